This design comes from an exercise in tuning for small area on the open sky130 flow, not from production work.
Only simulation tests tie the RTL to the original design; equivalence was not proved.
Order is by start time. A run may have started before the one above it ended, and the first run may already hold edits.
Not every run is shown, and edits may drop behaviour that the tests do not exercise.
In runs 8 to 11 the design's own scripts or RTL, not TritonCTS, make the clock network.
No driver is modelled on the clock port, so clock power and skew are understated where the tree is cut down; a real chip needs a root buffer or a tree.
Power is estimated from default activity; no workload was simulated.

$ cat design/flow/design.v
`timescale 1ns / 1ps
module sevseg (
    input clk,
    input rst,
    input [3:0] binary_input_0,  
    input [3:0] binary_input_1,
    input [3:0] binary_input_2,
    input [3:0] binary_input_3,
    output reg [3:0] IO_SSEG_SEL,  
    output reg [6:0] IO_SSEG  
    );
    reg [1:0] current_LED;
    reg [7:0] LED_out [3:0];
    reg [18:0] counter; 
    parameter max_counter = 5;  
    wire [3:0] four_bit_data [3:0];  
    assign  four_bit_data[0] = binary_input_0;
    assign  four_bit_data[1] = binary_input_1;
    assign  four_bit_data[2] = binary_input_2;
    assign  four_bit_data[3] = binary_input_3;
    integer i;
    always @(posedge clk) begin
      if (rst) begin
        counter <= 0;
        current_LED <= 0;
        for (i = 0; i < 4; i = i + 1)
            LED_out[i] <= 8'd0;
        IO_SSEG_SEL <= 4'b1111;
        IO_SSEG <= 7'b1111111;
      end else begin
        if (counter < max_counter) begin
            counter <= counter+1;
        end else begin
            current_LED <= current_LED + 1;
            counter <= 0;
        end
		case(four_bit_data[current_LED])  
			 4'b0000 : LED_out[current_LED] <= 7'b1000000;  
			 4'b0001 : LED_out[current_LED] <= 7'b1111001;  
			 4'b0010 : LED_out[current_LED] <= 7'b0100100;  
			 4'b0011 : LED_out[current_LED] <= 7'b0110000;  
			 4'b0100 : LED_out[current_LED] <= 7'b0011001;  
			 4'b0101 : LED_out[current_LED] <= 7'b0010010;  
			 4'b0110 : LED_out[current_LED] <= 7'b0000010;  
			 4'b0111 : LED_out[current_LED] <= 7'b1111000;  
			 4'b1000 : LED_out[current_LED] <= 7'b0000000;  
			 4'b1001 : LED_out[current_LED] <= 7'b0011000;  
			 4'b1010 : LED_out[current_LED] <= 7'b0001000;  
			 4'b1011 : LED_out[current_LED] <= 7'b0000011;  
			 4'b1100 : LED_out[current_LED] <= 7'b1000110;  
			 4'b1101 : LED_out[current_LED] <= 7'b0100001;  
			 4'b1110 : LED_out[current_LED] <= 7'b0000110;  
			 default : LED_out[current_LED] <= 7'b0001110;  
		 endcase
        case(current_LED)
            0: begin
                IO_SSEG_SEL <= 4'b1110;
                IO_SSEG <= LED_out[0];
            end
            1: begin
                IO_SSEG_SEL <= 4'b1101;
                IO_SSEG <= LED_out[1];            
            end
            2: begin
                IO_SSEG_SEL <= 4'b1011;
                IO_SSEG <= LED_out[2];
            end
            3: begin
                IO_SSEG_SEL <= 4'b0111;
                IO_SSEG <= LED_out[3];
            end                
        endcase        
      end  
    end    
endmodule
`timescale 1ns / 1ps
module Digital_Clock(
    input clk,  
    input rst,  
    input IO_BTN_C,IO_BTN_U, IO_BTN_L, IO_BTN_R, IO_BTN_D,  
    input [0:0] IO_SWITCH, 
    output [6:0] IO_SSEG, output [3:0] IO_SSEG_SEL,  
    output [0:0] IO_LED  
    );
    reg [31:0] counter;
    parameter max_counter = 23;   
    parameter set_counter = 5;    
    reg [5:0] Hours, Minutes, Seconds; 
    reg [3:0] Digit_0,Digit_1, Digit_2, Digit_3; 
    reg [0:0] current_bit;       
    reg Military_or_AMPM;  
    reg AM_PM;   
    assign IO_LED[0] = AM_PM;
    sevseg display(.clk(clk),        
        .rst(rst),
        .binary_input_0(Digit_0),
        .binary_input_1(Digit_1),
        .binary_input_2(Digit_2),
        .binary_input_3(Digit_3),
        .IO_SSEG_SEL(IO_SSEG_SEL),
        .IO_SSEG(IO_SSEG));
    parameter Hours_And_Minutes = 1'b0;  
    parameter Set_Clock = 1'b1;          
    reg [0:0] Current_Mode;  
    always @(posedge clk) begin
      if (rst) begin
        counter <= 0;
        Hours <= 0;
        Minutes <= 0;
        Seconds <= 0;
        Digit_0 <= 0;
        Digit_1 <= 0;
        Digit_2 <= 0;
        Digit_3 <= 0;
        current_bit <= 0;
        Military_or_AMPM <= 0;
        AM_PM <= 0;
        Current_Mode <= Set_Clock;
      end else begin
        case(Current_Mode)
            Hours_And_Minutes: begin  
                if (IO_BTN_C) begin
                    Current_Mode <= Set_Clock;  
                    counter <= 0;
                    current_bit <= 0;
                    Seconds <= 0;  
                end
                if (counter < max_counter) begin  
                    counter <= counter + 1;
                end else begin
                    counter <= 0;
                    Seconds <= Seconds + 1;
                end                                
            end  
            Set_Clock: begin
                if (IO_BTN_C) begin  
                    Current_Mode <= Hours_And_Minutes;
                end
                if (counter < (set_counter)) begin  
                    counter <= counter + 1;
                end else begin
                    counter <= 0;
                    case (current_bit)
                        1'b0: begin  
                            if (IO_BTN_U) begin  
                                Minutes <= Minutes + 1;
                            end
                            if (IO_BTN_D) begin  
                                if (Minutes > 0) begin
                                    Minutes <= Minutes - 1;
                                end else if (Hours > 1) begin
                                    Hours <= Hours - 1;
                                    Minutes <= 59;
                                end else if (Hours == 1) begin
                                    Hours <= 12;
                                    Minutes <= 59;
                                end
                            end
                            if (IO_BTN_L || IO_BTN_R) begin  
                                current_bit <= 1;
                            end
                        end  
                        1'b1: begin  
                            if (IO_BTN_U) begin  
                                Hours <= Hours + 1;
                            end
                            if (IO_BTN_D) begin  
                                if (Hours > 1) begin
                                    Hours <= Hours - 1;
                                end else if (Hours == 1) begin
                                    Hours <= 12;
                                end
                            end
                            if (IO_BTN_R || IO_BTN_L) begin  
                                current_bit <= 0;
                            end
                        end  
                endcase    
                end                    
            end  
        endcase  
        if (Seconds >= 60) begin  
                Seconds <= 0;
                Minutes <= Minutes + 1;
        end
        if (Minutes >= 60) begin  
                Minutes <= 0;
                Hours <= Hours + 1;
        end
        if (Hours >= 24) begin  
            Hours <= 0;
        end
        Military_or_AMPM <= IO_SWITCH[0];
        if (Military_or_AMPM) begin  
            Digit_0 <= Minutes % 10;   
            Digit_1 <= Minutes / 10;   
            Digit_2 <= Hours % 10;     
            Digit_3 <= Hours / 10;     
            AM_PM <= 0;
        end 
        else begin               
            Digit_0 <= Minutes % 10;   
            Digit_1 <= Minutes / 10;   
            if (Hours < 12) begin
                if (Hours == 0) begin  
                    Digit_2 <= 2;
                    Digit_3 <= 1;
                end else begin
                    Digit_2 <= Hours % 10;     
                    Digit_3 <= Hours / 10;     
                end
                AM_PM <= 0;
            end else begin  
                if (Hours == 12) begin  
                    Digit_2 <= 2;
                    Digit_3 <= 1;
                end else begin
                    Digit_2 <= (Hours - 12) % 10;     
                    Digit_3 <= (Hours - 12) / 10;     
                end
                AM_PM <= 1;                        
            end  
        end  
      end  
    end  
endmodule
$ cat design/flow/run.sh
#!/bin/bash
# synth_recipe.tcl (not shown) runs the flow's synth.tcl, then flattens the netlist and writes it again
# the make line also repeats each setting of config.mk as NAME=value (left out here)
make -C /OpenROAD-flow-scripts/flow DESIGN_CONFIG=/design/flow/config.mk WORK_HOME=/design/flow/orfs CLKGATE_MAP_FILE= SYNTH_SCRIPT=/design/flow/synth_recipe.tcl finish
$ cat design/flow/config.mk
export PLATFORM = sky130hd
export DESIGN_NAME = Digital_Clock
export DESIGN_NICKNAME = Digital_Clock
export VERILOG_FILES = /design/flow/design.v
export SDC_FILE = /design/flow/constraint.sdc
export NUM_CORES = 4
export LEC_CHECK = 0
export CAP_MARGIN = 20
export CORE_MARGIN = 2
export CORE_UTILIZATION = 35
export PLACE_DENSITY = 0.6
export SLEW_MARGIN = 20
$ cat design/flow/constraint.sdc
create_clock -name core_clock -period 10.0 [get_ports {clk}]
set_input_delay 2.0000 -clock core_clock [delete_from_list [all_inputs] [get_ports {clk}]]
set_output_delay 2.0000 -clock core_clock [all_outputs]
set_load 0.01 [all_outputs]
==> flow_summary.yaml, run 1 <==
placement:
  port_buffers: 19
  dp_hpwl_mm: 9.134
  placedCellCount: 951
  gp_congestion: 0.8504
  dpl-instance-area_um2: 6777
synthesis:
  yosys_warnings: 2
  syn_area_um2: 6295
  synth_edf_count: 28
  ys_seq_area_share_pct: 45.48
  synthFlopType: "dfxtp_1"
  synth_top_cell_area_share_pct: 32.12
  syn-mean-instance-area_um2: 9.005
  ys_ff_latch: 129
  yosysTopAreaCell: "dfxtp_1"
  synth_cell_types: 74
  ys_top_cells_by_area: "dfxtp_1, edfxtp_1, nor2_1"
  ys_async_sr_fraction_pct: 0
  netlist_instances: 699
worst_setup_path:
  rr_startpoint: "Hours[3]"
  path_cells: "clkdlybuf4s50_1 -> clkinv_1 -> a2111oi_4 -> nor2_2 -> nor2_2 -> nand2_2 -> a211o_1 -> a31oi_1"
  worstRegToRegCells: 10
  critPathSlowestCell: "clkdlybuf4s50_1"
  crit_arrival_ns: 4.18
  required_ns: 10.34
  reg2reg_to: "Digit_2[1]"
  cp-startpoint: "IO_BTN_D"
  critPathMaxStageDelay_ns: 0.64
  endpoint: "Hours[4]"
  path_common_cell: "nor2_2"
  startpoint_type: "input port"
  cp_max_fo: 9
  regToRegSetupSlack_ns: 6.32
  path_class: "in2reg"
  end_kind: "flip-flop"
die:
  num_rows: 49
  die_h_um: 138.1
  coreArea_um2: 17780
  chipWidth_um: 138.1
  ios: 20
  dieArea_um2: 19070
  start_util_pct: 35.40
clock_network:
  cts_made_buffers: 17
  cts_resized: 0
  path_clk_slew_ns: 0.06
  hold_buffers: 0
  cts_setup_buffers: 0
  clkLatencyLatePin_ns: 0.41
  cts_tree: "done"
  h-tree-depth: 4
  clockBufferDepth: 2
  clock_sinks: 129
  cts_root_buf: "clkbuf_16"
finish:
  syn_to_final_growth_pct: 17.31
  layoutNonFillerInstCount: 983
  n_antenna_cell: 0
  nNetsFinal: 772
  mostFrequentLayoutCells: "dfxtp_1, nor2_1, nand2_1, conb_1, a21oi_1"
  fillers: 1743
  final_util_pct: 41.53
  drive_above_1_share_pct: 7.162
  final_common_cell: "dfxtp_1"
  fin_area_um2: 7385
  seq_area_um2: 2863
  multi_input_area_um2: 3311
power:
  clockPowerShare_pct: 35.6
  irDropWorstVdd_v: 0.0001293
  p_sw_mw: 0.5905
  p_int_mw: 1.194
  leakagePower_nw: 2.912
  seq_power_share_pct: 36.2
  power_frac_comb_pct: 28.2
  switching_share_pct: 33.09
  p_per_area_nw_per_um2: 241.7
sta:
  setup_viol: 0
  finalCritPeriodShare_pct: 38.41
  setup-tns-final_ns: 0
  drv_slew: 0
  finalHoldViolations: 0
  worstMarginPinSlew_ns: 0.8762
  fmax_mhz: 260.3
  min_period_ns: 3.841
  skew_ns: 0.008917
  rsz0062_at_grt: "false"
  timing.slew.headroom_pct: 41.51
detailed_routing:
  dr.pass1.iters: 5
  via_per_inst: 5.194
  ant_nets: 0
  drt-total-wl_mm: 13.61
  routedWlPerCell_um: 13.84
  num_vias: 5106
  drtIter0Drc: 452
  drc: 0
status:
  status: "timing/DRC/antenna clean"
worst_hold_path:
  hold_path_class: "reg2reg"
grt:
  grt-ovfl-total: 0
  grt_start_max_net_pins: 53
  grt_pass1_wl_mm: 23.36
  grt_antenna_before_repair: 0
  grt_usage_pct: 14.75
  grt_pass1_vias: 4695
flow_run:
  cap_violations: 0
## critical path, delay by kind of cell
family | cells | cell delay, ns
buffers and inverters | 2 | 0.97
AO/OA/AOI/OAI | 3 | 0.86
AND/OR/NAND/NOR | 3 | 0.35
## how the worst min path moves through the flow
stage,slack [ns],from,cells after the start,end
global route,0.48,display.counter[0],1,display.counter[0]
finish,0.44,display.counter[0],1,display.counter[0]
CTS,0.45,display.counter[0],1,display.counter[0]
detailed placement,0.44,display.counter[0],1,display.counter[0]
global placement,0.43,display.counter[0],1,display.counter[0]
floorplan,0.41,display.counter[0],1,display.counter[0]
## state kept, by name (all words and copies together), names as in the netlist
signal and count:
AM_PM 1, Current_Mode 1, Digit_0 4, Digit_1 3, Digit_2 4, Digit_3 4
Hours 6, Military_or_AMPM 1, Minutes 6, Seconds 6, counter 32, current_bit 1
display.IO_SSEG 7, display.IO_SSEG_SEL 4, display.LED_out 28, display.counter 19, display.current_LED 2
## cell type report
class / count / share of cell area, %
clock inverter: 14 / 2.423
inverter: 29 / 1.474
multi-input combinational: 542 / 44.83
sequential: 129 / 38.77
clock buffer: 18 / 5.812
tap: 229 / 3.880
timing repair buffer: 22 / 2.813
## logic make-up after synthesis
kind of cell	after synthesis	share of synthesized area (%)
other	2	0.1193
AND/OR/NAND/NOR	257	20.14
flip-flops	129	45.48
adder cells (fa/ha/maj)	24	4.731
XOR/XNOR	14	1.948
buffers and inverters	70	4.432
AO/OA/AOI/OAI	193	21.51
multiplexers	10	1.650
## layer usage
| layer | track usage (%) | part of all wire (%) | vias to the layer above |
|---|---|---|---|
| li1 | - | - | 2585 |
| met1 | 20.04 | 48 | 2385 |
| met2 | 22.95 | 46 | 124 |
| met3 | 4.122 | 5.1 | 12 |
| met4 | 4.458 | 1.0 | 0 |
| met5 | 0 | 0 | - |
## cells in the mapped netlist, drive strengths merged (15+ instances only)
master	n
nand2	53
nand3	19
a21oi	40
o21ai	39
ha	23
nand2b	19
nor2	80
a21o	15
inv	28
dfxtp	101
nor3	15
clkbuf	32
edfxtp	28
## stage by stage
stage | hold slack, ns | total power [mW] | setup WS, ns
4_1_cts | 0.4460 | 1.794 | 6.202
3_5_place_dp | 0.4367 | 1.152 | 5.761
2_1_floorplan | 0.4128 | 1.043 | 6.444
6_report | 0.4428 | 1.785 | 6.159
3_3_place_gp | 0.4288 | 1.153 | 5.850
5_1_grt | 0.4762 | 1.896 | 6.037
## power groups by stage
stage                     clock, mW  combinational, mW  sequential [mW]
after floorplan                   0              0.422            0.621
after global placement            0              0.497            0.656
after detailed placement          0              0.496            0.656
after CTS                     0.650              0.499            0.645
after global routing          0.675              0.567            0.654
final                         0.636              0.503            0.646
==> run 2: changes to the inputs <==
==> design/flow/design.v (replaced) <==
module sevseg (
    input  [3:0] d,
    output [6:0] seg
    );
    assign seg[0] = (d[2] & ~d[1] & ~d[0]) | (~d[3] & ~d[2] & ~d[1] & d[0]);
    assign seg[1] = (d[2] & d[1] & ~d[0]) | (d[2] & ~d[1] & d[0]);
    assign seg[2] = ~d[2] & d[1] & ~d[0];
    assign seg[3] = (d[2] & ~d[1] & ~d[0]) | (~d[2] & ~d[1] & d[0]) | (d[2] & d[1] & d[0]);
    assign seg[4] = d[0] | (d[2] & ~d[1]);
    assign seg[5] = (~d[2] & d[1]) | (d[1] & d[0]) | (~d[3] & ~d[2] & d[0]);
    assign seg[6] = (~d[3] & ~d[2] & ~d[1]) | (d[2] & d[1] & d[0]);
endmodule
module Digital_Clock(
    input clk,
    input rst,
    input IO_BTN_C, IO_BTN_U, IO_BTN_L, IO_BTN_R, IO_BTN_D,
    input [0:0] IO_SWITCH,
    output [6:0] IO_SSEG, output [3:0] IO_SSEG_SEL,
    output [0:0] IO_LED
    );
    reg [1:0] ca;
    reg [2:0] cj;
    reg       mode;          
    reg [5:0] Seconds;       
    reg [2:0] mt;            
    reg [3:0] mo;            
    reg [1:0] ht;            
    reg [3:0] ho;            
    reg       current_bit;
    reg       Military_or_AMPM;
    reg       AM_PM;
    assign IO_LED[0] = AM_PM;
    wire cj5   = cj[2] & ~cj[1];
    wire ctr5  = ca[1] | ca[0] | cj5;            
    wire ctr23 = ca[1] & ~ca[0] & cj5;           
    wire tick  = mode & ctr5;                    
    wire tickm = tick & ~current_bit;
    wire tickh = tick & current_bit;
    wire sec60 = Seconds[5] & ~Seconds[4] & ~Seconds[2] & ~Seconds[1] & ~Seconds[0];
    wire [5:0] sec_inc = {Seconds[4:0], ~(Seconds[5] ^ Seconds[4])};
    wire min60 = mt[2] & mt[1];
    wire mo9   = mo[3] & mo[0];
    wire mo0   = ~(mo[3] | mo[2] | mo[1] | mo[0]);
    wire m_nz  = ~mo0 | (mt != 3'd0);
    wire h_nz  = (ho != 4'd0) | (ht != 2'd0);
    wire dn = IO_BTN_D, up = IO_BTN_U;
    wire dec_m = tickm & dn & (m_nz | h_nz);
    wire inc_m = sec60 | (tickm & up & ~(dn & (m_nz | h_nz)));
    wire dec_h = dn & h_nz & (tickh | (tickm & ~m_nz));
    wire inc_h = min60 | (tickh & up & ~(dn & h_nz));
    wire ci_m = inc_m & mo9;
    wire bi_m = dec_m & mo0;
    wire [3:0] n_mo; wire [2:0] n_mt; wire [5:0] n_h; wire [5:0] hdig;
    assign n_mo[0] = (~mo[0] & dec_m) | (~mo[0] & inc_m) | (mo[0] & ~inc_m & ~dec_m);
    assign n_mo[1] = (mo[1] & mo[0] & ~inc_m) | (mo[3] & ~mo[0] & dec_m) | (mo[1] & ~mo[0] & ~dec_m) | (~mo[3] & ~mo[1] & mo[0] & inc_m) | (mo[2] & ~mo[1] & ~mo[0] & dec_m);
    assign n_mo[2] = (mo[2] & ~mo[0] & ~dec_m) | (mo[3] & ~mo[0] & dec_m) | (mo[2] & ~mo[1] & mo[0]) | (mo[2] & mo[1] & ~inc_m) | (~mo[2] & mo[1] & mo[0] & inc_m);
    assign n_mo[3] = (mo[3] & ~mo[0] & ~dec_m) | (mo[3] & mo[0] & ~inc_m) | (mo[2] & mo[1] & mo[0] & inc_m) | (~mo[3] & ~mo[2] & ~mo[1] & ~mo[0] & dec_m);
    assign n_mt[0] = (~mt[0] & bi_m) | (~mt[0] & ci_m) | (mt[0] & ~ci_m & ~bi_m);
    assign n_mt[1] = (mt[1] & mt[0] & ~ci_m) | (mt[2] & ~mt[0] & bi_m) | (~mt[1] & mt[0] & ci_m) | (~mt[2] & mt[1] & ~mt[0] & ~bi_m);
    assign n_mt[2] = (mt[2] & mt[0]) | (mt[1] & mt[0] & ci_m) | (mt[2] & ~mt[1] & ~bi_m) | (~mt[2] & ~mt[1] & ~mt[0] & bi_m);
    assign n_h[0] = (~ho[0] & dec_h) | (~ho[0] & inc_h) | (ho[0] & ~inc_h & ~dec_h);
    assign n_h[1] = (ho[1] & ~ho[0] & ~dec_h) | (ho[1] & ho[0] & ~inc_h) | (ho[3] & ~ho[0] & dec_h) | (ho[2] & ~ho[1] & ~ho[0] & dec_h) | (~ho[3] & ~ho[1] & ho[0] & inc_h) | (~ht[1] & ~ht[0] & ~ho[3] & ~ho[2] & ho[0] & dec_h);
    assign n_h[2] = (ho[2] & ~ho[1] & ho[0]) | (ho[2] & ho[1] & ~inc_h) | (ho[3] & ~ho[0] & dec_h) | (~ho[2] & ho[1] & ho[0] & inc_h) | (~ht[1] & ho[2] & ~ho[0] & ~dec_h);
    assign n_h[3] = (ho[3] & ho[0] & ~inc_h) | (ho[3] & ~ho[0] & ~dec_h) | (ho[2] & ho[1] & ho[0] & inc_h) | (~ho[3] & ~ho[2] & ~ho[1] & ~ho[0] & dec_h);
    assign n_h[4] = (ht[0] & ~ho[3] & ~dec_h) | (ht[0] & ho[0] & ~inc_h) | (ht[0] & ho[3] & ~ho[0]) | (ht[0] & ho[2]) | (ht[0] & ho[1]) | (ht[1] & ~ho[1] & ~ho[0] & dec_h) | (~ht[0] & ho[3] & ho[0] & inc_h) | (~ht[1] & ~ht[0] & ~ho[3] & ~ho[2] & ~ho[1] & dec_h);
    assign n_h[5] = (ht[1] & ho[0]) | (ht[1] & ho[1]) | (ht[1] & ~ho[2] & ~dec_h) | (ht[0] & ho[3] & ho[0] & inc_h);
    assign hdig[0] = (ho[0]);
    assign hdig[1] = (Military_or_AMPM & ho[1]) | (~ht[1] & ~ht[0] & ho[1]) | (~Military_or_AMPM & ht[0] & ho[3]) | (~Military_or_AMPM & ht[0] & ho[2] & ~ho[1]) | (~Military_or_AMPM & ht[1] & ho[2]) | (~ht[1] & ~ho[2] & ho[1] & ~ho[0]) | (~Military_or_AMPM & ~ht[1] & ~ht[0] & ~ho[3] & ~ho[2] & ~ho[0]);
    assign hdig[2] = (Military_or_AMPM & ho[2]) | (ho[2] & ho[1]) | (~Military_or_AMPM & ht[0] & ho[3]) | (~ht[1] & ~ht[0] & ho[2]);
    assign hdig[3] = (~ht[0] & ho[3]) | (Military_or_AMPM & ho[3]) | (~Military_or_AMPM & ht[1] & ~ho[2] & ~ho[1]);
    assign hdig[4] = (Military_or_AMPM & ht[0]) | (~Military_or_AMPM & ht[1] & ho[2]) | (~Military_or_AMPM & ht[1] & ho[1]) | (ht[0] & ~ho[3] & ~ho[2] & ~ho[1]) | (ht[0] & ~ho[3] & ~ho[2] & ~ho[0]) | (~Military_or_AMPM & ~ht[1] & ~ho[3] & ~ho[2] & ~ho[1] & ~ho[0]);
    assign hdig[5] = (Military_or_AMPM & ht[1]);
    reg [2:0] ph;
    reg [1:0] cl;
    reg       blank;             
    wire wrap  = ph[2] & ~ph[1];
    wire ph0   = ~ph[2] & ~ph[0];
    wire [1:0] cl_n = wrap ? {cl[0], ~cl[1]} : cl;
    reg [3:0] dig;
    always @(*) begin
        case (cl_n)
            2'b00: dig = mo;
            2'b01: dig = {1'b0, mt};
            2'b11: dig = hdig[3:0];
            default: dig = {2'b0, hdig[5:4]};
        endcase
    end
    reg [3:0] cd;                
    reg [3:0] L0, L2;            
    reg [2:0] L1;                
    reg [1:0] L3;                
    reg [3:0] O;                 
    always @(posedge clk) begin
        blank <= rst;
        if (rst) begin
            ca <= 2'd0; cj <= 3'd0;
            mode <= 1'b1;
            Seconds <= 6'd0;
            mt <= 3'd0; mo <= 4'd0; ht <= 2'd0; ho <= 4'd0;
            current_bit <= 1'b0;
            Military_or_AMPM <= 1'b0;
            AM_PM <= 1'b0;
            ph <= 3'd0;
            cl <= 2'd0;
            cd <= 4'd0;
            L0 <= 4'd8; L1 <= 3'd7; L2 <= 4'd8; L3 <= 2'd3;
        end else begin
            if (tick) begin
                ca <= 2'd0; cj <= 3'd0;
            end else begin
                cj <= {cj[1:0], ~cj[2]};
                if (cj5) ca <= {ca[0], ~ca[1]};
            end
            if (IO_BTN_C) mode <= ~mode;
            if (sec60) Seconds <= 6'd0;
            else if (!mode) begin
                if (ctr23) Seconds <= sec_inc;
                else if (IO_BTN_C) Seconds <= 6'd0;
            end
            mt <= n_mt; mo <= n_mo; ht <= n_h[5:4]; ho <= n_h[3:0];
            if (!mode && IO_BTN_C) current_bit <= 1'b0;
            else if (tick && (IO_BTN_L || IO_BTN_R)) current_bit <= ~current_bit;
            Military_or_AMPM <= IO_SWITCH[0];
            AM_PM <= !Military_or_AMPM && (ht[1] | (ht[0] & (ho[3] | ho[2] | ho[1])));
            ph <= {ph[1:0], ~ph[2]};
            cl <= cl_n;
            cd <= dig;
            case (cl)
                2'b00: L0 <= cd;
                2'b01: L1 <= cd[2:0];
                2'b11: L2 <= cd;
                default: L3 <= cd[1:0];
            endcase
        end
        case (cl)
            2'b00: O <= L0;
            2'b01: O <= {&L1, L1 & {3{~&L1}}};
            2'b11: O <= L2;
            default: O <= {&L3, 1'b0, L3 & {2{~&L3}}};
        endcase
    end
    wire [6:0] seg;
    sevseg decoder(.d(O), .seg(seg));
    assign IO_SSEG = seg | {7{blank}};
    wire [1:0] clp = ph0 ? {~cl[0], cl[1]} : cl;   
    assign IO_SSEG_SEL = {4{blank}} | {~(clp == 2'b10), ~(clp == 2'b11), ~(clp == 2'b01), ~(clp == 2'b00)};
endmodule
--- a/design/flow/config.mk
+++ b/design/flow/config.mk
@@ -5,6 +5,7 @@
 export SDC_FILE = /design/flow/constraint.sdc
 export NUM_CORES = 4
 export LEC_CHECK = 0
+export ABC_AREA = 1
 export CAP_MARGIN = 20
 export CORE_MARGIN = 2
 export CORE_UTILIZATION = 35
==> run 2 against run 1 <==
Against the previous run: non-clock buffer count decreased by 3; sequential power decreased by 64%; global-route usage decreased by 0.093 points; critical endpoint is now IO_SSEG_SEL[1]; flip-flop and latch count down 74; area after synthesis fell by 53%.
==> flow_summary.yaml, run 2 <==
synthesis:
  synth_top_cell_area_share_pct: 37.24
  synth_cell_types: 36
  synthFlopType: "dfxtp_1"
  synth_commonest_cells: "nand2_1, nor2_1, inv_1, dfxtp_1, nand3_1"
  netlist_instances: 447
  ys_top_cells_by_area: "dfxtp_1, nand2_1, nand3_1"
  synth_edf_count: 0
  syn_area_um2: 2957
  ys_async_sr_fraction_pct: 0
  ys_ff_latch: 55
  ys_seq_area_share_pct: 37.24
  yosysTopAreaCell: "dfxtp_1"
  yosysMostFrequentCell: "nand2_1"
  syn-mean-instance-area_um2: 6.614
  yosys_warnings: 1
die:
  coreArea_um2: 8217
  ios: 20
  die_h_um: 95.91
  start_util_pct: 35.98
  dieArea_um2: 9199
  num_rows: 33
  chipWidth_um: 95.91
flow_run:
  cap_violations: 0
sta:
  fmax_mhz: 259.7
  drv_slew: 0
  setup-tns-final_ns: 0
  setup_viol: 0
  min_period_ns: 3.851
  timing.slew.headroom_pct: 52.24
  finalCritPeriodShare_pct: 38.51
  worstMarginPinSlew_ns: 0.7141
  rsz0062_at_grt: "false"
  skew_ns: 0.008419
  finalHoldViolations: 0
detailed_routing:
  dr.pass1.iters: 4
  drt-total-wl_mm: 6.175
  ant_nets: 0
  routedWlPerCell_um: 10.81
  top_layer: "met4"
  drtIter0Drc: 130
  m1WireLength_mm: 2.984
  drc: 0
  dr_wl_met2_mm: 2.900
  via_per_inst: 4.772
  met3WireLength_um: 237
  num_vias: 2725
clock_network:
  cts_tree: "done"
  h-tree-depth: 2
  clock_sinks: 55
  path_clk_slew_ns: 0.10
  cts_made_buffers: 5
  cts_resized: 0
  cts_root_buf: "clkbuf_8"
  clkLatencyLatePin_ns: 0.31
  hold_buffers: 0
  cts_setup_buffers: 0
  clockBufferDepth: 2
grt:
  grt_pass1_vias: 2549
  grt_usage_pct: 14.66
  grt_pass1_wl_mm: 10.92
  grt-ovfl-total: 0
  grt_start_max_net_pins: 22
  grt_antenna_before_repair: 0
worst_setup_path:
  path_class: "reg2out"
  crit_arrival_ns: 1.85
  critPathMaxStageDelay_ns: 0.54
  startpoint_type: "flip-flop"
  end_kind: "primary output"
  path_common_cell: "inv_1"
  worstRegToRegCells: 9
  cp_max_fo: 7
  path_cells: "inv_1 -> o21ai_0 -> inv_1 -> nand3_1 -> clkdlybuf4s50_1"
  critPathSlowestCell: "clkdlybuf4s50_1"
  required_ns: 8.00
finish:
  syn_to_final_growth_pct: 13.42
  layoutNonFillerInstCount: 571
  largest_register_ffs: 6
  drive_above_1_share_pct: 6.652
  nNetsFinal: 474
  final_common_cell: "nand2_1"
  largest-register: "Seconds"
  mostFrequentLayoutCells: "nand2_1, nor2_1, inv_1, dfxtp_1, nand3_1"
  n_antenna_cell: 0
power:
  p_per_area_nw_per_um2: 134.5
  leakagePower_nw: 1.469
  irDropWorstVdd_v: 0.00009281
  power.total_mw: 0.4510
worst_hold_path:
  hold_depth: 2
  hold_path_class: "reg2reg"
placement:
  dp_hpwl_mm: 4.684
  gp_congestion: 0.9064
  placedCellCount: 563
  port_buffers: 19
status:
  status: "timing/DRC/antenna clean"
-- run 2: cell types whose count changed after synthesis, moves of 23 or more --
cell	delta
edfxtp_1	-28
nand3_1	+32
inv_1	+33
clkbuf_1	-30
dfxtp_1	-46
nand2_1	+50
a21oi_1	-23
-- run 2: final timing paths --
kind,slack [ns],startpoint,to
worst min-delay path,0.42,cj[0],cj[1]
worst max register to register,8.24,ho[0],ho[1]
worst min register to register,0.42,cj[0],cj[1]
worst max-delay path,6.15,cl[1],IO_SSEG_SEL[1]
-- run 2: per-layer routing --
layer	vias to the layer above	global-route usage, %
li1	1486	-
met1	1185	18.96
met2	49	25.52
met3	5	2.349
met4	0	3.452
met5	-	0
-- run 2: power breakdown --
| part | total, mW | internal, mW | switching, mW |
|---|---|---|---|
| clock | 0.171 | 0.100 | 0.0711 |
| sequential | 0.232 | 0.226 | 0.00606 |
| combinational | 0.0477 | 0.0194 | 0.0283 |
-- run 2: area by class of cell --
type / count / area [µm²]
Fill cell: 881 / 4863
Multi-Input combinational cell: 320 / 1558
Sequential cell: 55 / 1101
Inverter: 64 / 240.2
Timing Repair Buffer: 19 / 190.2
Tap cell: 105 / 131.4
Clock buffer: 6 / 72.57
Clock inverter: 2 / 60.06
-- run 2: stage by stage --
step	hold slack, ns	instance area (µm²)	utilization, %	setup slack (ns)
final	0.4184	3353	40.81	6.149
after global routing	0.4279	3353	40.81	5.968
after CTS	0.4193	3353	40.81	6.130
after detailed placement	0.4041	3221	39.20	5.949
after global placement	0.4004	3221	39.20	5.972
after floorplan	0.3929	2957	-	7.081
-- run 2: critical path, delay by kind of cell, from the launching register on --
family,cells,cell delay [ns]
AOI/OAI and AO/OA,1,0.28
DFF,1,0.44
buffers and inverters,3,0.74
and+or+nand+nor,1,0.09
-- run 2: cells by family (layout without fill, tap and decap cells) --
logic type               Yosys count  in the layout  synth area share [%]
AO/OA/AOI/OAI                     67             67                 12.91
adder cells (fa/ha/maj)            1              1                0.4231
buffers and inverters             72             91                 10.07
flip-flops                        55             55                 37.24
AND/OR/NAND/NOR                  252            252                 39.36
==> run 3: changes to the inputs <==
--- a/design/flow/design.v
+++ b/design/flow/design.v
@@ -72,7 +72,8 @@
     assign hdig[5] = (Military_or_AMPM & ht[1]);
     reg [2:0] ph;
     reg [1:0] cl;
-    reg       blank;             
+    reg       fr;                
+    wire blank = ~ph[2] & ph[1] & ~ph[0];
     wire wrap  = ph[2] & ~ph[1];
     wire ph0   = ~ph[2] & ~ph[0];
     wire [1:0] cl_n = wrap ? {cl[0], ~cl[1]} : cl;
@@ -87,23 +88,21 @@
     end
     reg [3:0] cd;                
     reg [3:0] L0, L2;            
-    reg [2:0] L1;                
-    reg [1:0] L3;                
+    reg [2:0] L1;
+    reg [1:0] L3;
     reg [3:0] O;                 
     always @(posedge clk) begin
-        blank <= rst;
         if (rst) begin
             ca <= 2'd0; cj <= 3'd0;
             mode <= 1'b1;
             Seconds <= 6'd0;
             mt <= 3'd0; mo <= 4'd0; ht <= 2'd0; ho <= 4'd0;
             current_bit <= 1'b0;
-            Military_or_AMPM <= 1'b0;
             AM_PM <= 1'b0;
-            ph <= 3'd0;
+            ph <= 3'b010;
+            fr <= 1'b1;
             cl <= 2'd0;
             cd <= 4'd0;
-            L0 <= 4'd8; L1 <= 3'd7; L2 <= 4'd8; L3 <= 2'd3;
         end else begin
             if (tick) begin
                 ca <= 2'd0; cj <= 3'd0;
@@ -120,9 +119,9 @@
             mt <= n_mt; mo <= n_mo; ht <= n_h[5:4]; ho <= n_h[3:0];
             if (!mode && IO_BTN_C) current_bit <= 1'b0;
             else if (tick && (IO_BTN_L || IO_BTN_R)) current_bit <= ~current_bit;
-            Military_or_AMPM <= IO_SWITCH[0];
             AM_PM <= !Military_or_AMPM && (ht[1] | (ht[0] & (ho[3] | ho[2] | ho[1])));
-            ph <= {ph[1:0], ~ph[2]};
+            ph <= {ph[1] & (ph[2] | ph[0]), ph[0], ~ph[2]};
+            if (wrap && cl == 2'b10) fr <= 1'b0;
             cl <= cl_n;
             cd <= dig;
             case (cl)
@@ -132,11 +131,13 @@
                 default: L3 <= cd[1:0];
             endcase
         end
-        case (cl)
+        Military_or_AMPM <= IO_SWITCH[0];
+        if (fr && ph0) O <= 4'd8;
+        else case (cl)
             2'b00: O <= L0;
-            2'b01: O <= {&L1, L1 & {3{~&L1}}};
+            2'b01: O <= {1'b0, L1};
             2'b11: O <= L2;
-            default: O <= {&L3, 1'b0, L3 & {2{~&L3}}};
+            default: O <= {2'b0, L3};
         endcase
     end
     wire [6:0] seg;
==> design/flow/flow/run.sh (new file) <==
#!/bin/bash
# Own layout flow: the standard ORFS flow (standard.sh), with three changes:
#  - synthesis maps the logic with flow/abc_deep.script (deeper area-oriented
#    ABC optimisation) instead of ORFS's ABC script, and leaves adders to ABC
#    (no separate half/full adder cells); registers come out exactly as in
#    the standard synthesis;
#  - port buffers use sky130_fd_sc_hd__buf_1;
#  - CTS does not add dummy loads.
set -euo pipefail
W=$PWD
cp flow/abc_deep.script abc_deep.script
{
  echo "proc abc {args} {"
  echo "  set i [lsearch -exact \$args -script]"
  echo "  if {\$i >= 0} { lset args [expr {\$i + 1}] $W/abc_deep.script }"
  echo "  yosys abc {*}\$args"
  echo "}"
  echo "source $W/synth_recipe.tcl"
} > own_synth.tcl
bash standard.sh SYNTH_SCRIPT=$W/own_synth.tcl ADDER_MAP_FILE= \
  "BUFFER_PORTS_ARGS=-buffer_cell sky130_fd_sc_hd__buf_1" \
  "CTS_ARGS=-sink_clustering_enable -repair_clock_nets -dont_use_dummy_load" \
  finish > flow.log 2>&1
==> design/flow/flow/abc_deep.script (new file) <==
strash
&get -n
&deepsyn -T 20
&put
dch -f
amap
topo
==> design/flow/standard.sh (new file) <==
#!/bin/bash
# synth_recipe.tcl (not shown) runs the flow's synth.tcl, then flattens the netlist and writes it again
# the make line also repeats each setting of config.mk as NAME=value (left out here)
make -C /OpenROAD-flow-scripts/flow DESIGN_CONFIG=/design/flow/config.mk WORK_HOME=/design/flow/orfs CLKGATE_MAP_FILE= SYNTH_SCRIPT=/design/flow/synth_recipe.tcl "${@:-finish}"
--- a/design/flow/config.mk
+++ b/design/flow/config.mk
@@ -5,7 +5,6 @@
 export SDC_FILE = /design/flow/constraint.sdc
 export NUM_CORES = 4
 export LEC_CHECK = 0
-export ABC_AREA = 1
 export CAP_MARGIN = 20
 export CORE_MARGIN = 2
 export CORE_UTILIZATION = 35
removed: design/flow/run.sh
==> run 3 against run 2 <==
Against the previous run: still clean; core utilization decreased by 1.3 points; sequential power increased by 3%; first-iteration DRC count decreased by 39%.
==> flow_summary.yaml, run 3 <==
sta:
  drv_slew: 0
  setup_viol: 0
  finalHoldViolations: 0
  rsz0062_at_grt: "false"
  fmax_mhz: 253.4
  setup-tns-final_ns: 0
  skew_ns: 0.01543
  finalCritPeriodShare_pct: 39.47
  timing.slew.headroom_pct: 59.14
  min_period_ns: 3.947
  worstMarginPinSlew_ns: 0.6106
die:
  dieArea_um2: 7565
  start_util_pct: 35.87
  ios: 20
  chipWidth_um: 86.98
  num_rows: 30
  coreArea_um2: 6719
  die_h_um: 86.98
finish:
  mostFrequentLayoutCells: "nor2_1, clkinv_1, dfxtp_1, nand2_1, buf_1"
  final_util_pct: 39.55
  syn_to_final_growth_pct: 10.28
  fillers: 697
  multi_input_area_um2: 1006
  nNetsFinal: 323
  n_antenna_cell: 0
  seq_area_um2: 1231
  largest_register_ffs: 6
  final_common_cell: "nor2_1"
  drive_above_1_share_pct: 1.917
  largest-register: "Seconds"
detailed_routing:
  drtIter0Drc: 79
  dr.pass1.iters: 4
  num_vias: 2063
  routedWlPerCell_um: 12.73
  drt-total-wl_mm: 5.002
  via_per_inst: 5.249
  drc: 0
  ant_nets: 0
worst_setup_path:
  cp_max_fo: 11
  required_ns: 8.00
  crit_arrival_ns: 1.95
  path_cells: "nor2_1 -> nand2_1 -> clkinv_1 -> a31oi_1 -> clkinv_1 -> or3_1 -> buf_1"
  startpoint_type: "flip-flop"
  path_class: "reg2out"
  path_delay_family: "simple AND/OR/NAND/NOR gates"
  end_kind: "primary output"
  critPathBufInv: 3
  critPathSlowestCell: "dfxtp_1"
  path_common_cell: "clkinv_1"
  critPathMaxStageDelay_ns: 0.39
  regToRegSetupSlack_ns: 7.67
synthesis:
  synth_top_cell_area_share_pct: 34.89
  yosysMostFrequentCell: "nor2_1"
  synth_cell_types: 33
  synth_commonest_cells: "nor2_1, clkinv_1, dfxtp_1, nand2_1"
  ys_async_sr_fraction_pct: 0
  ys_ff_latch: 55
  syn_area_um2: 2410
  synthFlopType: "dfxtp_1"
  ys_seq_area_share_pct: 51.09
  yosys_warnings: 1
  netlist_instances: 288
  yosysTopAreaCell: "dfxtp_1"
  syn-mean-instance-area_um2: 8.367
  synth_edf_count: 13
  ys_top_cells_by_area: "dfxtp_1, edfxtp_1, nor2_1"
worst_hold_path:
  hold_path_class: "reg2reg"
grt:
  met3_usage_pct: 3.033
  grt_antenna_before_repair: 0
  grt_start_max_net_pins: 25
  grt-busiest-layer: "met2"
  use_met1_pct: 19.17
  grt_usage_pct: 14.29
  grt-ovfl-total: 0
  grt_pass1_wl_mm: 8.604
  met2_usage_pct: 23.11
  grt_pass1_vias: 1872
power:
  leakagePower_nw: 0.8789
  irDropWorstVdd_v: 0.00005869
  p_per_area_nw_per_um2: 143.8
clock_network:
  clock_sinks: 55
  cts_tree: "done"
  clkLatencyLatePin_ns: 0.30
  hold_buffers: 0
  cts_made_buffers: 5
  path_clk_slew_ns: 0.09
  clockBufferDepth: 2
  cts_setup_buffers: 0
  cts_resized: 0
  h-tree-depth: 2
  cts_root_buf: "clkbuf_8"
status:
  status: "timing/DRC/antenna clean"
placement:
  dp_hpwl_mm: 3.797
  port_buffers: 19
  gp_congestion: 0.8853
flow_run:
  cap_violations: 0
==> run 3: changes by cell type in the layout (fill, tap and decap cells not counted), moves of 15 or more <==
| cell | before | now |
|---|---|---|
| nand2_1 | 102 | 23 |
| clkdlybuf4s50_1 | 19 | 0 |
| clkinv_1 | 1 | 46 |
| nand3_1 | 51 | 9 |
| nor2_1 | 66 | 51 |
| buf_1 | 0 | 19 |
| inv_1 | 60 | 0 |
==> run 3: worst paths after layout <==
kind / startpoint / to / cells after the start
max: ph[2] / IO_SSEG[3] / 7
min: cd[3] / L0[3] / 0
max reg2reg: ho[2] / ht[0] / 10
min reg2reg: cd[3] / L0[3] / 0
==> run 3: worst reg2reg max path, stage by stage (launching register included) <==
cell	delay, ns
dfxtp_1	0.38
clkinv_1	0.15
nand2_1	0.08
nor3_1	0.19
nand2_1	0.13
nand2_1	0.11
a41oi_1	0.24
nor2_1	0.30
clkinv_1	0.13
o311ai_0	0.36
a31oi_1	0.13
==> run 3: area by class of cell <==
| type | count | area share, % |
|---|---|---|
| inverters | 46 | 6.497 |
| repair buffers | 20 | 2.966 |
| well taps | 80 | 3.766 |
| multi-input cells | 187 | 37.85 |
| clock buffers | 5 | 2.589 |
| flip-flops and latches | 55 | 46.33 |
==> run 3: cells by family after synthesis <==
kind of cell	count (synthesis)	share of synthesized area, %
AO/OA/AOI/OAI	79	22.33
AND/OR/NAND/NOR	108	19.42
flip-flops	55	51.09
buffers and inverters	46	7.165
==> run 3: per-stage QoR <==
stage / hold WS [ns] / instances / power, mW / area (µm²) / setup WS, ns
detailed placement: 0.4064 / 388 / 0.2777 / 2589 / 6.364
floorplan: 0.3920 / 288 / 0.2652 / 2410 / 6.635
global placement: 0.4102 / 388 / 0.2770 / 2589 / 6.419
CTS: 0.4211 / 393 / 0.3854 / 2658 / 6.034
finish: 0.4135 / 393 / 0.3822 / 2658 / 6.053
global route: 0.4340 / 393 / 0.3995 / 2658 / 5.851
==> run 3: per-layer routing <==
layer / wire length (µm) / up-vias / part of all wire (%)
li1: - / 1078 / -
met1: 2420 / 945 / 48
met2: 2302 / 34 / 46
met3: 215 / 6 / 4.3
met4: 63 / 0 / 1.3
met5: 0 / - / 0
==> run 3: where the power goes <==
part	internal (mW)	switching (mW)	total, mW
Sequential	0.233	0.00463	0.238
Clock	0.0454	0.0645	0.110
Combinational	0.0120	0.0227	0.0348
==> run 4: changes to the inputs <==
--- a/design/flow/design.v
+++ b/design/flow/design.v
@@ -24,8 +24,7 @@
     reg [5:0] Seconds;       
     reg [2:0] mt;            
     reg [3:0] mo;            
-    reg [1:0] ht;            
-    reg [3:0] ho;            
+    reg [4:0] hr;            
     reg       current_bit;
     reg       Military_or_AMPM;
     reg       AM_PM;
@@ -42,7 +41,7 @@
     wire mo9   = mo[3] & mo[0];
     wire mo0   = ~(mo[3] | mo[2] | mo[1] | mo[0]);
     wire m_nz  = ~mo0 | (mt != 3'd0);
-    wire h_nz  = (ho != 4'd0) | (ht != 2'd0);
+    wire h_nz;
     wire dn = IO_BTN_D, up = IO_BTN_U;
     wire dec_m = tickm & dn & (m_nz | h_nz);
     wire inc_m = sec60 | (tickm & up & ~(dn & (m_nz | h_nz)));
@@ -50,7 +49,9 @@
     wire inc_h = min60 | (tickh & up & ~(dn & h_nz));
     wire ci_m = inc_m & mo9;
     wire bi_m = dec_m & mo0;
-    wire [3:0] n_mo; wire [2:0] n_mt; wire [5:0] n_h; wire [5:0] hdig;
+    wire [3:0] n_mo; wire [2:0] n_mt; wire [4:0] n_h; wire [5:0] hdig;
+    wire [0:0] h_ge12, h_nzv;
+    assign h_nz = h_nzv[0];
     assign n_mo[0] = (~mo[0] & dec_m) | (~mo[0] & inc_m) | (mo[0] & ~inc_m & ~dec_m);
     assign n_mo[1] = (mo[1] & mo[0] & ~inc_m) | (mo[3] & ~mo[0] & dec_m) | (mo[1] & ~mo[0] & ~dec_m) | (~mo[3] & ~mo[1] & mo[0] & inc_m) | (mo[2] & ~mo[1] & ~mo[0] & dec_m);
     assign n_mo[2] = (mo[2] & ~mo[0] & ~dec_m) | (mo[3] & ~mo[0] & dec_m) | (mo[2] & ~mo[1] & mo[0]) | (mo[2] & mo[1] & ~inc_m) | (~mo[2] & mo[1] & mo[0] & inc_m);
@@ -58,18 +59,19 @@
     assign n_mt[0] = (~mt[0] & bi_m) | (~mt[0] & ci_m) | (mt[0] & ~ci_m & ~bi_m);
     assign n_mt[1] = (mt[1] & mt[0] & ~ci_m) | (mt[2] & ~mt[0] & bi_m) | (~mt[1] & mt[0] & ci_m) | (~mt[2] & mt[1] & ~mt[0] & ~bi_m);
     assign n_mt[2] = (mt[2] & mt[0]) | (mt[1] & mt[0] & ci_m) | (mt[2] & ~mt[1] & ~bi_m) | (~mt[2] & ~mt[1] & ~mt[0] & bi_m);
-    assign n_h[0] = (~ho[0] & dec_h) | (~ho[0] & inc_h) | (ho[0] & ~inc_h & ~dec_h);
-    assign n_h[1] = (ho[1] & ~ho[0] & ~dec_h) | (ho[1] & ho[0] & ~inc_h) | (ho[3] & ~ho[0] & dec_h) | (ho[2] & ~ho[1] & ~ho[0] & dec_h) | (~ho[3] & ~ho[1] & ho[0] & inc_h) | (~ht[1] & ~ht[0] & ~ho[3] & ~ho[2] & ho[0] & dec_h);
-    assign n_h[2] = (ho[2] & ~ho[1] & ho[0]) | (ho[2] & ho[1] & ~inc_h) | (ho[3] & ~ho[0] & dec_h) | (~ho[2] & ho[1] & ho[0] & inc_h) | (~ht[1] & ho[2] & ~ho[0] & ~dec_h);
-    assign n_h[3] = (ho[3] & ho[0] & ~inc_h) | (ho[3] & ~ho[0] & ~dec_h) | (ho[2] & ho[1] & ho[0] & inc_h) | (~ho[3] & ~ho[2] & ~ho[1] & ~ho[0] & dec_h);
-    assign n_h[4] = (ht[0] & ~ho[3] & ~dec_h) | (ht[0] & ho[0] & ~inc_h) | (ht[0] & ho[3] & ~ho[0]) | (ht[0] & ho[2]) | (ht[0] & ho[1]) | (ht[1] & ~ho[1] & ~ho[0] & dec_h) | (~ht[0] & ho[3] & ho[0] & inc_h) | (~ht[1] & ~ht[0] & ~ho[3] & ~ho[2] & ~ho[1] & dec_h);
-    assign n_h[5] = (ht[1] & ho[0]) | (ht[1] & ho[1]) | (ht[1] & ~ho[2] & ~dec_h) | (ht[0] & ho[3] & ho[0] & inc_h);
-    assign hdig[0] = (ho[0]);
-    assign hdig[1] = (Military_or_AMPM & ho[1]) | (~ht[1] & ~ht[0] & ho[1]) | (~Military_or_AMPM & ht[0] & ho[3]) | (~Military_or_AMPM & ht[0] & ho[2] & ~ho[1]) | (~Military_or_AMPM & ht[1] & ho[2]) | (~ht[1] & ~ho[2] & ho[1] & ~ho[0]) | (~Military_or_AMPM & ~ht[1] & ~ht[0] & ~ho[3] & ~ho[2] & ~ho[0]);
-    assign hdig[2] = (Military_or_AMPM & ho[2]) | (ho[2] & ho[1]) | (~Military_or_AMPM & ht[0] & ho[3]) | (~ht[1] & ~ht[0] & ho[2]);
-    assign hdig[3] = (~ht[0] & ho[3]) | (Military_or_AMPM & ho[3]) | (~Military_or_AMPM & ht[1] & ~ho[2] & ~ho[1]);
-    assign hdig[4] = (Military_or_AMPM & ht[0]) | (~Military_or_AMPM & ht[1] & ho[2]) | (~Military_or_AMPM & ht[1] & ho[1]) | (ht[0] & ~ho[3] & ~ho[2] & ~ho[1]) | (ht[0] & ~ho[3] & ~ho[2] & ~ho[0]) | (~Military_or_AMPM & ~ht[1] & ~ho[3] & ~ho[2] & ~ho[1] & ~ho[0]);
-    assign hdig[5] = (Military_or_AMPM & ht[1]);
+    assign n_h[0] = (~hr[0] & dec_h) | (~hr[0] & inc_h) | (hr[0] & ~inc_h & ~dec_h);
+    assign n_h[1] = (hr[1] & ~hr[0] & ~dec_h) | (hr[1] & hr[0] & ~inc_h) | (~hr[1] & ~hr[0] & dec_h) | (~hr[1] & hr[0] & inc_h);
+    assign n_h[2] = (hr[2] & ~hr[1] & ~dec_h) | (hr[2] & hr[0] & ~inc_h) | (hr[2] & hr[1] & ~hr[0]) | (~hr[2] & hr[1] & hr[0] & inc_h) | (~hr[2] & ~hr[1] & ~hr[0] & dec_h) | (~hr[4] & ~hr[3] & ~hr[2] & ~hr[1] & dec_h);
+    assign n_h[3] = (hr[3] & hr[2] & ~inc_h) | (~hr[4] & hr[3] & ~hr[2] & ~dec_h) | (hr[3] & hr[0] & dec_h) | (hr[3] & ~hr[0] & inc_h) | (~hr[3] & hr[2] & hr[1] & hr[0] & inc_h) | (hr[3] & hr[1] & dec_h) | (hr[3] & hr[2] & ~hr[1]) | (~hr[3] & ~hr[2] & ~hr[1] & ~hr[0] & dec_h) | (~hr[4] & ~hr[3] & ~hr[2] & ~hr[1] & dec_h);
+    assign n_h[4] = (hr[4] & hr[0]) | (hr[4] & hr[1]) | (hr[4] & hr[2]) | (hr[4] & ~hr[3] & ~dec_h) | (hr[3] & hr[2] & hr[1] & hr[0] & inc_h);
+    assign hdig[0] = (hr[0]);
+    assign hdig[1] = (~hr[4] & ~hr[3] & hr[1]) | (Military_or_AMPM & hr[3] & hr[2] & ~hr[1]) | (~Military_or_AMPM & ~hr[3] & ~hr[2] & hr[1]) | (~Military_or_AMPM & hr[3] & hr[2] & hr[1]) | (Military_or_AMPM & hr[4] & hr[2] & hr[1]) | (Military_or_AMPM & hr[4] & ~hr[3] & ~hr[2] & ~hr[1]) | (~Military_or_AMPM & hr[4] & hr[3]) | (hr[3] & hr[2] & ~hr[1] & ~hr[0]) | (~Military_or_AMPM & ~hr[4] & ~hr[3] & ~hr[2] & ~hr[0]);
+    assign hdig[2] = (~hr[4] & ~hr[3] & hr[2]) | (Military_or_AMPM & hr[3] & hr[2] & hr[1]) | (~Military_or_AMPM & hr[4] & ~hr[3] & ~hr[2]) | (Military_or_AMPM & hr[4] & ~hr[2] & ~hr[1]);
+    assign hdig[3] = (~hr[4] & hr[3] & ~hr[2] & ~hr[1]) | (~Military_or_AMPM & hr[4] & hr[2] & ~hr[1]) | (Military_or_AMPM & hr[4] & ~hr[2] & hr[1]);
+    assign hdig[4] = (hr[3] & ~hr[2] & hr[1]) | (Military_or_AMPM & hr[3] & hr[2]) | (Military_or_AMPM & hr[4] & ~hr[3] & ~hr[2]) | (~Military_or_AMPM & hr[4] & hr[2] & hr[1]) | (~Military_or_AMPM & hr[4] & hr[3]) | (hr[3] & hr[2] & ~hr[1] & ~hr[0]) | (~Military_or_AMPM & ~hr[4] & ~hr[3] & ~hr[2] & ~hr[1] & ~hr[0]);
+    assign hdig[5] = (Military_or_AMPM & hr[4] & hr[3]) | (Military_or_AMPM & hr[4] & hr[2]);
+    assign h_ge12[0] = (hr[4]) | (hr[3] & hr[2]);
+    assign h_nzv[0] = (hr[4]) | (hr[3]) | (hr[2]) | (hr[0]) | (hr[1]);
     reg [2:0] ph;
     reg [1:0] cl;
     reg       fr;                
@@ -96,7 +98,7 @@
             ca <= 2'd0; cj <= 3'd0;
             mode <= 1'b1;
             Seconds <= 6'd0;
-            mt <= 3'd0; mo <= 4'd0; ht <= 2'd0; ho <= 4'd0;
+            mt <= 3'd0; mo <= 4'd0; hr <= 5'd0;
             current_bit <= 1'b0;
             AM_PM <= 1'b0;
             ph <= 3'b010;
@@ -116,10 +118,10 @@
                 if (ctr23) Seconds <= sec_inc;
                 else if (IO_BTN_C) Seconds <= 6'd0;
             end
-            mt <= n_mt; mo <= n_mo; ht <= n_h[5:4]; ho <= n_h[3:0];
+            mt <= n_mt; mo <= n_mo; hr <= n_h;
             if (!mode && IO_BTN_C) current_bit <= 1'b0;
             else if (tick && (IO_BTN_L || IO_BTN_R)) current_bit <= ~current_bit;
-            AM_PM <= !Military_or_AMPM && (ht[1] | (ht[0] & (ho[3] | ho[2] | ho[1])));
+            AM_PM <= !Military_or_AMPM && h_ge12[0];
             ph <= {ph[1] & (ph[2] | ph[0]), ph[0], ~ph[2]};
             if (wrap && cl == 2'b10) fr <= 1'b0;
             cl <= cl_n;
==> run 4 against run 3 <==
Against the previous run: combinational power grew 110%; flip-flop and latch count shrank 1; synthesized cell count grew 1.0%; register-to-register slack lost 0.19 ns; largest power group unchanged.
==> flow_summary.yaml, run 4 <==
clock_network:
  h-tree-depth: 2
  path_clk_slew_ns: 0.11
  clkLatencyLatePin_ns: 0.31
  hold_buffers: 0
  cts_setup_buffers: 0
  cts_resized: 0
  cts_tree: "done"
  clock_sinks: 54
  cts_made_buffers: 5
  clockBufferDepth: 2
  cts_root_buf: "clkbuf_8"
die:
  coreArea_um2: 6422
  dieArea_um2: 7415
  start_util_pct: 36.74
  chipWidth_um: 86.11
  num_rows: 29
  die_h_um: 86.11
  ios: 20
finish:
  multi_input_area_um2: 975.9
  nNetsFinal: 326
  seq_area_um2: 1211
  drive_above_1_share_pct: 1.899
  mostFrequentLayoutCells: "nor2_1, clkinv_1, dfxtp_1, nand2_1, a21oi_1"
  fillers: 667
  top_regs: "Seconds: 6 flops, hr: 5 flops"
  syn_to_final_growth_pct: 10.34
  final_common_cell: "nor2_1"
  layoutNonFillerInstCount: 393
  largest-register: "Seconds"
  largest_register_ffs: 6
  n_antenna_cell: 0
detailed_routing:
  num_vias: 2057
  routedWlPerCell_um: 12.76
  drc: 0
  drt-total-wl_mm: 5.013
  ant_nets: 0
  drtIter0Drc: 150
  dr.pass1.iters: 4
  via_per_inst: 5.234
grt:
  grt-ovfl-total: 0
  grt_start_max_net_pins: 24
  grt_usage_pct: 14.45
  grt_pass1_wl_mm: 8.597
  grt_pass1_vias: 1918
  grt_antenna_before_repair: 0
sta:
  setup-tns-final_ns: 0
  rsz0062_at_grt: "false"
  skew_ns: 0.03684
  drv_slew: 0
  timing.slew.headroom_pct: 57.25
  fmax_mhz: 255.7
  setup_viol: 0
  worstMarginPinSlew_ns: 0.6251
  min_period_ns: 3.912
  finalHoldViolations: 0
  finalCritPeriodShare_pct: 39.12
  timing.final.ws_setup_ns: 6.088
synthesis:
  synth_cell_types: 30
  yosysTopAreaCell: "dfxtp_1"
  syn_area_um2: 2360
  ys_top_cells_by_area: "dfxtp_1, edfxtp_1, nor2_1"
  syn-mean-instance-area_um2: 8.109
  yosysMostFrequentCell: "nor2_1"
  synthFlopType: "dfxtp_1"
  ys_async_sr_fraction_pct: 0
  netlist_instances: 291
  synth_top_cell_area_share_pct: 34.78
  synth_commonest_cells: "nor2_1, clkinv_1, dfxtp_1, nand2_1, a21oi_1"
  ys_seq_area_share_pct: 51.33
  synth_edf_count: 13
  yosys_warnings: 1
  ys_ff_latch: 54
worst_setup_path:
  cp-startpoint: "ph[2]"
  reg2reg_to: "mt[1]"
  cp_max_fo: 5
  crit_arrival_ns: 1.91
  worstRegToRegCells: 12
  required_ns: 8.00
  endpoint: "IO_SSEG[5]"
  startpoint_type: "flip-flop"
  regToRegSetupSlack_ns: 7.48
  path_class: "reg2out"
  end_kind: "primary output"
  rr_startpoint: "ca[1]"
worst_hold_path:
  min_from: "cd[3]"
  hold_depth: 0
  hold_path_class: "reg2reg"
placement:
  port_buffers: 19
  gp_congestion: 0.8058
  placedCellCount: 388
  dp_hpwl_mm: 3.752
  post-place-ws_ns: 6.224
power:
  irDropWorstVdd_v: 0.00006648
  leakagePower_nw: 0.8779
  p_per_area_nw_per_um2: 164.2
status:
  status: "timing/DRC/antenna clean"
flow_run:
  cap_violations: 0
run 4: cell types whose count changed after synthesis, sizes merged, moves of 3 or more:
cell   previous run  this run
a21oi            13        21
nor3              9        16
and3              7         1
nor4              0         3
o22a              6         2
o21ai            13        10
nor2             51        59
run 4: per-stage QoR:
stage,hold WS [ns],util (%),instance area [µm²],power [mW]
finish,0.4062,40.54,2604,0.4274
global route,0.4332,40.54,2604,0.4526
floorplan,0.3922,-,2360,0.3007
CTS,0.4163,40.54,2604,0.4324
global placement,0.4069,39.47,2535,0.3233
detailed placement,0.4078,39.47,2535,0.3250
run 4: final cells by class:
class	instances	area share, %
repair buffers	20	3.027
clock buffers	5	2.643
inverters	46	6.631
multi-input cells	191	37.48
flip-flops and latches	54	46.52
well taps	77	3.700
run 4: cells by family after synthesis:
logic type	count (synthesis)	synth area share [%]
buffers and inverters	46	7.317
DFF	54	51.33
AOI/OAI and AO/OA	72	19.72
and+or+nand+nor	119	21.63
run 4: power breakdown:
part	internal (mW)	total, mW	switching (mW)
registers	0.239	0.248	0.00927
logic	0.0227	0.0717	0.0490
clock network	0.0453	0.108	0.0624
run 4: per-layer routing:
layer  global-route usage (%)  wire length, µm  vias to the layer above  part of all wire (%)
met3                    2.695              167                        6                   3.3
li1                         -                -                     1079                     -
met4                    4.906               62                        0                   1.2
met2                    24.95             2356                       42                    47
met5                        0                0                        -                     0
met1                    18.06             2426                      930                    48
run 4: critical path, stage by stage (launching register included):
cell      delay, ns
dfxtp_1        0.34
nor2_1         0.28
clkinv_1       0.21
nor2_1         0.25
a31oi_1        0.09
clkinv_1       0.09
nor2_1         0.05
o22ai_1        0.13
buf_1          0.16
run 4: how the worst min path moves through the flow:
stage / to / slack [ns]
after global routing: L0[3] / 0.43
after floorplan: cj[0] / 0.39
after CTS: L0[3] / 0.42
final: L0[3] / 0.41
after global placement: cj[0] / 0.41
after detailed placement: cj[0] / 0.41
==> run 5: changes to the inputs <==
--- a/design/flow/flow/run.sh
+++ b/design/flow/flow/run.sh
@@ -19,5 +19,5 @@
 } > own_synth.tcl
 bash standard.sh SYNTH_SCRIPT=$W/own_synth.tcl ADDER_MAP_FILE= \
   "BUFFER_PORTS_ARGS=-buffer_cell sky130_fd_sc_hd__buf_1" \
-  "CTS_ARGS=-sink_clustering_enable -repair_clock_nets -dont_use_dummy_load" \
+  "CTS_ARGS=-sink_clustering_enable -repair_clock_nets -dont_use_dummy_load -buf_list sky130_fd_sc_hd__clkbuf_4 -root_buf sky130_fd_sc_hd__clkbuf_8 -sink_clustering_size 10 -sink_clustering_max_diameter 50" \
   finish > flow.log 2>&1
==> run 5 against run 4 <==
Against the previous run: non-clock buffer count unchanged; critical path type unchanged; worst hold slack unchanged; still clean on timing, DRC and antenna; clock power about the same; largest cell class unchanged.
==> flow_summary.yaml, run 5 <==
power:
  switching_share_pct: 28.24
  power_frac_comb_pct: 16.8
  clockPowerShare_pct: 25.2
  leakagePower_nw: 0.8779
  irDropWorstVdd_v: 0.00006648
  seq_power_share_pct: 58.0
  p_sw_mw: 0.1207
  p_per_area_nw_per_um2: 164.2
  p_int_mw: 0.3067
grt:
  grt-ovfl-total: 0
  grt_pass1_vias: 1918
  grt_pass1_wl_mm: 8.597
  grt_start_max_net_pins: 24
  grt_antenna_before_repair: 0
  grt_usage_pct: 14.45
finish:
  final_common_cell: "nor2_1"
  drive_above_1_share_pct: 1.899
  largest_register_ffs: 6
  largest-register: "Seconds"
  top_regs: "Seconds: 6 flops, hr: 5 flops"
  layoutNonFillerInstCount: 393
  syn_to_final_growth_pct: 10.34
  nNetsFinal: 326
  n_antenna_cell: 0
  final_util_pct: 40.54
  mostFrequentLayoutCells: "nor2_1, clkinv_1, dfxtp_1, nand2_1, a21oi_1"
die:
  num_rows: 29
  chipWidth_um: 86.11
  die_h_um: 86.11
  ios: 20
  coreArea_um2: 6422
  dieArea_um2: 7415
  start_util_pct: 36.74
sta:
  finalHoldViolations: 0
  timing.final.ws_setup_ns: 6.088
  drv_slew: 0
  fmax_mhz: 255.7
  setup-tns-final_ns: 0
  worstMarginPinSlew_ns: 0.6251
  skew_ns: 0.03684
  rsz0062_at_grt: "false"
  timing.slew.headroom_pct: 57.25
  holdWs_ns: 0.4062
  setup_viol: 0
  finalCritPeriodShare_pct: 39.12
  min_period_ns: 3.912
synthesis:
  synthFlopType: "dfxtp_1"
  ys_async_sr_fraction_pct: 0
  yosysMostFrequentCell: "nor2_1"
  syn_area_um2: 2360
  yosys_warnings: 1
  syn-mean-instance-area_um2: 8.109
  synth_top_cell_area_share_pct: 34.78
  synth_edf_count: 13
  ys_seq_area_share_pct: 51.33
  netlist_instances: 291
  ys_top_cells_by_area: "dfxtp_1, edfxtp_1, nor2_1"
  synth_commonest_cells: "nor2_1, clkinv_1, dfxtp_1, nand2_1, a21oi_1"
  yosysTopAreaCell: "dfxtp_1"
  ys_ff_latch: 54
  synth_cell_types: 30
placement:
  dp_hpwl_mm: 3.752
  placedCellCount: 388
  post-place-ws_ns: 6.224
  port_buffers: 19
  gp_congestion: 0.8058
clock_network:
  path_clk_slew_ns: 0.11
  cts_root_buf: "clkbuf_8"
  cts_made_buffers: 5
  clockBufferDepth: 2
  h-tree-depth: 2
  clock_sinks: 54
  hold_buffers: 0
  clkLatencyLatePin_ns: 0.31
  cts_setup_buffers: 0
  cts_resized: 0
  cts_tree: "done"
worst_setup_path:
  startpoint_type: "flip-flop"
  end_kind: "primary output"
  regToRegSetupSlack_ns: 7.48
  cp_max_fo: 5
  reg2reg_to: "mt[1]"
  crit_arrival_ns: 1.91
  required_ns: 8.00
  worstRegToRegCells: 12
  rr_startpoint: "ca[1]"
  path_class: "reg2out"
detailed_routing:
  routedWlPerCell_um: 12.76
  ant_nets: 0
  drc: 0
  num_vias: 2057
  via_per_inst: 5.234
  drt-total-wl_mm: 5.013
  drtIter0Drc: 150
  dr.pass1.iters: 4
worst_hold_path:
  hold_path_end: "L0[3]"
  min_from: "cd[3]"
  hold_path_class: "reg2reg"
  hold_depth: 0
flow_run:
  cap_violations: 0
status:
  status: "timing/DRC/antenna clean"
[run 5: cell counts in the layout (fill, tap and decap cells not counted)]
Identical to the previous run, type by type.
[run 5: final cells by class]
cell class	count	area, µm²
clock buffer	5	68.82
multi-input combinational	191	975.9
inverter	46	172.7
fill	667	3819
tap	77	96.34
timing repair buffer	20	78.83
sequential	54	1211
[run 5: critical path, stage by stage (launching register included)]
cell and delay, ns:
dfxtp_1 0.34, nor2_1 0.28, clkinv_1 0.21, nor2_1 0.25, a31oi_1 0.09, clkinv_1 0.09, nor2_1 0.05, o22ai_1 0.13
buf_1 0.16
[run 5: worst max path at each step]
stage | startpoint | cells after the start | slack, ns | end
detailed placement | rst | 9 | 6.22 | cd[0]
finish | ph[2] | 8 | 6.09 | IO_SSEG[5]
global placement | rst | 9 | 6.28 | cd[0]
floorplan | IO_BTN_D | 10 | 6.65 | mt[1]
global route | ph[2] | 8 | 5.88 | IO_SSEG[5]
CTS | ph[2] | 8 | 6.06 | IO_SSEG[5]
[run 5: power by group through the flow]
stage               registers, mW  logic [mW]  clock network [mW]
floorplan                   0.250      0.0504                   0
global placement            0.253      0.0708                   0
detailed placement          0.253      0.0720                   0
CTS                         0.248      0.0724               0.112
global route                0.250      0.0817               0.121
finish                      0.248      0.0717               0.108
[run 5: logic make-up after synthesis]
family / after synthesis / synth area share [%]
AOI/OAI and AO/OA: 72 / 19.72
buffers and inverters: 46 / 7.317
DFF: 54 / 51.33
and+or+nand+nor: 119 / 21.63
[run 5: layer usage]
layer	up-vias	GRT usage [%]	part of all wire (%)
met4	0	4.906	1.2
li1	1079	-	-
met5	-	0	0
met1	930	18.06	48
met2	42	24.95	47
met3	6	2.695	3.3
[run 5: through the flow]
step | total power, mW | area, µm²
3_3_place_gp | 0.3233 | 2535
4_1_cts | 0.4324 | 2604
3_5_place_dp | 0.3250 | 2535
6_report | 0.4274 | 2604
5_1_grt | 0.4526 | 2604
2_1_floorplan | 0.3007 | 2360
==> run 6: changes to the inputs <==
--- a/design/flow/flow/run.sh
+++ b/design/flow/flow/run.sh
@@ -19,5 +19,5 @@
 } > own_synth.tcl
 bash standard.sh SYNTH_SCRIPT=$W/own_synth.tcl ADDER_MAP_FILE= \
   "BUFFER_PORTS_ARGS=-buffer_cell sky130_fd_sc_hd__buf_1" \
-  "CTS_ARGS=-sink_clustering_enable -repair_clock_nets -dont_use_dummy_load -buf_list sky130_fd_sc_hd__clkbuf_4 -root_buf sky130_fd_sc_hd__clkbuf_8 -sink_clustering_size 10 -sink_clustering_max_diameter 50" \
+  "CTS_ARGS=-sink_clustering_enable -repair_clock_nets -dont_use_dummy_load -buf_list sky130_fd_sc_hd__clkbuf_8 -root_buf sky130_fd_sc_hd__clkbuf_8 -sink_clustering_size 28 -sink_clustering_max_diameter 120" \
   finish > flow.log 2>&1
==> run 6 against run 5 <==
Against the previous run: still clean on timing, DRC and antenna; sequential share of layout area stayed put; wire length unchanged; flip-flop and latch count stayed put; critical path depth is the same; total power unchanged; maximum frequency did not move; final area stayed put; non-clock buffer count did not move; clock power about the same; largest cell class unchanged.
==> flow_summary.yaml, run 6 <==
placement:
  post-place-ws_ns: 6.224
  dpl-instance-area_um2: 2535
  dp_hpwl_mm: 3.752
  gp_congestion: 0.8058
  port_buffers: 19
worst_setup_path:
  path_common_cell: "nor2_1"
  path_cells: "nor2_1 -> clkinv_1 -> nor2_1 -> a31oi_1 -> clkinv_1 -> nor2_1 -> o22ai_1 -> buf_1"
  cp_max_fo: 5
  critPathSlowestCell: "dfxtp_1"
  required_ns: 8.00
  critPathMaxStageDelay_ns: 0.34
  path_class: "reg2out"
  startpoint_type: "flip-flop"
  worstRegToRegCells: 12
  crit_arrival_ns: 1.91
  end_kind: "primary output"
  regToRegSetupSlack_ns: 7.48
clock_network:
  clock_sinks: 54
  clockBufferDepth: 2
  hold_buffers: 0
  cts_made_buffers: 5
  cts_tree: "done"
  cts_setup_buffers: 0
  path_clk_slew_ns: 0.11
  cts_resized: 0
  cts_root_buf: "clkbuf_8"
  clkLatencyLatePin_ns: 0.31
  h-tree-depth: 2
synthesis:
  synth_compound_area_share_pct: 19.72
  synth_top_cell_area_share_pct: 34.78
  yosys_warnings: 1
  ys_ff_latch: 54
  muxShareOfSynthArea_pct: 0
  synth_commonest_cells: "nor2_1, clkinv_1, dfxtp_1, nand2_1, a21oi_1"
  synthXorXnorAreaFrac_pct: 0
  synth_adder_area_share_pct: 0
  syn_area_um2: 2360
  ys_top_cells_by_area: "dfxtp_1, edfxtp_1, nor2_1"
  ys_async_sr_fraction_pct: 0
  netlist_instances: 291
  synth_cell_types: 30
  ys_seq_area_share_pct: 51.33
  syn-mean-instance-area_um2: 8.109
  yosysTopAreaCell: "dfxtp_1"
  synth_top_family_by_area: "simple AND/OR/NAND/NOR gates"
  synth_edf_count: 13
  synth_simple_gate_area_share_pct: 21.63
  synthFlopType: "dfxtp_1"
  yosysMostFrequentCell: "nor2_1"
power:
  power_frac_comb_pct: 16.8
  p_sw_mw: 0.1207
  switching_share_pct: 28.24
  seq_power_share_pct: 58.0
  power.total_mw: 0.4274
  p_int_mw: 0.3067
  leakagePower_nw: 0.8779
  p_per_area_nw_per_um2: 164.2
  clockPowerShare_pct: 25.2
  irDropWorstVdd_v: 0.00006648
die:
  ios: 20
  die_h_um: 86.11
  chipWidth_um: 86.11
  coreArea_um2: 6422
  num_rows: 29
  start_util_pct: 36.74
  dieArea_um2: 7415
finish:
  drive_above_1_share_pct: 1.899
  largest_register_ffs: 6
  mostFrequentLayoutCells: "nor2_1, clkinv_1, dfxtp_1, nand2_1, a21oi_1"
  syn_to_final_growth_pct: 10.34
  nNetsFinal: 326
  largest-register: "Seconds"
  fin_area_um2: 2604
  final_common_cell: "nor2_1"
  n_antenna_cell: 0
  top_regs: "Seconds: 6 flops, hr: 5 flops"
grt:
  grt_pass1_vias: 1918
  grt_start_max_net_pins: 24
  grt-ovfl-total: 0
  grt_antenna_before_repair: 0
  grt_pass1_wl_mm: 8.597
  grt_usage_pct: 14.45
sta:
  holdWs_ns: 0.4062
  drv_slew: 0
  skew_ns: 0.03684
  finalHoldViolations: 0
  setup-tns-final_ns: 0
  setup_viol: 0
  rsz0062_at_grt: "false"
  timing.final.ws_setup_ns: 6.088
  worstMarginPinSlew_ns: 0.6251
  timing.slew.headroom_pct: 57.25
  finalCritPeriodShare_pct: 39.12
  fmax_mhz: 255.7
  min_period_ns: 3.912
detailed_routing:
  drc: 0
  routedWlPerCell_um: 12.76
  ant_nets: 0
  dr.pass1.iters: 4
  drt-total-wl_mm: 5.013
  drtIter0Drc: 150
  num_vias: 2057
  via_per_inst: 5.234
worst_hold_path:
  hold_depth: 0
  hold_path_class: "reg2reg"
status:
  status: "timing/DRC/antenna clean"
flow_run:
  cap_violations: 0
==> run 6: cell counts in the layout (fill, tap and decap cells not counted) <==
Identical to the previous run, type by type.
==> run 6: worst max-delay path: cells and delay by family (launching register included) <==
kind,cells,cell delay [ns]
DFF,1,0.34
AOI/OAI and AO/OA,2,0.22
and+or+nand+nor,3,0.58
buffers and inverters,3,0.46
==> run 6: worst paths after layout <==
path / start / to
max reg2reg: ca[1] / mt[1]
max: ph[2] / IO_SSEG[5]
min reg2reg: cd[3] / L0[3]
min: cd[3] / L0[3]
==> run 6: metrics by stage <==
step | util, % | instances
after global routing | 40.54 | 393
after detailed placement | 39.47 | 388
after CTS | 40.54 | 393
final | 40.54 | 393
after global placement | 39.47 | 388
after floorplan | - | 291
==> run 6: metal layers <==
| metal | GRT usage, % | share of wire [%] | vias up |
|---|---|---|---|
| met5 | 0 | 0 | - |
| met4 | 4.906 | 1.2 | 0 |
| met1 | 18.06 | 48 | 930 |
| met3 | 2.695 | 3.3 | 6 |
| met2 | 24.95 | 47 | 42 |
| li1 | - | - | 1079 |
==> run 6: power groups by stage <==
stage,Combinational [mW],Clock [mW],Sequential [mW]
after floorplan,0.0504,0,0.250
after global placement,0.0708,0,0.253
after detailed placement,0.0720,0,0.253
after CTS,0.0724,0.112,0.248
after global routing,0.0817,0.121,0.250
final,0.0717,0.108,0.248
==> run 6: cell type report <==
type                            count  area (µm²)
Clock buffer                        5       68.82
Fill cell                         667        3819
Inverter                           46       172.7
Multi-Input combinational cell    191       975.9
Sequential cell                    54        1211
Tap cell                           77       96.34
Timing Repair Buffer               20       78.83
==> run 6: cells by family (layout without fill, tap and decap cells) <==
kind of cell / Yosys count / after routing
compound gates: 72 / 72
buf+inv: 46 / 71
flops: 54 / 54
simple gates: 119 / 119
==> run 7: changes to the inputs <==
--- a/design/flow/flow/run.sh
+++ b/design/flow/flow/run.sh
@@ -19,5 +19,5 @@
 } > own_synth.tcl
 bash standard.sh SYNTH_SCRIPT=$W/own_synth.tcl ADDER_MAP_FILE= \
   "BUFFER_PORTS_ARGS=-buffer_cell sky130_fd_sc_hd__buf_1" \
-  "CTS_ARGS=-sink_clustering_enable -repair_clock_nets -dont_use_dummy_load -buf_list sky130_fd_sc_hd__clkbuf_8 -root_buf sky130_fd_sc_hd__clkbuf_8 -sink_clustering_size 28 -sink_clustering_max_diameter 120" \
+  "CTS_ARGS=-sink_clustering_enable -repair_clock_nets -dont_use_dummy_load" \
   finish > flow.log 2>&1
--- a/design/flow/config.mk
+++ b/design/flow/config.mk
@@ -7,6 +7,6 @@
 export LEC_CHECK = 0
 export CAP_MARGIN = 20
 export CORE_MARGIN = 2
-export CORE_UTILIZATION = 35
-export PLACE_DENSITY = 0.6
+export CORE_UTILIZATION = 60
+export PLACE_DENSITY = 0.75
 export SLEW_MARGIN = 20
==> run 7 against run 6 <==
Against the previous run: still clean on timing, DRC and antenna; synthesized cell count did not move; combinational power barely moved; setup slack got worse by 0.010 ns.
==> flow_summary.yaml, run 7 <==
status:
  status: "timing/DRC/antenna clean"
sta:
  setup_viol: 0
  timing.slew.headroom_pct: 57.64
  rsz0062_at_grt: "false"
  finalHoldViolations: 0
  drv_slew: 0
  setup-tns-final_ns: 0
  skew_ns: 0.01707
  fmax_mhz: 255.0
  min_period_ns: 3.922
  worstMarginPinSlew_ns: 0.6195
  finalCritPeriodShare_pct: 39.22
finish:
  final_common_cell: "nor2_1"
  drive_above_1_share_pct: 1.899
  fin_area_um2: 2567
  mostFrequentLayoutCells: "nor2_1, clkinv_1, dfxtp_1, nand2_1, a21oi_1"
  final_util_pct: 69.09
  nNetsFinal: 326
  largest_register_ffs: 6
  top_regs: "Seconds: 6 flops, hr: 5 flops"
  syn_to_final_growth_pct: 8.802
  n_antenna_cell: 0
  largest-register: "Seconds"
die:
  num_rows: 22
  start_util_pct: 63.50
  die_h_um: 66.72
  chipWidth_um: 66.72
  ios: 20
  dieArea_um2: 4451
  coreArea_um2: 3716
power:
  switching_share_pct: 28.42
  p_int_mw: 0.3066
  power_frac_comb_pct: 16.8
  p_sw_mw: 0.1218
  p_per_area_nw_per_um2: 166.9
  irDropWorstVdd_v: 0.00008700
  clockPowerShare_pct: 25.4
  power.total_mw: 0.4284
  leakagePower_nw: 0.8779
  seq_power_share_pct: 57.8
synthesis:
  synth_top_cell_area_share_pct: 34.78
  synth_cell_types: 30
  syn_area_um2: 2360
  yosysMostFrequentCell: "nor2_1"
  yosys_warnings: 1
  synthFlopType: "dfxtp_1"
  synth_edf_count: 13
  yosysTopAreaCell: "dfxtp_1"
  ys_seq_area_share_pct: 51.33
  ys_top_cells_by_area: "dfxtp_1, edfxtp_1, nor2_1"
  netlist_instances: 291
  ys_ff_latch: 54
  syn-mean-instance-area_um2: 8.109
  synth_commonest_cells: "nor2_1, clkinv_1, dfxtp_1, nand2_1, a21oi_1"
  ys_async_sr_fraction_pct: 0
placement:
  dpl-instance-area_um2: 2499
  dp_hpwl_mm: 3.592
  gp_congestion: 0.8466
  port_buffers: 19
detailed_routing:
  drc: 0
  dr.pass1.iters: 5
  routedWlPerCell_um: 13.24
  ant_nets: 0
  num_vias: 2059
  drt-total-wl_mm: 4.818
  via_per_inst: 5.657
  drtIter0Drc: 93
clock_network:
  cts_setup_buffers: 0
  cts_root_buf: "clkbuf_8"
  clockBufferDepth: 2
  path_clk_slew_ns: 0.09
  cts_tree: "done"
  clkLatencyLatePin_ns: 0.31
  h-tree-depth: 2
  hold_buffers: 0
  cts_made_buffers: 5
  clock_sinks: 54
  cts_resized: 0
worst_setup_path:
  required_ns: 8.00
  cp_max_fo: 5
  end_kind: "primary output"
  path_class: "reg2out"
  startpoint_type: "flip-flop"
  crit_arrival_ns: 1.92
grt:
  grt_usage_pct: 24.67
  grt_pass1_wl_mm: 8.114
  grt_start_max_net_pins: 24
  grt-ovfl-total: 0
  grt_pass1_vias: 1866
  grt_antenna_before_repair: 0
worst_hold_path:
  hold_path_class: "reg2reg"
flow_run:
  cap_violations: 0
-- run 7: cell counts after synthesis --
Identical to the previous run, type by type.
-- run 7: cell type report --
class                   instances  area [µm²]
well taps                      48       60.06
repair buffers                 20       78.83
multi-input cells             191       975.9
flip-flops and latches         54        1211
fillers                       327        1149
inverters                      46       172.7
clock buffers                   5       68.82
-- run 7: worst paths after layout --
check,startpoint,slack [ns],end,cells past startpoint
setup / recovery,ph[2],6.08,IO_SSEG[5],8
hold / removal,cj[1],0.44,cj[2],2
setup reg to reg,ca[1],7.47,mt[1],12
hold reg to reg,cj[1],0.44,cj[2],2
-- run 7: worst max-delay path: stages, from the launching register on --
cell,delay [ns]
dfxtp_1,0.34
nor2_1,0.29
clkinv_1,0.21
nor2_1,0.24
a31oi_1,0.09
clkinv_1,0.09
nor2_1,0.05
o22ai_1,0.12
buf_1,0.17
-- run 7: metal layers --
metal	vias to the layer above	wire length, µm	global-route usage [%]
met1	926	2243	29.97
li1	1082	-	-
met5	-	0	0
met3	6	195	5.574
met4	0	66	9.694
met2	45	2312	42.25
-- run 7: power groups by stage --
stage / Combinational, mW / Sequential [mW] / Clock (mW)
final: 0.0719 / 0.248 / 0.109
after global routing: 0.0817 / 0.249 / 0.118
after CTS: 0.0721 / 0.248 / 0.112
after detailed placement: 0.0715 / 0.253 / 0
after global placement: 0.0706 / 0.253 / 0
after floorplan: 0.0504 / 0.250 / 0
-- run 7: kinds of logic after synthesis --
logic type	synth area share, %
simple gates	21.63
flops	51.33
compound gates	19.72
buf+inv	7.317
-- run 7: stage by stage --
stage | worst slack, ns | hold WS, ns | cells
2_1_floorplan | 6.654 | 0.3922 | 291
3_3_place_gp | 6.237 | 0.4005 | 359
3_5_place_dp | 6.258 | 0.4142 | 359
4_1_cts | 6.077 | 0.4359 | 364
5_1_grt | 5.912 | 0.4493 | 364
6_report | 6.078 | 0.4353 | 364
==> run 8: changes to the inputs <==
--- a/design/flow/flow/run.sh
+++ b/design/flow/flow/run.sh
@@ -5,7 +5,8 @@
 #    (no separate half/full adder cells); registers come out exactly as in
 #    the standard synthesis;
 #  - port buffers use sky130_fd_sc_hd__buf_1;
-#  - CTS does not add dummy loads.
+#  - after CTS, flow/own_cts.tcl (POST_CTS_TCL hook) replaces the clock
+#    tree with two clkbuf_16 leaf buffers fed straight from the clock port.
 set -euo pipefail
 W=$PWD
 cp flow/abc_deep.script abc_deep.script
@@ -20,4 +21,5 @@
 bash standard.sh SYNTH_SCRIPT=$W/own_synth.tcl ADDER_MAP_FILE= \
   "BUFFER_PORTS_ARGS=-buffer_cell sky130_fd_sc_hd__buf_1" \
   "CTS_ARGS=-sink_clustering_enable -repair_clock_nets -dont_use_dummy_load" \
+  POST_CTS_TCL=$W/flow/own_cts.tcl \
   finish > flow.log 2>&1
==> design/flow/flow/own_cts.tcl (new file) <==
proc own_clock_tree {K bufname} {
  set block [ord::get_db_block]
  set db [ord::get_db]
  set clk [$block findNet clk]
  # walk the tree from the port: clock cells to remove, register pins to keep
  set sinks {}
  set tree {}
  set todo [list $clk]
  while {[llength $todo]} {
    set net [lindex $todo 0]; set todo [lrange $todo 1 end]
    foreach it [$net getITerms] {
      if {![$it isInputSignal]} continue
      set inst [$it getInst]
      set m [[$inst getMaster] getName]
      if {[string match "*__clkbuf_*" $m] || [string match "*__clkinv_*" $m] || [string match "*__buf_*" $m] || [string match "*__inv_*" $m]} {
        lappend tree $inst
        foreach o [$inst getITerms] {
          if {[$o isOutputSignal] && [$o getNet] != "NULL"} { lappend todo [$o getNet] }
        }
      } else {
        lappend sinks $it
      }
    }
  }
  set oldnets {}
  foreach inst $tree {
    foreach o [$inst getITerms] { if {[$o isOutputSignal] && [$o getNet] != "NULL"} { lappend oldnets [$o getNet] } }
    odb::dbInst_destroy $inst
  }
  foreach it $sinks { $it disconnect }
  foreach net $oldnets { odb::dbNet_destroy $net }
  set pts {}
  foreach it $sinks {
    set b [[$it getInst] getBBox]
    lappend pts [list [expr {([$b xMin] + [$b xMax]) / 2.0}] [expr {([$b yMin] + [$b yMax]) / 2.0}]]
  }
  set n [llength $pts]
  set sorted [lsort -real -index 0 $pts]
  set cents {}
  for {set k 0} {$k < $K} {incr k} { lappend cents [lindex $sorted [expr {int(($k + 0.5) * $n / $K)}]] }
  for {set iter 0} {$iter < 50} {incr iter} {
    set assign {}
    foreach p $pts {
      set best 0; set bd 1e30
      for {set k 0} {$k < $K} {incr k} {
        set c [lindex $cents $k]
        set d [expr {abs([lindex $p 0] - [lindex $c 0]) + abs([lindex $p 1] - [lindex $c 1])}]
        if {$d < $bd} { set bd $d; set best $k }
      }
      lappend assign $best
    }
    set nc {}
    for {set k 0} {$k < $K} {incr k} {
      set sx 0; set sy 0; set c 0
      foreach p $pts a $assign {
        if {$a == $k} { set sx [expr {$sx + [lindex $p 0]}]; set sy [expr {$sy + [lindex $p 1]}]; incr c }
      }
      if {$c > 0} { lappend nc [list [expr {$sx / $c}] [expr {$sy / $c}]] } else { lappend nc [lindex $cents $k] }
    }
    set cents $nc
  }
  set master [$db findMaster $bufname]
  for {set k 0} {$k < $K} {incr k} {
    set inst [odb::dbInst_create $block $master "clkleaf_$k"]
    set net [odb::dbNet_create $block "clknet_leaf_$k"]
    $net setSigType CLOCK
    [$inst findITerm A] connect $clk
    [$inst findITerm X] connect $net
    set c [lindex $cents $k]
    $inst setLocation [expr {int([lindex $c 0])}] [expr {int([lindex $c 1])}]
    $inst setPlacementStatus PLACED
    set cnt 0
    foreach it $sinks a $assign { if {$a == $k} { $it connect $net; incr cnt } }
    puts "own clock tree: leaf $k ($bufname) drives $cnt clock pins"
  }
  puts "own clock tree: removed [llength $tree] TritonCTS cells"
}
own_clock_tree 2 sky130_fd_sc_hd__clkbuf_16
detailed_placement
check_placement -verbose
estimate_parasitics -placement
==> run 8 against run 7 <==
Against the previous run: still clean on timing, DRC and antenna; critical path depth unchanged; flip-flop and latch count unchanged; sequential share of layout area grew 0.35 points; total power decreased by 4.3%; worst hold slack improved by 0.0011 ns; first-iteration DRC count is 2.2% lower; synthesized cell count unchanged; area after synthesis stayed put; register-to-register slack improved by 0.02 ns; cell count decreased by 0.82%; clock skew up 0.0034 ns; critical endpoint unchanged; highest routed layer unchanged.
==> flow_summary.yaml, run 8 <==
die:
  coreArea_um2: 3716
  dieArea_um2: 4451
  die_h_um: 66.72
  ios: 20
  chipWidth_um: 66.72
  num_rows: 22
  start_util_pct: 63.50
finish:
  mostFrequentLayoutCells: "nor2_1, clkinv_1, dfxtp_1, nand2_1, a21oi_1"
  n_antenna_cell: 0
  final_common_cell: "nor2_1"
  nNetsFinal: 323
  top_regs: "Seconds: 6 flops, hr: 5 flops"
  largest_register_ffs: 6
  largest-register: "Seconds"
  drive_above_1_share_pct: 0.9585
  layoutNonFillerInstCount: 361
  syn_to_final_growth_pct: 8.006
grt:
  grt-busiest-layer: "met2"
  met3_usage_pct: 2.534
  met2_usage_pct: 41.75
  grt_usage_pct: 23.23
  grt_pass1_vias: 1839
  grt_pass1_wl_mm: 7.962
  use_met1_pct: 30.29
  grt_start_max_net_pins: 31
  grt_antenna_before_repair: 0
  grt-ovfl-total: 0
synthesis:
  synth_top_cell_area_share_pct: 34.78
  yosys_warnings: 1
  yosysTopAreaCell: "dfxtp_1"
  syn-mean-instance-area_um2: 8.109
  ys_seq_area_share_pct: 51.33
  synthFlopType: "dfxtp_1"
  netlist_instances: 291
  ys_ff_latch: 54
  synth_commonest_cells: "nor2_1, clkinv_1, dfxtp_1, nand2_1, a21oi_1"
  synth_cell_types: 30
  ys_top_cells_by_area: "dfxtp_1, edfxtp_1, nor2_1"
  ys_async_sr_fraction_pct: 0
  yosysMostFrequentCell: "nor2_1"
  syn_area_um2: 2360
  synth_edf_count: 13
worst_setup_path:
  cp_max_fo: 5
  reg2reg_to: "mt[1]"
  required_ns: 8.00
  regToRegSetupSlack_ns: 7.49
  crit_arrival_ns: 1.79
  startpoint_type: "flip-flop"
  worstRegToRegCells: 12
  end_kind: "primary output"
  path_class: "reg2out"
  rr_startpoint: "ca[1]"
detailed_routing:
  dr.pass1.iters: 4
  num_vias: 2026
  routedWlPerCell_um: 13.10
  ant_nets: 0
  drc: 0
  drt-total-wl_mm: 4.729
  via_per_inst: 5.612
  drtIter0Drc: 91
placement:
  dp_hpwl_mm: 3.592
  port_buffers: 19
  gp_congestion: 0.8466
  placedCellCount: 359
  post-place-ws_ns: 6.258
sta:
  skew_ns: 0.02045
  fmax_mhz: 263.8
  worstMarginPinSlew_ns: 0.6129
  min_period_ns: 3.790
  finalHoldViolations: 0
  setup_viol: 0
  finalCritPeriodShare_pct: 37.90
  timing.slew.headroom_pct: 58.08
  rsz0062_at_grt: "false"
  drv_slew: 0
  setup-tns-final_ns: 0
  holdWs_ns: 0.4363
  timing.final.ws_setup_ns: 6.210
worst_hold_path:
  hold_depth: 1
  hold_path_end: "cj[0]"
  min_from: "cj[2]"
  hold_path_class: "reg2reg"
status:
  status: "timing/DRC/antenna clean"
clock_network:
  path_clk_slew_ns: 0.11
  clkLatencyLatePin_ns: 0.17
  clock_sinks: 54
power:
  p_per_area_nw_per_um2: 160.9
  irDropWorstVdd_v: 0.00008820
  power.total_mw: 0.4102
  leakagePower_nw: 0.8666
flow_run:
  cap_violations: 0
run 8: cell count changes in the layout (fill, tap and decap cells not counted), sizes merged:
cell	before	now
clkbuf	5	2
run 8: final cells by class:
class,instances,area (µm²)
Multi-Input combinational cell,191,975.9
Sequential cell,54,1211
Tap cell,48,60.06
Fill cell,330,1167
Timing Repair Buffer,20,78.83
Buffer,2,50.05
Inverter,46,172.7
run 8: how the worst max path moves through the flow:
stage                         from          to  slack [ns]  cells past startpoint
after floorplan           IO_BTN_D       mt[1]        6.65                     10
after global placement         rst       cd[0]        6.24                      9
after detailed placement       rst       cd[0]        6.26                      9
after global routing         ph[2]  IO_SSEG[5]        6.06                      8
final                        ph[2]  IO_SSEG[5]        6.21                      8
run 8: logic make-up (layout without fill, tap and decap cells):
family	Yosys count	count (layout)	synth area share (%)
compound gates	72	72	19.72
simple gates	119	119	21.63
flops	54	54	51.33
buf+inv	46	68	7.317
run 8: routing by layer:
layer | vias to the layer above | wire length, µm
met5 | - | 0
met4 | 0 | 23
met3 | 2 | 123
met2 | 36 | 2275
met1 | 912 | 2306
li1 | 1076 | -
run 8: critical path, stage by stage (launching register included):
cell,delay [ns]
dfxtp_1,0.35
nor2_1,0.29
clkinv_1,0.21
nor2_1,0.24
a31oi_1,0.09
clkinv_1,0.09
nor2_1,0.05
o22ai_1,0.12
buf_1,0.17
run 8: through the flow:
stage	util, %	cell area (µm²)
2_1_floorplan	-	2360
3_3_place_gp	67.24	2499
3_5_place_dp	67.24	2499
5_1_grt	68.59	2549
6_report	68.59	2549
run 8: power breakdown:
part | internal (mW) | total (mW) | switching (mW)
combinational | 0.0227 | 0.0720 | 0.0493
clock | 0.0370 | 0.0904 | 0.0535
sequential | 0.239 | 0.248 | 0.00905
total | 0.298 | 0.410 | 0.112
==> run 9: changes to the inputs <==
==> design/flow/design.v (replaced) <==
module sevseg (
    input  [3:0] d,
    output [6:0] seg
    );
    assign seg[0] = (d[2] & ~d[1] & ~d[0]) | (~d[3] & ~d[2] & ~d[1] & d[0]);
    assign seg[1] = (d[2] & d[1] & ~d[0]) | (d[2] & ~d[1] & d[0]);
    assign seg[2] = ~d[2] & d[1] & ~d[0];
    assign seg[3] = (d[2] & ~d[1] & ~d[0]) | (~d[2] & ~d[1] & d[0]) | (d[2] & d[1] & d[0]);
    assign seg[4] = d[0] | (d[2] & ~d[1]);
    assign seg[5] = (~d[2] & d[1]) | (d[1] & d[0]) | (~d[3] & ~d[2] & d[0]);
    assign seg[6] = (~d[3] & ~d[2] & ~d[1]) | (d[2] & d[1] & d[0]);
endmodule
module Digital_Clock(
    input clk,
    input rst,
    input IO_BTN_C, IO_BTN_U, IO_BTN_L, IO_BTN_R, IO_BTN_D,
    input [0:0] IO_SWITCH,
    output [6:0] IO_SSEG, output [3:0] IO_SSEG_SEL,
    output [0:0] IO_LED
    );
    reg [1:0] ca;
    reg [2:0] cj;
    reg       mode;          
    reg [5:0] Seconds;       
    reg [2:0] mt;            
    reg [3:0] mo;            
    reg       hpm;           
    reg [3:0] hq;
    reg       current_bit;
    reg       Military_or_AMPM;
    reg       AM_PM;
    assign IO_LED[0] = AM_PM;
    wire cj5   = cj[2] & ~cj[1];
    wire ctr5  = ca[1] | ca[0] | cj5;            
    wire ctr23 = ca[1] & ~ca[0] & cj5;           
    wire tick  = mode & ctr5;                    
    wire tickm = tick & ~current_bit;
    wire tickh = tick & current_bit;
    wire sec60 = Seconds[5] & ~Seconds[4] & ~Seconds[2] & ~Seconds[1] & ~Seconds[0];
    wire [5:0] sec_inc = {Seconds[4:0], ~(Seconds[5] ^ Seconds[4])};
    wire min60 = mt[2] & mt[1];
    wire mo9   = mo[3] & mo[0];
    wire mo0   = ~(mo[3] | mo[2] | mo[1] | mo[0]);
    wire m_nz  = ~mo0 | (mt != 3'd0);
    wire h_nz;
    wire dn = IO_BTN_D, up = IO_BTN_U;
    wire dec_m = tickm & dn & (m_nz | h_nz);
    wire inc_m = sec60 | (tickm & up & ~(dn & (m_nz | h_nz)));
    wire dec_h = dn & h_nz & (tickh | (tickm & ~m_nz));
    wire inc_h = min60 | (tickh & up & ~(dn & h_nz));
    wire ci_m = inc_m & mo9;
    wire bi_m = dec_m & mo0;
    wire [3:0] n_mo; wire [2:0] n_mt; wire [4:0] n_h; wire [3:0] hd4; wire hsel;
    wire [0:0] h_nzv;
    assign h_nz = h_nzv[0];
    assign n_mo[0] = (~mo[0] & dec_m) | (~mo[0] & inc_m) | (mo[0] & ~inc_m & ~dec_m);
    assign n_mo[1] = (mo[1] & mo[0] & ~inc_m) | (mo[3] & ~mo[0] & dec_m) | (mo[1] & ~mo[0] & ~dec_m) | (~mo[3] & ~mo[1] & mo[0] & inc_m) | (mo[2] & ~mo[1] & ~mo[0] & dec_m);
    assign n_mo[2] = (mo[2] & ~mo[0] & ~dec_m) | (mo[3] & ~mo[0] & dec_m) | (mo[2] & ~mo[1] & mo[0]) | (mo[2] & mo[1] & ~inc_m) | (~mo[2] & mo[1] & mo[0] & inc_m);
    assign n_mo[3] = (mo[3] & ~mo[0] & ~dec_m) | (mo[3] & mo[0] & ~inc_m) | (mo[2] & mo[1] & mo[0] & inc_m) | (~mo[3] & ~mo[2] & ~mo[1] & ~mo[0] & dec_m);
    assign n_mt[0] = (~mt[0] & bi_m) | (~mt[0] & ci_m) | (mt[0] & ~ci_m & ~bi_m);
    assign n_mt[1] = (mt[1] & mt[0] & ~ci_m) | (mt[2] & ~mt[0] & bi_m) | (~mt[1] & mt[0] & ci_m) | (~mt[2] & mt[1] & ~mt[0] & ~bi_m);
    assign n_mt[2] = (mt[2] & mt[0]) | (mt[1] & mt[0] & ci_m) | (mt[2] & ~mt[1] & ~bi_m) | (~mt[2] & ~mt[1] & ~mt[0] & bi_m);
    assign n_h[0] = (~hq[0] & dec_h) | (~hq[0] & inc_h) | (hq[0] & ~inc_h & ~dec_h);
    assign n_h[1] = (hq[1] & ~hq[0] & ~dec_h) | (hq[1] & hq[0] & ~inc_h) | (~hq[1] & ~hq[0] & dec_h) | (~hq[1] & hq[0] & inc_h);
    assign n_h[2] = (hq[2] & ~hq[1] & hq[0]) | (hq[2] & hq[1] & ~inc_h) | (~hq[3] & hq[2] & ~hq[0] & ~dec_h) | (hq[3] & ~hq[1] & ~hq[0] & dec_h) | (hpm & ~hq[2] & hq[1] & hq[0] & inc_h) | (~hq[3] & ~hq[2] & hq[1] & hq[0] & inc_h);
    assign n_h[3] = (hpm & hq[3] & hq[1]) | (hq[3] & ~hq[1] & hq[0]) | (hq[3] & hq[1] & ~inc_h) | (hq[2] & hq[1] & hq[0] & inc_h) | (hq[3] & ~hq[2] & ~hq[0] & ~dec_h) | (~hq[3] & ~hq[2] & ~hq[1] & ~hq[0] & dec_h);
    assign n_h[4] = (hpm & hq[1]) | (hpm & ~hq[2] & ~dec_h) | (hpm & hq[3] & dec_h) | (hpm & ~hq[3] & hq[2]) | (hq[3] & hq[1] & hq[0] & inc_h) | (~hq[3] & ~hq[2] & ~hq[1] & hq[0] & dec_h);
    assign hd4[0] = (~hsel & hq[0]) | (hsel & Military_or_AMPM & hpm & ~hq[3]) | (hsel & ~Military_or_AMPM & hq[3] & hq[2]) | (hsel & ~hpm & hq[3] & hq[1]) | (hsel & ~Military_or_AMPM & hq[3] & hq[1]) | (hsel & ~Military_or_AMPM & ~hq[3] & ~hq[2] & ~hq[1] & ~hq[0]);
    assign hd4[1] = (~hsel & ~hpm & ~hq[3] & hq[1]) | (hsel & Military_or_AMPM & hpm & hq[3]) | (~hsel & ~Military_or_AMPM & ~hq[3] & hq[1]) | (~hsel & Military_or_AMPM & hpm & ~hq[3] & ~hq[1]) | (Military_or_AMPM & hpm & hq[3] & hq[1]) | (~hsel & ~Military_or_AMPM & ~hq[3] & ~hq[2] & ~hq[0]) | (~hsel & ~Military_or_AMPM & hq[3] & hq[2]);
    assign hd4[2] = (~hsel & ~hpm & hq[2]) | (~hsel & ~Military_or_AMPM & ~hq[3] & hq[2]) | (~hsel & Military_or_AMPM & hq[2] & ~hq[1]) | (~hsel & Military_or_AMPM & hpm & ~hq[3] & ~hq[2] & hq[1]);
    assign hd4[3] = (~hsel & ~hpm & hq[3] & ~hq[1]) | (~hsel & Military_or_AMPM & hpm & hq[2] & hq[1]) | (~hsel & ~Military_or_AMPM & hq[3] & ~hq[2] & ~hq[1]);
    assign h_nzv[0] = (hpm) | (hq[3]) | (hq[2]) | (hq[0]) | (hq[1]);
    reg [2:0] ph;
    reg [1:0] cl;
    reg       fr;                
    wire blank = ~ph[2] & ph[1] & ~ph[0];
    wire wrap  = ph[2] & ~ph[1];
    wire ph0   = ~ph[2] & ~ph[0];
    wire [1:0] cl_n = wrap ? cl + 2'd1 : cl;
    assign hsel = cl_n[0];
    reg [3:0] dig;
    always @(*) begin
        case (cl_n)
            2'b00: dig = mo;
            2'b01: dig = {1'b0, mt};
            2'b10: dig = hd4;
            default: dig = hd4;
        endcase
    end
    reg [3:0] cd;                
    reg [3:0] L0, L2;            
    reg [2:0] L1;
    reg [1:0] L3;
    reg [3:0] O;                 
    always @(posedge clk) begin
        if (rst) begin
            ca <= 2'd0; cj <= 3'd0;
            mode <= 1'b1;
            Seconds <= 6'd0;
            mt <= 3'd0; mo <= 4'd0; hpm <= 1'b0; hq <= 4'd0;
            current_bit <= 1'b0;
            AM_PM <= 1'b0;
            ph <= 3'b010;
            fr <= 1'b1;
            cl <= 2'd0;
            cd <= 4'd0;
        end else begin
            if (tick) begin
                ca <= 2'd0; cj <= 3'd0;
            end else begin
                cj <= {cj[1:0], ~cj[2]};
                if (cj5) ca <= {ca[0], ~ca[1]};
            end
            if (IO_BTN_C) mode <= ~mode;
            if (sec60) Seconds <= 6'd0;
            else if (!mode) begin
                if (ctr23) Seconds <= sec_inc;
                else if (IO_BTN_C) Seconds <= 6'd0;
            end
            mt <= n_mt; mo <= n_mo; {hpm, hq} <= n_h;
            if (!mode && IO_BTN_C) current_bit <= 1'b0;
            else if (tick && (IO_BTN_L || IO_BTN_R)) current_bit <= ~current_bit;
            AM_PM <= !Military_or_AMPM && hpm;
            ph <= {ph[1] & (ph[2] | ph[0]), ph[0], ~ph[2]};
            if (wrap && cl == 2'b11) fr <= 1'b0;
            cl <= cl_n;
            cd <= dig;
            case (cl)
                2'b00: L0 <= cd;
                2'b01: L1 <= cd[2:0];
                2'b10: L2 <= cd;
                default: L3 <= cd[1:0];
            endcase
        end
        Military_or_AMPM <= IO_SWITCH[0];
        if (fr && ph0) O <= 4'd8;
        else case (cl)
            2'b00: O <= L0;
            2'b01: O <= {1'b0, L1};
            2'b10: O <= L2;
            default: O <= {2'b0, L3};
        endcase
    end
    wire [6:0] seg;
    sevseg decoder(.d(O), .seg(seg));
    assign IO_SSEG = seg | {7{blank}};
    wire [1:0] clp = ph0 ? cl - 2'd1 : cl;   
    assign IO_SSEG_SEL = {4{blank}} | {~(clp == 2'b11), ~(clp == 2'b10), ~(clp == 2'b01), ~(clp == 2'b00)};
endmodule
==> run 9 against run 8 <==
Against the previous run: flip-flop and latch count is the same; combinational power shrank 46%; area after synthesis shrank 2.6%; cell count is 3.9% lower; critical path type unchanged.
==> flow_summary.yaml, run 9 <==
status:
  status: "timing/DRC/antenna clean"
detailed_routing:
  num_vias: 1957
  routedWlPerCell_um: 12.53
  drc: 0
  drt-total-wl_mm: 4.349
  dr.pass1.iters: 4
  via_per_inst: 5.640
  ant_nets: 0
  drtIter0Drc: 131
placement:
  gp_congestion: 0.9007
  dp_hpwl_mm: 3.349
  placedCellCount: 345
  port_buffers: 19
synthesis:
  yosys_warnings: 1
  ys_ff_latch: 54
  synth_edf_count: 13
  synth_cell_types: 31
  syn-mean-instance-area_um2: 8.298
  syn_area_um2: 2298
  synth_commonest_cells: "nor2_1, clkinv_1, dfxtp_1, o21ai_0, nand2_1"
  netlist_instances: 277
  ys_async_sr_fraction_pct: 0
  yosysMostFrequentCell: "nor2_1"
  synthFlopType: "dfxtp_1"
  synth_top_cell_area_share_pct: 35.71
  yosysTopAreaCell: "dfxtp_1"
  ys_seq_area_share_pct: 52.69
  ys_top_cells_by_area: "dfxtp_1, edfxtp_1, nor2_1"
sta:
  drv_slew: 0
  worstMarginPinSlew_ns: 0.5530
  holdWs_ns: 0.4341
  setup-tns-final_ns: 0
  fmax_mhz: 271.0
  skew_ns: 0.03872
  timing.slew.headroom_pct: 63.13
  rsz0062_at_grt: "false"
  min_period_ns: 3.690
  setup_viol: 0
  finalHoldViolations: 0
  finalCritPeriodShare_pct: 36.90
worst_hold_path:
  min_from: "cj[2]"
  hold_path_class: "reg2reg"
  hold_depth: 1
  hold_path_end: "cj[0]"
worst_setup_path:
  reg2reg_to: "hq[3]"
  worstRegToRegCells: 14
  crit_arrival_ns: 1.69
  cp_max_fo: 4
  startpoint_type: "flip-flop"
  end_kind: "primary output"
  path_class: "reg2out"
  rr_startpoint: "cj[1]"
  required_ns: 8.00
  regToRegSetupSlack_ns: 7.29
clock_network:
  clock_sinks: 54
  clkLatencyLatePin_ns: 0.18
  path_clk_slew_ns: 0.12
finish:
  final_util_pct: 67.94
  mostFrequentLayoutCells: "nor2_1, clkinv_1, dfxtp_1, o21ai_0, buf_1"
  layoutNonFillerInstCount: 347
  nNetsFinal: 309
  largest-register: "Seconds"
  n_antenna_cell: 0
  fillers: 314
  final_common_cell: "nor2_1"
  drive_above_1_share_pct: 1.003
  largest_register_ffs: 6
  syn_to_final_growth_pct: 8.220
power:
  leakagePower_nw: 0.8384
  irDropWorstVdd_v: 0.0001207
  power.total_mw: 0.3601
  p_per_area_nw_per_um2: 144.8
flow_run:
  cap_violations: 0
grt:
  grt_start_max_net_pins: 36
  grt_pass1_vias: 1698
  grt_usage_pct: 21.78
  grt_pass1_wl_mm: 7.376
  grt-ovfl-total: 0
  grt_antenna_before_repair: 0
die:
  num_rows: 22
  start_util_pct: 62.78
  die_h_um: 65.90
  coreArea_um2: 3661
  dieArea_um2: 4342
  chipWidth_um: 65.90
  ios: 20
[run 9: cell count changes in the layout (fill, tap and decap cells not counted), moves of 3 or more]
cell,previous run,this run
nand2_1,23,18
a221oi_1,0,3
a211oi_1,5,8
or3_1,4,0
nor2b_1,3,0
o21ai_0,10,20
o22ai_1,11,8
nor3_1,16,10
clkinv_1,46,42
a21oi_1,21,9
nand3_1,7,11
[run 9: metal layers]
metal / wire length, µm / share of wire, % / up-vias / track usage [%]
met5: 0 / 0 / - / 0
met2: 2084 / 48 / 34 / 37.88
li1: - / - / 1023 / -
met3: 129 / 3.0 / 3 / 3.066
met1: 2103 / 48 / 897 / 28.92
met4: 32 / 0.74 / 0 / 4.427
[run 9: worst max-delay path by stage]
stage / slack [ns] / end / from
6_report: 6.31 / IO_SSEG[1] / O[2]
5_1_grt: 6.17 / IO_SSEG[4] / O[2]
3_5_place_dp: 6.44 / hq[3] / IO_BTN_D
3_3_place_gp: 6.48 / hq[3] / IO_BTN_D
2_1_floorplan: 6.61 / IO_SSEG[1] / O[2]
[run 9: through the flow]
stage / setup WS (ns) / area (µm²)
final: 6.310 / 2487
after detailed placement: 6.441 / 2437
after global placement: 6.481 / 2437
after global routing: 6.169 / 2487
after floorplan: 6.610 / 2298
[run 9: power breakdown]
group | leakage, nW | total [mW] | internal, mW | switching (mW)
logic | 0.355 | 0.0386 | 0.0129 | 0.0257
registers | 0.459 | 0.234 | 0.230 | 0.00405
clock network | 0.0246 | 0.0875 | 0.0368 | 0.0507
total | 0.838 | 0.360 | 0.280 | 0.0804
[run 9: logic make-up (layout without fill, tap and decap cells)]
family	after synthesis	in the layout	synth area share [%]
compound gates	71	71	20.14
buf+inv	42	64	6.859
simple gates	110	110	20.30
flops	54	54	52.69
[run 9: cell type report]
| class | count | area [µm²] | area share, % |
|---|---|---|---|
| multi-input combinational | 181 | 929.6 | 37.37 |
| timing repair buffer | 20 | 78.83 | 3.169 |
| tap | 48 | 60.06 | 2.414 |
| sequential | 54 | 1211 | 48.69 |
| inverter | 42 | 157.7 | 6.338 |
| buffer | 2 | 50.05 | 2.012 |
[run 9: worst max-delay path, cell delays in order (launching register included)]
cell and delay (ns):
dfxtp_1 0.40, clkinv_1 0.14, o21ai_0 0.30, o21a_1 0.17
o21ai_0 0.15, o21ai_0 0.19, buf_1 0.17
==> run 10: changes to the inputs <==
--- a/design/flow/config.mk
+++ b/design/flow/config.mk
@@ -5,8 +5,8 @@
 export SDC_FILE = /design/flow/constraint.sdc
 export NUM_CORES = 4
 export LEC_CHECK = 0
-export CAP_MARGIN = 20
+export CAP_MARGIN = 0
 export CORE_MARGIN = 2
 export CORE_UTILIZATION = 60
 export PLACE_DENSITY = 0.75
-export SLEW_MARGIN = 20
+export SLEW_MARGIN = 0
==> run 10 against run 9 <==
Against the previous run: worst hold slack got worse by 0.0094 ns; core utilization is 0.37 points higher; final area grew 1.3%; sequential share of layout area fell by 0.63 points; wire length is 4.6% higher; first-iteration DRC count down 36%; flip-flop and latch count unchanged; clock skew down 0.0070 ns.
==> flow_summary.yaml, run 10 <==
die:
  num_rows: 22
  chipWidth_um: 66.33
  ios: 20
  coreArea_um2: 3689
  start_util_pct: 63.20
  dieArea_um2: 4400
  die_h_um: 66.33
power:
  p_int_mw: 0.2826
  clockPowerShare_pct: 24.3
  leakagePower_nw: 0.8315
  power.total_mw: 0.3680
  switching_share_pct: 23.23
  power_frac_comb_pct: 11.6
  seq_power_share_pct: 64.1
  p_sw_mw: 0.08548
  irDropWorstVdd_v: 0.0001014
  p_per_area_nw_per_um2: 146.1
placement:
  port_buffers: 19
  gp_congestion: 0.9187
  dpl-instance-area_um2: 2470
  placedCellCount: 352
  dp_hpwl_mm: 3.415
detailed_routing:
  routedWlPerCell_um: 12.85
  drc: 0
  dr.pass1.iters: 4
  num_vias: 2007
  via_per_inst: 5.669
  ant_nets: 0
  drt-total-wl_mm: 4.548
  drtIter0Drc: 84
finish:
  mostFrequentLayoutCells: "nor2_1, clkinv_1, dfxtp_1, nand2_1, buf_1"
  nNetsFinal: 316
  largest-register: "Seconds"
  fin_area_um2: 2520
  layoutNonFillerInstCount: 354
  largest_register_ffs: 6
  final_common_cell: "nor2_1"
  drive_above_1_share_pct: 0.9804
  n_antenna_cell: 0
  syn_to_final_growth_pct: 8.105
grt:
  grt_pass1_vias: 1843
  grt-ovfl-total: 0
  grt_usage_pct: 22.45
  grt_antenna_before_repair: 0
  grt_start_max_net_pins: 34
  grt_pass1_wl_mm: 7.707
sta:
  rsz0062_at_grt: "false"
  setup_viol: 0
  skew_ns: 0.03169
  finalCritPeriodShare_pct: 38.16
  finalHoldViolations: 0
  worstMarginPinSlew_ns: 0.4572
  timing.slew.headroom_pct: 69.12
  min_period_ns: 3.816
  drv_slew: 0
  setup-tns-final_ns: 0
  fmax_mhz: 262.0
clock_network:
  clkLatencyLatePin_ns: 0.17
  path_clk_slew_ns: 0.12
  clock_sinks: 54
synthesis:
  syn_area_um2: 2331
  yosysMostFrequentCell: "nor2_1"
  ys_top_cells_by_area: "dfxtp_1, edfxtp_1, nor2_1"
  synth_top_cell_area_share_pct: 35.21
  yosys_warnings: 1
  ys_async_sr_fraction_pct: 0
  synth_commonest_cells: "nor2_1, clkinv_1, dfxtp_1, nand2_1, o21ai_0"
  synth_cell_types: 33
  synthFlopType: "dfxtp_1"
  ys_ff_latch: 54
  yosysTopAreaCell: "dfxtp_1"
  synth_edf_count: 13
  ys_seq_area_share_pct: 51.96
  syn-mean-instance-area_um2: 8.208
  netlist_instances: 284
worst_setup_path:
  rr_startpoint: "ca[1]"
  endpoint: "IO_SSEG[0]"
  required_ns: 8.00
  path_depth: 8
  path_delay_family: "compound AO/OA/AOI/OAI gates"
  critPathBufInv: 3
  end_kind: "primary output"
  regToRegSetupSlack_ns: 7.64
  cp-startpoint: "ph[2]"
  critPathSlowestCell: "dfxtp_1"
  path_class: "reg2out"
  cp_max_fo: 7
  reg2reg_to: "hq[2]"
  path_cells: "nor2_1 -> clkinv_1 -> nor2_1 -> clkinv_1 -> o21ai_0 -> a31o_1 -> a21boi_0 -> buf_1"
  crit_arrival_ns: 1.82
  startpoint_type: "flip-flop"
  critPathMaxStageDelay_ns: 0.34
  worstRegToRegCells: 8
status:
  status: "timing/DRC/antenna clean"
worst_hold_path:
  hold_path_class: "reg2reg"
flow_run:
  cap_violations: 0
[run 10: changes by cell type after synthesis, sizes merged, moves of 3 or more]
| cell | previous run | this run |
|---|---|---|
| clkinv | 42 | 46 |
| a21oi | 9 | 12 |
| a31oi | 5 | 8 |
| nand3 | 11 | 8 |
| a221oi | 3 | 0 |
| o21ai | 20 | 15 |
| o22ai | 8 | 13 |
| nor3 | 10 | 7 |
| a211oi | 8 | 2 |
| nand2 | 18 | 22 |
[run 10: stage by stage]
| stage | utilization [%] | hold WS (ns) | worst slack [ns] |
|---|---|---|---|
| 2_1_floorplan | - | 0.3920 | 6.508 |
| 3_3_place_gp | 66.96 | 0.4083 | 6.415 |
| 5_1_grt | 68.32 | 0.4405 | 5.971 |
| 3_5_place_dp | 66.96 | 0.4074 | 6.375 |
| 6_report | 68.32 | 0.4248 | 6.184 |
[run 10: worst min-delay path by stage]
stage | start | endpoint | slack (ns) | depth (start not counted)
floorplan | cj[2] | cj[0] | 0.39 | 1
global placement | cj[2] | cj[0] | 0.41 | 1
detailed placement | cj[2] | cj[0] | 0.41 | 1
global route | cj[2] | cj[0] | 0.44 | 1
finish | cj[2] | cj[0] | 0.42 | 1
[run 10: power by group through the flow]
stage	Combinational [mW]	Clock, mW	Sequential, mW
6_report	0.0428	0.0895	0.236
5_1_grt	0.0487	0.0979	0.237
3_5_place_dp	0.0429	0	0.241
3_3_place_gp	0.0421	0	0.240
2_1_floorplan	0.0296	0	0.239
[run 10: worst reg2reg max path, delay by kind of cell, from the launching register on]
family / cells / cell delay [ns]
AND/OR/NAND/NOR: 1 / 0.44
flip-flops: 1 / 0.35
buffers and inverters: 3 / 0.55
AO/OA/AOI/OAI: 4 / 0.92
[run 10: kinds of logic (layout without fill, tap and decap cells)]
family                 count (synthesis)  after routing  share of synthesized area, %
buffers and inverters                 46             68                         7.408
AOI/OAI and AO/OA                     73             73                         20.40
and+or+nand+nor                      111            111                         20.24
DFF                                   54             54                         51.96
[run 10: area by class of cell]
| type | count | area [µm²] |
|---|---|---|
| sequential | 54 | 1211 |
| fill | 328 | 1169 |
| multi-input combinational | 184 | 947.2 |
| inverter | 46 | 172.7 |
| timing repair buffer | 20 | 78.83 |
| tap | 48 | 60.06 |
| buffer | 2 | 50.05 |
[run 10: per-layer routing]
| metal | GRT usage, % | vias to the layer above | share of wire [%] |
|---|---|---|---|
| li1 | - | 1038 | - |
| met1 | 28.43 | 913 | 47 |
| met2 | 39.75 | 54 | 48 |
| met3 | 3.407 | 2 | 4.3 |
| met4 | 5.867 | 0 | 0.75 |
| met5 | 0 | - | 0 |
==> run 11: changes to the inputs <==
--- a/design/flow/flow/run.sh
+++ b/design/flow/flow/run.sh
@@ -6,7 +6,7 @@
 #    the standard synthesis;
 #  - port buffers use sky130_fd_sc_hd__buf_1;
 #  - after CTS, flow/own_cts.tcl (POST_CTS_TCL hook) replaces the clock
-#    tree with two clkbuf_16 leaf buffers fed straight from the clock port.
+#    tree with three clkbuf_8 leaf buffers fed straight from the clock port.
 set -euo pipefail
 W=$PWD
 cp flow/abc_deep.script abc_deep.script
--- a/design/flow/flow/own_cts.tcl
+++ b/design/flow/flow/own_cts.tcl
@@ -38,16 +38,27 @@
   set sorted [lsort -real -index 0 $pts]
   set cents {}
   for {set k 0} {$k < $K} {incr k} { lappend cents [lindex $sorted [expr {int(($k + 0.5) * $n / $K)}]] }
+  # k-means with a cap on cluster size (balanced clusters)
+  set cap [expr {($n + $K - 1) / $K}]
   for {set iter 0} {$iter < 50} {incr iter} {
-    set assign {}
+    # all (distance, point, cluster) pairs, assigned greedily by distance
+    set pairs {}
+    set i 0
     foreach p $pts {
-      set best 0; set bd 1e30
       for {set k 0} {$k < $K} {incr k} {
         set c [lindex $cents $k]
-        set d [expr {abs([lindex $p 0] - [lindex $c 0]) + abs([lindex $p 1] - [lindex $c 1])}]
-        if {$d < $bd} { set bd $d; set best $k }
+        lappend pairs [list [expr {abs([lindex $p 0] - [lindex $c 0]) + abs([lindex $p 1] - [lindex $c 1])}] $i $k]
       }
-      lappend assign $best
+      incr i
+    }
+    set pairs [lsort -real -index 0 $pairs]
+    set assign [lrepeat $n -1]
+    set size [lrepeat $K 0]
+    foreach pr $pairs {
+      lassign $pr d i k
+      if {[lindex $assign $i] >= 0 || [lindex $size $k] >= $cap} continue
+      lset assign $i $k
+      lset size $k [expr {[lindex $size $k] + 1}]
     }
     set nc {}
     for {set k 0} {$k < $K} {incr k} {
@@ -75,7 +86,7 @@
   }
   puts "own clock tree: removed [llength $tree] TritonCTS cells"
 }
-own_clock_tree 2 sky130_fd_sc_hd__clkbuf_16
+own_clock_tree 3 sky130_fd_sc_hd__clkbuf_8
 detailed_placement
 check_placement -verbose
 estimate_parasitics -placement
--- a/design/flow/config.mk
+++ b/design/flow/config.mk
@@ -5,8 +5,8 @@
 export SDC_FILE = /design/flow/constraint.sdc
 export NUM_CORES = 4
 export LEC_CHECK = 0
-export CAP_MARGIN = 0
+export CAP_MARGIN = 20
 export CORE_MARGIN = 2
 export CORE_UTILIZATION = 60
 export PLACE_DENSITY = 0.75
-export SLEW_MARGIN = 0
+export SLEW_MARGIN = 20
==> run 11 against run 10 <==
Against the previous run: still clean on timing, DRC and antenna; sequential power is essentially flat; synthesized cell count fell by 3.5%; via count down 2.7%; flip-flop and latch count stayed put; first-iteration DRC count grew 61%; wire length is 5.5% lower; critical endpoint is now IO_SSEG[4].
==> flow_summary.yaml, run 11 <==
power:
  p_int_mw: 0.2697
  clockPowerShare_pct: 22.8
  switching_share_pct: 23.09
  seq_power_share_pct: 66.7
  power_frac_comb_pct: 10.5
  p_sw_mw: 0.08094
  leakagePower_nw: 0.8094
  irDropWorstVdd_v: 0.0001026
  p_per_area_nw_per_um2: 141.5
worst_setup_path:
  worstRegToRegCells: 10
  cp-startpoint: "O[2]"
  path_class: "reg2out"
  rr_startpoint: "hq[3]"
  critPathSlowestCell: "dfxtp_1"
  path_depth: 7
  regToRegSetupSlack_ns: 7.77
  end_kind: "primary output"
  critPathBufInv: 2
  crit_arrival_ns: 1.71
  path_cells: "clkinv_1 -> o21ai_0 -> nor2_1 -> nor2_1 -> o21ai_0 -> or2_0 -> buf_1"
  path_delay_family: "compound AO/OA/AOI/OAI gates"
  endpoint: "IO_SSEG[4]"
  required_ns: 8.00
  startpoint_type: "flip-flop"
  reg2reg_to: "hpm"
  critPathMaxStageDelay_ns: 0.35
  cp_max_fo: 6
synthesis:
  synth_cell_types: 31
  yosysMostFrequentCell: "nor2_1"
  netlist_instances: 274
  ys_top_cells_by_area: "dfxtp_1, edfxtp_1, nor2_1"
  synthFlopType: "dfxtp_1"
  ys_seq_area_share_pct: 52.72
  synth_commonest_cells: "nor2_1, clkinv_1, dfxtp_1, nand2_1, o21ai_0"
  syn-mean-instance-area_um2: 8.384
  yosys_warnings: 1
  synth_edf_count: 13
  yosysTopAreaCell: "dfxtp_1"
  ys_async_sr_fraction_pct: 0
  syn_area_um2: 2297
  synth_top_cell_area_share_pct: 35.73
  ys_ff_latch: 54
finish:
  layoutNonFillerInstCount: 345
  nNetsFinal: 307
  drive_above_1_share_pct: 1.347
  fillers: 317
  multi_input_area_um2: 928.4
  syn_to_final_growth_pct: 7.843
  seq_area_um2: 1211
  largest-register: "Seconds"
  n_antenna_cell: 0
  final_common_cell: "nor2_1"
  mostFrequentLayoutCells: "nor2_1, clkinv_1, dfxtp_1, nand2_1"
  largest_register_ffs: 6
die:
  dieArea_um2: 4340
  num_rows: 22
  ios: 20
  die_h_um: 65.88
  start_util_pct: 62.75
  coreArea_um2: 3661
  chipWidth_um: 65.88
flow_run:
  cap_violations: 0
sta:
  drv_slew: 0
  timing.slew.headroom_pct: 65.64
  setup-tns-final_ns: 0
  skew_ns: 0.004574
  finalCritPeriodShare_pct: 37.06
  fmax_mhz: 269.9
  min_period_ns: 3.706
  worstMarginPinSlew_ns: 0.5131
  setup_viol: 0
  rsz0062_at_grt: "false"
  finalHoldViolations: 0
placement:
  placedCellCount: 342
  gp_congestion: 0.8651
  port_buffers: 19
  dp_hpwl_mm: 3.325
detailed_routing:
  via_per_inst: 5.661
  dr.pass1.iters: 4
  routedWlPerCell_um: 12.46
  ant_nets: 0
  drc: 0
  num_vias: 1953
  drtIter0Drc: 135
  drt-total-wl_mm: 4.299
worst_hold_path:
  hold_path_class: "reg2reg"
grt:
  grt_usage_pct: 22.64
  grt_pass1_wl_mm: 7.672
  grt-ovfl-total: 0
  grt_start_max_net_pins: 25
  grt_pass1_vias: 1799
  grt_antenna_before_repair: 0
clock_network:
  clock_sinks: 54
  clkLatencyLatePin_ns: 0.16
  path_clk_slew_ns: 0.10
status:
  status: "timing/DRC/antenna clean"
[run 11: logic make-up (layout without fill, tap and decap cells)]
logic type / count (synthesis) / in the layout / share of synthesized area (%)
AOI/OAI and AO/OA: 76 / 76 / 20.97
buffers and inverters: 42 / 65 / 6.863
DFF: 54 / 54 / 52.72
and+or+nand+nor: 102 / 102 / 19.44
[run 11: final cells by class]
class | instances | share of cell area, %
timing repair buffer | 20 | 3.182
multi-input combinational | 178 | 37.47
buffer | 3 | 1.667
inverter | 42 | 6.364
sequential | 54 | 48.89
tap | 48 | 2.424
[run 11: metrics by stage]
stage	util, %	total power [mW]	setup slack, ns	hold slack [ns]	instance area, µm²
global route	67.67	0.3652	6.152	0.4395	2477
global placement	66.54	0.2749	6.439	0.4100	2436
finish	67.67	0.3506	6.294	0.4222	2477
detailed placement	66.54	0.2757	6.412	0.4115	2436
floorplan	-	0.2626	6.631	0.3920	2297
[run 11: how the worst min path moves through the flow]
stage	startpoint	end	slack, ns	cells after the start
after floorplan	cj[2]	cj[0]	0.39	1
after global placement	cj[2]	cj[0]	0.41	1
after detailed placement	cj[2]	cj[0]	0.41	1
after global routing	cj[2]	cj[0]	0.44	1
final	cj[2]	cj[0]	0.42	1
[run 11: worst reg2reg max path: stages (launching register included)]
cell and delay [ns]:
dfxtp_1 0.37, clkinv_1 0.15, nand3_1 0.12, nor3_1 0.29, nor2_1 0.10, nor3_1 0.26
a21oi_1 0.12, or2_0 0.25, nor2_1 0.19, a22oi_1 0.12, a211oi_1 0.17
[run 11: power by group through the flow]
stage                     Clock, mW  Combinational (mW)  Sequential (mW)
final                        0.0801              0.0367            0.234
after global routing         0.0885              0.0420            0.235
after detailed placement          0              0.0368            0.239
after global placement            0              0.0363            0.239
after floorplan                   0              0.0249            0.238
[run 11: metal layers]
layer / vias to the layer above / part of all wire [%] / track usage, % / wire length, µm
met5: - / 0 / 0 / 0
met4: 0 / 1.2 / 5.469 / 51
met3: 6 / 3.4 / 5.281 / 148
met2: 25 / 48 / 39.90 / 2069
met1: 890 / 47 / 27.91 / 2029
li1: 1032 / - / - / -

-- re-timing with driven ports --
Ports are ideal in the flow. The routed layouts listed here were re-timed in OpenROAD.
Step 1 (the two cells are an assumption about what drives the block):
set clk [get_ports {clk}]
set_driving_cell -lib_cell sky130_fd_sc_hd__clkbuf_16 $clk
set_driving_cell -lib_cell sky130_fd_sc_hd__buf_2 [delete_from_list [all_inputs] $clk]
Step 2, shift: input delay + t, output delay - t, t = (earliest + latest rising clock arrival at the registers) / 2. This alone moves slack from input paths to output paths.
a / b / c = no drivers / after step 1 / after step 2; a / b = the first two.
run | t, ns | slack for setup (ns) | hold WS [ns] | clock arrival spread, ns
run 1 | 0.446 | 6.159 / 6.174 / 5.729 | 0.443 / 0.443 / 0.443 | 0.009 / 0.009
run 2 | 0.329 | 6.149 / 6.121 / 6.005 | 0.418 / 0.418 / 0.418 | 0.009 / 0.009
run 3 | 0.324 | 6.053 / 6.026 / 6.350 | 0.414 / 0.414 / 0.414 | 0.015 / 0.015
run 4 | 0.322 | 6.088 / 6.060 / 6.238 | 0.406 / 0.406 / 0.406 | 0.037 / 0.037
run 5 | 0.322 | 6.088 / 6.060 / 6.238 | 0.406 / 0.406 / 0.406 | 0.037 / 0.037
run 6 | 0.322 | 6.088 / 6.060 / 6.238 | 0.406 / 0.406 / 0.406 | 0.037 / 0.037
run 7 | 0.331 | 6.078 / 6.050 / 6.227 | 0.435 / 0.435 / 0.435 | 0.018 / 0.017
run 8 | 0.203 | 6.210 / 6.166 / 6.217 | 0.436 / 0.436 / 0.436 | 0.023 / 0.023
run 9 | 0.206 | 6.310 / 6.263 / 6.397 | 0.434 / 0.434 / 0.434 | 0.039 / 0.039
run 10 | 0.204 | 6.184 / 6.139 / 6.343 | 0.425 / 0.425 / 0.425 | 0.033 / 0.032
run 11 | 0.207 | 6.294 / 6.246 / 6.402 | 0.422 / 0.422 / 0.422 | 0.005 / 0.005
After both steps every run listed still meets setup and hold. The setup slack of run 1, which loses most, moves by +0.015 ns with the drivers and by -0.430 ns with both steps.
